What follows belongs to an exercise in optimizing a design on an open flow for small area; a production flow would make more cautious choices.
In this exercise RTL edits were held to simulation tests only and were not proved equivalent to the original.
Order is by start time. A run may have started before the one above it ended, and the first run may already hold edits.
Some runs may be left out. An edit can pass the tests and still lose a function that they never use.

==> design.v <==
module ascon_permutation (
    input logic clk,
    input logic permutation_start,
    input logic [319:0] state_in,
    output logic [319:0] state_out,
    output logic permutation_done
);
function [63:0] round_constant;
    input integer index;
    begin
        case (index)
            0: round_constant = 64'h000000000000003c;
            1: round_constant = 64'h000000000000002d;
            2: round_constant = 64'h000000000000001e;
            3: round_constant = 64'h000000000000000f;
            4: round_constant = 64'h00000000000000f0;
            5: round_constant = 64'h00000000000000e1;
            6: round_constant = 64'h00000000000000d2;
            7: round_constant = 64'h00000000000000c3;
            8: round_constant = 64'h00000000000000b4;
            9: round_constant = 64'h00000000000000a5;
            10: round_constant = 64'h0000000000000096;
            11: round_constant = 64'h0000000000000087;
            default: round_constant = 64'h0000000000000000;
        endcase
    end
endfunction
function [63:0] rot;
    input [63:0] x;     
    input [5:0] n;      
    begin
        rot = (x >> n) | (x << (64 - n));   
    end
endfunction
logic [3:0] round;
logic [63:0] s0, s1, s2, s3, s4;  
logic [63:0] s0_next, s1_next, s2_next, s3_next, s4_next;
logic [63:0] T[4:0];
always @(posedge clk) begin
    if (permutation_start && !permutation_done) begin
        s2 = s2 ^ round_constant(round);
        s0_next = s0 ^ s4;
        s4_next = s4 ^ s3;
        s2_next = s2 ^ s1;
        T[0] = (s0_next ^ 64'hFFFFFFFFFFFFFFFF) & s1;
        T[1] = (s1 ^ 64'hFFFFFFFFFFFFFFFF) & s2_next;
        T[2] = (s2_next ^ 64'hFFFFFFFFFFFFFFFF) & s3;
        T[3] = (s3 ^ 64'hFFFFFFFFFFFFFFFF) & s4_next;
        T[4] = (s4_next ^ 64'hFFFFFFFFFFFFFFFF) & s0_next;
        s0_next = s0_next ^ T[1];
        s1_next = s1 ^ T[2];
        s2_next = s2_next ^ T[3];
        s3_next = s3 ^ T[4];
        s4_next = s4_next ^ T[0];
        s1_next = s1_next ^ s0_next;
        s0_next = s0_next ^ s4_next;
        s3_next = s3_next ^ s2_next;
        s2_next = s2_next ^ 64'hFFFFFFFFFFFFFFFF;
        s0_next = s0_next ^ rot(s0_next, 19) ^ rot(s0_next, 28);
        s1_next = s1_next ^ rot(s1_next, 61) ^ rot(s1_next, 39);
        s2_next = s2_next ^ rot(s2_next, 1) ^ rot(s2_next, 6);
        s3_next = s3_next ^ rot(s3_next, 10) ^ rot(s3_next, 17);
        s4_next = s4_next ^ rot(s4_next, 7) ^ rot(s4_next, 41);
        s0 = s0_next;
        s1 = s1_next;
        s2 = s2_next;
        s3 = s3_next;
        s4 = s4_next;
        if (round == 11) begin  
            state_out = {s0_next, s1_next, s2_next, s3_next, s4_next};
            permutation_done <= 1;
        end else begin
            round <= round + 1;
        end
    end else if (!permutation_start) begin
        round <= 0;
        permutation_done <= 0;
        state_out <= 0;
        s0 <= state_in[319:256];
        s1 <= state_in[255:192];
        s2 <= state_in[191:128];
        s3 <= state_in[127:64];
        s4 <= state_in[63:0];
    end
end
endmodule
module ascon_state_machine ( 
    input logic clk,
    input logic rst_n,
    input logic msg_start,
    input logic msg_last,
    input logic permutation_done,
    input logic absorb_done,
    output reg [2:0] current_state,
    output reg hash_ready,
    output reg [2:0] squeeze_counter
);
localparam INIT = 3'b000;
localparam IDLE = 3'b001;
localparam ABSORB = 3'b010;
localparam PERMUTE = 3'b011;
localparam SQUEEZE = 3'b100;
always @(posedge clk or negedge rst_n) begin
    if (!rst_n) begin
        current_state <= INIT;
        squeeze_counter <= 2'd0;
        hash_ready <= 1'b0;
    end else begin
        case (current_state)
            INIT: begin  
                current_state <= PERMUTE;
                squeeze_counter <= 2'd0;
                hash_ready <= 1'b0;
            end
            IDLE: begin
                if (msg_start == 1'b1) begin
                    current_state <= ABSORB;
                end else begin
                    current_state <= IDLE;
                end
            end
            ABSORB: begin  
                if(msg_start == 1'b1 && absorb_done == 1'b1)
                    current_state <= PERMUTE;
                else if(msg_start == 1)
                    current_state <= ABSORB;
                else
                    current_state <= IDLE;
            end
            PERMUTE: begin  
                if(msg_last == 1'b0 && permutation_done) begin
                    current_state <= IDLE;
                end else if(msg_last == 1'b1 && permutation_done) begin  
                    current_state <= SQUEEZE;
                end else begin
                end
            end
            SQUEEZE: begin  
                if (squeeze_counter == 3) begin
                    current_state <= IDLE;
                    hash_ready = 1'b1;
                end else begin
                    current_state <= PERMUTE;
                    squeeze_counter <= squeeze_counter + 1;
                end if(hash_ready == 1'b1)
                        squeeze_counter <= 2'd0;
            end
            default: begin
                current_state <= IDLE;
            end
        endcase
    end
end
endmodule
module ascon_statmachine_top (
    input logic clk,
    input logic rst_n,
    input logic [63:0] msg_in,
    input logic msg_start,
    input logic msg_last,
    output logic [0:255] hash_out,
    output wire hash_ready
);
logic [319:0] state_in;
wire [319:0] state_out;
wire [2:0] current_state;  
wire [319:0] permutation_out;
wire [2:0] squeeze_counter;
logic permutation_done;
logic absorb_done;
logic msg_start_prev;
logic msg_start_short;
logic [1:0] pulse_counter;
localparam INIT = 3'b000;
localparam IDLE = 3'b001;
localparam ABSORB = 3'b010;
localparam PERMUTE = 3'b011;
localparam SQUEEZE = 3'b100;
localparam [63:0] IV = 64'h0000080100cc0002;
reg [319:0] state_reg;
ascon_state_machine state_machine (
    .clk(clk),
    .rst_n(rst_n),
    .msg_start(msg_start_short),  
    .msg_last(msg_last),
    .permutation_done(permutation_done),
    .absorb_done(absorb_done),
    .current_state(current_state),
    .hash_ready(hash_ready),
    .squeeze_counter(squeeze_counter)
);
ascon_permutation ascon_permutation (
    .clk(clk),
    .state_in(state_reg),  
    .permutation_start(current_state == PERMUTE),  
    .state_out(permutation_out),
    .permutation_done(permutation_done)
);
always @(posedge clk) begin
    if (!rst_n) begin
        state_reg <= {IV, 256'b0};     
    end else begin
        case (current_state)
            INIT: state_reg <= {IV, 256'b0};  
            IDLE: begin 
                state_in = state_reg;  
                absorb_done <= 0;
            end
            ABSORB: begin
                    if(absorb_done == 0)
                        state_reg <= {state_reg[319:256] ^ msg_in, state_reg[255:0]};  
                        absorb_done <= 1;
                    if(absorb_done == 1) begin
                        absorb_done <= 0;
                        end
                    end 
            PERMUTE: begin   
                    if (permutation_done)
                        state_reg <= permutation_out;  
                    end
            SQUEEZE: begin
                case (squeeze_counter)
                    0: hash_out[192:255] <= state_reg[319:256];  
                    1: hash_out[128:191] <= state_reg[319:256];  
                    2: hash_out[64:127] <= state_reg[319:256];  
                    3: hash_out[0:63] <= state_reg[319:256];  
                    default: hash_out = hash_out;  
                endcase
            end
            default: state_in = state_reg;  
        endcase
    end
end
always @(posedge clk or negedge rst_n) begin
    if (!rst_n) begin
        msg_start_prev <= 0;
        msg_start_short <= 0;
        pulse_counter <= 0;
    end else begin
        msg_start_prev <= msg_start;
        if (msg_start && !msg_start_prev) begin
            msg_start_short <= 1;
            pulse_counter <= 2'd2;
        end else if (pulse_counter > 0) begin
            pulse_counter <= pulse_counter - 1;
        end else begin
            msg_start_short <= 0;
        end
    end
end
endmodule
==> run.sh <==
#!/bin/bash
# synth_recipe.tcl (not shown) runs the flow's synth.tcl, then flattens the netlist and writes it again
# the make line also repeats each setting of config.mk as NAME=value (left out here)
make -C /OpenROAD-flow-scripts/flow DESIGN_CONFIG=/design/flow/config.mk WORK_HOME=/design/flow/orfs CLKGATE_MAP_FILE= SYNTH_SCRIPT=/design/flow/synth_recipe.tcl finish
==> config.mk <==
export PLATFORM = sky130hd
export DESIGN_NAME = ascon_statmachine_top
export DESIGN_NICKNAME = ascon_statmachine_top
export VERILOG_FILES = /design/flow/design.v
export SDC_FILE = /design/flow/constraint.sdc
export NUM_CORES = 4
export LEC_CHECK = 0
export CAP_MARGIN = 20
export CORE_MARGIN = 2
export CORE_UTILIZATION = 40
export SLEW_MARGIN = 20
==> constraint.sdc <==
create_clock -name core_clock -period 6.0 [get_ports {clk}]
set_input_delay 1.2000 -clock core_clock [delete_from_list [all_inputs] [get_ports {clk}]]
set_output_delay 1.2000 -clock core_clock [all_outputs]
set_load 0.01 [all_outputs]
==> flow_summary.toml, run 1 <==
[status]
outcome = "complete, no violations"

[worst_hold_path]
hold_class = "in2async"

[place]
port_buffers = 324
dp.cells = 7356
place_area_um2 = 67570
hpwlAfterDp_mm = 140.4
place.gp.congestion = 0.9506

[worst_setup_path]
critical_path.endpoint_type = "register"
crit_required_ns = 6.72
crit_chain = "nand2_1, nor2_4, buf_12, buf_4, a32o_1, a22oi_1, nor2b_1"
reg2reg_depth = 7
crit_slowest_cell = "buf_4"
r2r_start = "state_machine.current_state[0]"
crit_type = "reg2reg"
critPathMaxStageDelay_ns = 0.92
critPathLaunchType = "register"
path_max_fanout = 129
arrival_ns = 4.06
cp-startpoint = "state_machine.current_state[0]"

[logic_synthesis]
synth-async-reset-ratio_pct = 0.8864
ys.flop_type = "edfxtp_1"
syn_avg_cell_area_um2 = 12.12
yosysTopAreaCellShare_pct = 43.36
ys_top_cells_by_area = "edfxtp_1, dfxtp_1, xnor3_1"
yosysSeqAreaShare_pct = 54.31
yosys-top-cells-count = "edfxtp_1, nand2_1, xnor2_1"
yosysTopAreaCell = "edfxtp_1"
synth-warning-count = 4
synth_edf_count = 902
syn-num-nets = 5357
synthesis.area_um2 = 62460
syn_inst = 5154
yosysUniqueCellTypes = 50
post-synth-top-count-cell = "edfxtp_1"
ys_ff_latch = 1241

[grt]
met3_usage_pct = 4.068
grt_max_degree = 145
busiest_layer = "met2"
grt_use_total_pct = 24.02
grt_pass1_wl_mm = 274.8
met2_usage_pct = 37.40
grt_pass1_vias = 37650
gr-usage-met1_pct = 32.88
overflow = 0
antenna_found_initial = 1

[floorplan]
rows = 145
die_w_um = 399.2
die_y_um = 399.2
coreArea_um2 = 155700
start_util_pct = 40.13
ios = 325
fp.dieArea_um2 = 159300

[cells_and_area]
fin_util_pct = 46.31
area_growth_pct = 15.40
nFillCells = 13960
final_layout_size_suffix_gt1_share_pct = 7.756
design_area_um2 = 72090
antenna-diode-count = 0
fin_cells = 7602
fin_nets = 5636

[sta]
max_freq_mhz = 299.7
final.period_utilization_pct = 55.62
relSlewSlack_pct = 11.49
period_needed_ns = 3.337
rsz0062_at_grt = "false"
timing_hold_violations_final = 0
slew_viol_final = 0
setup_viol = 0
tightest_slew_ns = 1.318
finClkSkew_ns = 0.03917
setup_tns_ns = 0

[detailed_routing]
drc_errors = 0
drt-total-wl_mm = 194.2
avgRoutedWirePerCell_um = 25.55
ant_nets = 0
drtIter0Drc = 4379
via_per_inst = 5.349
firstDrtPassIters = 6
num_vias = 40660

[clocking]
tritoncts = "built"
postCtsResizedCells = 0
clkTransAtPathRegs_ns = 0.06
cts_root_buffer = "clkbuf_16"
clkSinkCount = 1241
clock_path_buffers = 3
post_cts_buffers = 0
clock_latency_ns = 0.79
hold_buffers = 0
h-tree-depth = 4
numCtsBuffers = 133

[flow_run]
cap_violations = 0
-- layout by cell type, fill, tap and decap left out, types with 9 or more instances in the layout --
cell and n:
buf_4 66, dfxtp_1 328, clkbuf_1 43, buf_12 15
dfrtp_1 11, a21o_1 66, clkbuf_16 136, xnor2_2 68
a21oi_1 39, xor3_1 30, nor2_1 326, xnor3_1 226
ha_1 134, nor2_2 64, o21ai_0 114, mux2i_1 18
a32o_1 57, a21boi_0 45, xnor2_1 457, nor2b_1 58
bufinv_16 11, o22ai_1 9, inv_1 225, nand2_1 724
edfxtp_1 902, clkbuf_8 20, o21ai_1 252, a21boi_1 211
a22oi_1 57, maj3_1 31, clkinv_2 14, nand3_1 258
xor2_1 128, clkdlybuf4s50_1 323
-- cell families (layout without fill, tap and decap cells) --
kind of cell / Yosys count / count (layout) / synth area share, %
and+or+nand+nor: 1459 / 1459 / 9.889
DFF: 1241 / 1241 / 54.31
xor gates and xnor gates: 909 / 909 / 19.18
AOI/OAI and AO/OA: 874 / 874 / 9.094
buffers and inverters: 486 / 876 / 4.016
adders and majority gates: 166 / 166 / 3.201
muxes: 19 / 19 / 0.3065
-- metal layers --
metal  share of wire, %  up-vias
li1                   -    18470
met1                 42    20010
met2                 45     1852
met3                8.1      325
met4                4.8        2
met5             0.0046        -
-- cell type report --
| type | instances | area (um^2) | share of cell area [%] |
|---|---|---|---|
| inverters | 225 | 844.6 | 1.172 |
| clock inverters | 47 | 671.9 | 0.9321 |
| multi-input cells | 3427 | 26180 | 36.32 |
| repair buffers | 405 | 4044 | 5.610 |
| clock buffers | 199 | 3840 | 5.327 |
| well taps | 2058 | 2575 | 3.572 |
| flip-flops and latches | 1241 | 33930 | 47.06 |
-- stage by stage --
stage          setup WS [ns]  hold slack [ns]
5_1_grt                2.462           0.4595
6_report               2.663           0.4122
2_1_floorplan         -3.130           0.4310
4_1_cts                2.650           0.4193
3_5_place_dp           1.991           0.4418
3_3_place_gp           1.994           0.4365
-- worst paths after layout --
path | endpoint | slack, ns
setup / recovery | state_reg[295] | 2.66
hold / removal | msg_start_short | 0.41
setup reg to reg | state_reg[295] | 2.66
hold reg to reg | state_reg[92] | 0.45
max in group asynchronous | state_machine.squeeze_counter[0] | 5.05
min in group core_clock | state_reg[92] | 0.45
-- critical path: cells and delay by family (launching register included) --
family,cells,cell delay [ns]
AOI/OAI and AO/OA,2,0.32
buffers and inverters,2,1.40
and+or+nand+nor,3,0.58
DFF,1,0.68
Power of run 1 is left out: the tool's default activity adds up to more than one toggle a clock period on the data nets, which glitch-free logic cannot reach.
==> run 2: changes to the inputs <==
==> design.v (replaced) <==
module ascon_permutation (
    input  logic [319:0] state_in,
    input  logic [3:0]   rc,
    output logic [319:0] state_out
);
function automatic [63:0] rot(input [63:0] x, input integer n);
    rot = (x >> n) | (x << (64 - n));
endfunction
logic [63:0] x0, x1, x2, x3, x4;
logic [63:0] a0, a1, a2, a3, a4;
logic [63:0] b0, b1, b2, b3, b4;
always_comb begin
    x0 = state_in[319:256];
    x1 = state_in[255:192];
    x2 = state_in[191:128] ^ {56'd0, ~rc, rc};
    x3 = state_in[127:64];
    x4 = state_in[63:0];
    a0 = x0 ^ x4;
    a4 = x4 ^ x3;
    a2 = x2 ^ x1;
    b0 = a0 ^ (~x1 & a2);
    b1 = x1 ^ (~a2 & x3);
    b2 = a2 ^ (~x3 & a4);
    b3 = x3 ^ (~a4 & a0);
    b4 = a4 ^ (~a0 & x1);
    b1 = b1 ^ b0;
    b0 = b0 ^ b4;
    b3 = b3 ^ b2;
    b2 = ~b2;
    state_out[319:256] = b0 ^ rot(b0, 19) ^ rot(b0, 28);
    state_out[255:192] = b1 ^ rot(b1, 61) ^ rot(b1, 39);
    state_out[191:128] = b2 ^ rot(b2, 1)  ^ rot(b2, 6);
    state_out[127:64]  = b3 ^ rot(b3, 10) ^ rot(b3, 17);
    state_out[63:0]    = b4 ^ rot(b4, 7)  ^ rot(b4, 41);
end
endmodule
module ascon_state_machine (
    input  logic       clk,
    input  logic       rst_n,
    input  logic       msg_start,
    input  logic       msg_last,
    output logic       run,         
    output logic [3:0] rc,
    output logic       absorb,      
    output logic       capture,     
    output logic       hash_ready
);
logic       start_prev;
logic [1:0] sq;
wire block_edge = msg_start & ~start_prev & ~run & ~hash_ready;
wire last_round = (rc == 4'd7);
always_ff @(posedge clk or negedge rst_n) begin
    if (!rst_n) begin
        start_prev <= 1'b0;
        run        <= 1'b0;
        rc         <= 4'd12;
        sq         <= 2'd0;
        hash_ready <= 1'b0;
    end else begin
        start_prev <= msg_start;
        if (run) begin
            rc <= last_round ? 4'd12 : rc + 4'd1;
            if (last_round) begin
                if (!msg_last) begin
                    run <= 1'b0;
                end else if (sq == 2'd3) begin
                    run        <= 1'b0;
                    hash_ready <= 1'b1;
                end else begin
                    sq <= sq + 2'd1;
                end
            end
        end else if (block_edge) begin
            run <= 1'b1;
        end
    end
end
assign absorb  = run & (rc == 4'd12) & (sq == 2'd0);
assign capture = run & (rc == 4'd12) & (sq != 2'd0);
endmodule
module ascon_statmachine_top (
    input logic clk,
    input logic rst_n,
    input logic [63:0] msg_in,
    input logic msg_start,
    input logic msg_last,
    output logic [0:255] hash_out,
    output wire hash_ready
);
localparam [319:0] INIT_STATE = 320'h6a7a78353667c5aac79a235d95b5ac4847cd172ccff3184fa1893074191cd8dc0033ab61e5b0cdbd;
logic [319:0] state;
logic [319:0] round_out;
logic [63:0]  h2, h1, h0;
logic         run, absorb, capture;
logic [3:0]   rc;
ascon_state_machine state_machine (
    .clk(clk),
    .rst_n(rst_n),
    .msg_start(msg_start),
    .msg_last(msg_last),
    .run(run),
    .rc(rc),
    .absorb(absorb),
    .capture(capture),
    .hash_ready(hash_ready)
);
ascon_permutation ascon_permutation (
    .state_in({state[319:256] ^ (msg_in & {64{absorb}}), state[255:0]}),
    .rc(rc),
    .state_out(round_out)
);
always_ff @(posedge clk) begin
    if (!rst_n)
        state <= INIT_STATE;
    else if (run)
        state <= round_out;
end
always_ff @(posedge clk) begin
    if (capture) begin
        h2 <= state[319:256];
        h1 <= h2;
        h0 <= h1;
    end
end
assign hash_out = {state[319:256], h2, h1, h0};
endmodule
==> flow_summary.toml, run 2 <==
[status]
outcome = "complete, no violations"

[worst_setup_path]
crit_type = "reg2reg"
r2r_setup_slack_ns = 1.60
cp-startpoint = "state_machine.rc[0]"
critPathLaunchType = "register"
critical_path.endpoint_type = "register"
crit_required_ns = 6.46
path_max_fanout = 59
r2r_start = "state_machine.rc[0]"
arrival_ns = 4.86

[logic_synthesis]
synthesis.area_um2 = 34110
yosys-top-cells-count = "xnor2_1, nor2_1, dfxtp_1"
yosysSeqAreaShare_pct = 36.35
ys.flop_type = "dfxtp_1"
syn_avg_cell_area_um2 = 9.735
synth-xor-area-share_pct = 32.15
ys_top_cells_by_area = "xnor2_1, dfxtp_1, edfxtp_1"
synth_compound_area_share_pct = 7.714
ys_ff_latch = 521
syn_inst = 3504
synthSimpleGateAreaFrac_pct = 9.893
syn-num-nets = 3704
synth_edf_count = 192
synth-async-reset-ratio_pct = 1.727
yosysTopAreaCellShare_pct = 22.03
post-synth-top-count-cell = "xnor2_1"
synth_top_family_by_area = "XOR/XNOR gates"
yosysUniqueCellTypes = 67
synthMuxAreaShare_pct = 3.734
synth-warning-count = 3
yosysTopAreaCell = "xnor2_1"
synth_fa_ha_area_share_pct = 6.753

[clocking]
numCtsBuffers = 69
cts_root_buffer = "clkbuf_16"
post_cts_buffers = 0
clock_path_buffers = 3
clock_latency_ns = 0.63
hold_buffers = 0
clkTransAtPathRegs_ns = 0.06
h-tree-depth = 3
postCtsResizedCells = 0
clkSinkCount = 521
tritoncts = "built"

[grt]
grt_pass1_wl_mm = 179.7
antenna_found_initial = 3
grt_max_degree = 102
overflow = 0
grt_use_total_pct = 28.85
grt_pass1_vias = 24550

[sta]
finClkSkew_ns = 0.03235
rsz0062_at_grt = "false"
final.period_utilization_pct = 73.39
setup_tns_ns = 0
period_needed_ns = 4.403
slew_viol_final = 0
setup_viol = 0
tightest_slew_ns = 1.288
timing_hold_violations_final = 0
max_freq_mhz = 227.1
fin_hold_ws_ns = 0.4357
relSlewSlack_pct = 13.49

[cells_and_area]
largest_reg_flops = 320
regMostFlops = "state"
fin_nets = 4015
final_cell_mix = "xnor2_1, nor2_1, clkdlybuf4s50_1"
antenna-diode-count = 0
final_layout_size_suffix_gt1_share_pct = 7.032
fin_util_pct = 48.18
final_common_cell = "xnor2_1"
area_growth_pct = 19.90

[detailed_routing]
via_per_inst = 5.293
avgRoutedWirePerCell_um = 25.63
drt-total-wl_mm = 128.4
num_vias = 26530
drtIter0Drc = 2873
drc_errors = 0
ant_nets = 0
firstDrtPassIters = 6

[place]
port_buffers = 324
hpwlAfterDp_mm = 100.1
place.gp.congestion = 1.076

[floorplan]
die_y_um = 296.0
fp.dieArea_um2 = 87630
coreArea_um2 = 84880
die_w_um = 296.0
start_util_pct = 40.19
rows = 107
ios = 325

[worst_hold_path]
worstHoldStart = "h1[4]"
hold_class = "reg2reg"

[flow_run]
cap_violations = 0
run 2: worst max-delay path: stages (launching register included):
cell and delay (ns):
dfrtp_1 0.47, inv_1 0.11, ha_1 0.21, nand4_4 0.55, buf_12 0.46, buf_4 0.21
or3_1 0.41, a21oi_1 0.19, xnor2_1 0.08, buf_4 0.20, xnor2_1 0.82, xnor2_1 0.20
nor2_1 0.13, o21ai_0 0.08
run 2: layout make-up:
type | instances | area (um^2)
timing repair buffer | 375 | 3690
inverter | 144 | 548.0
fill | 8060 | 43980
sequential | 521 | 12400
clock inverter | 31 | 339.1
multi-input combinational | 2704 | 20620
clock buffer | 93 | 1869
tap | 1144 | 1431
run 2: cells by family (layout without fill, tap and decap cells):
family / after synthesis / after routing
AO/OA/AOI/OAI: 452 / 452
multiplexers: 127 / 127
adder cells (fa/ha/maj): 196 / 196
XOR/XNOR: 1176 / 1176
buffers and inverters: 279 / 643
flip-flops: 521 / 521
AND/OR/NAND/NOR: 753 / 753
run 2: final timing paths:
check / to / cells past startpoint
max in group asynchronous: state_machine.hash_ready / 2
worst min-delay path: h0[4] / 0
min in group asynchronous: state_machine.start_prev / 1
worst min register to register: h0[4] / 0
worst max-delay path: state[8] / 13
worst max register to register: state[8] / 13
run 2: through the flow:
step / cell area, um^2 / std cells / setup WS [ns]
3_3_place_gp: 38640 / 4888 / 1.770
5_1_grt: 40900 / 5012 / 1.473
4_1_cts: 40900 / 5012 / 1.760
3_5_place_dp: 38690 / 4888 / 1.768
6_report: 40900 / 5012 / 1.597
2_1_floorplan: 34120 / 3504 / 1.409
run 2: routing by layer:
| metal | track usage [%] | wire length [um] | up-vias |
|---|---|---|---|
| met5 | 0 | 70 | - |
| met4 | 15.11 | 7345 | 4 |
| met3 | 6.528 | 12430 | 271 |
| met2 | 43.67 | 55340 | 1227 |
| met1 | 38.35 | 53260 | 12740 |
| li1 | - | - | 12290 |
Power of run 2 is left out for the same reason.
==> run 3: changes to the inputs <==
==> flow/run.sh (new file) <==
#!/bin/bash
# Standard ORFS layout with area-oriented tweaks:
#  - port buffers use the smallest buffer (buf_1) instead of clkdlybuf4s50_1
#  - CTS without dummy loads
#  - power (area) recovery after global routing downsizes non-critical cells
set -euo pipefail
export BUFFER_PORTS_ARGS="-buffer_cell sky130_fd_sc_hd__buf_1"
export CTS_ARGS="-sink_clustering_enable -repair_clock_nets -dont_use_dummy_load"
export RECOVER_POWER=100
bash standard.sh > orfs_make.log 2>&1
==> standard.sh (new file) <==
#!/bin/bash
# synth_recipe.tcl (not shown) runs the flow's synth.tcl, then flattens the netlist and writes it again
# the make line also repeats each setting of config.mk as NAME=value (left out here)
make -C /OpenROAD-flow-scripts/flow DESIGN_CONFIG=/design/flow/config.mk WORK_HOME=/design/flow/orfs CLKGATE_MAP_FILE= SYNTH_SCRIPT=/design/flow/synth_recipe.tcl "${@:-finish}"
--- a/config.mk
+++ b/config.mk
@@ -7,5 +7,5 @@
 export LEC_CHECK = 0
 export CAP_MARGIN = 20
 export CORE_MARGIN = 2
-export CORE_UTILIZATION = 40
+export CORE_UTILIZATION = 60
 export SLEW_MARGIN = 20
removed: run.sh
==> flow_summary.toml, run 3 <==
[logic_synthesis]
ys.flop_type = "dfxtp_1"
yosysTopAreaCellShare_pct = 22.03
syn_avg_cell_area_um2 = 9.735
synth_edf_count = 192
yosysUniqueCellTypes = 67
synth-async-reset-ratio_pct = 1.727
ys_ff_latch = 521
syn_inst = 3504
yosys-top-cells-count = "xnor2_1, nor2_1, dfxtp_1"
post-synth-top-count-cell = "xnor2_1"
yosysSeqAreaShare_pct = 36.35
yosysTopAreaCell = "xnor2_1"
synth-warning-count = 3
synthesis.area_um2 = 34110
ys_top_cells_by_area = "xnor2_1, dfxtp_1, edfxtp_1"
syn-num-nets = 3704

[clocking]
clkSinkCount = 521
hold_buffers = 0
clock_path_buffers = 3
postCtsResizedCells = 0
numCtsBuffers = 57
cts_root_buffer = "clkbuf_16"
h-tree-depth = 2
post_cts_buffers = 0
tritoncts = "built"
clkTransAtPathRegs_ns = 0.06
clock_latency_ns = 0.64

[cells_and_area]
largest_reg_flops = 320
regMostFlops = "state"
area_growth_pct = 9.629
fin_nets = 4008
final_layout_size_suffix_gt1_share_pct = 4.992
final_cell_mix = "xnor2_1, nor2_1, buf_1"
final_common_cell = "xnor2_1"

[sta]
slew_viol_final = 329
period_needed_ns = 5.073
setup_viol = 0
timing_hold_violations_final = 0
relSlewSlack_pct = -90.59
setup_tns_ns = 0
tightest_slew_ns = 2.859
max_freq_mhz = 197.1
fin_hold_ws_ns = 0.4351
finClkSkew_ns = 0.05720
final.period_utilization_pct = 84.56
rsz0062_at_grt = "false"

[grt]
grt_max_degree = 207
grt_pass1_vias = 27060
antenna_found_initial = 3
grt_use_total_pct = 44.83
grt_pass1_wl_mm = 189.5
overflow = 0

[detailed_routing]
drt-total-wl_mm = 133.9
avgRoutedWirePerCell_um = 29.33
drc_errors = 0
drtIter0Drc = 3816
ant_nets = 0
num_vias = 28140
via_per_inst = 6.163
firstDrtPassIters = 6

[floorplan]
ios = 325
fp.dieArea_um2 = 58770
die_w_um = 242.4
coreArea_um2 = 56280
die_y_um = 242.4
rows = 87
start_util_pct = 60.61

[worst_setup_path]
path_max_fanout = 48
arrival_ns = 5.60
critical_path.endpoint_type = "register"
crit_required_ns = 6.53
critPathLaunchType = "input pin"
crit_type = "in2reg"

[place]
port_buffers = 324
place.gp.congestion = 1.131
hpwlAfterDp_mm = 104.0

[status]
outcome = "failed layout checks"
so_faults = "max-capacitance violations, max-slew violations"

[flow_run]
cap_violations = 8

[worst_hold_path]
hold_class = "reg2reg"
==> run 3: cell count changes in the layout (fill, tap and decap cells not counted), moves of 6 or more <==
| cell | delta |
|---|---|
| and2_0 | +7 |
| and2_1 | -7 |
| buf_1 | +323 |
| buf_4 | -16 |
| bufinv_16 | -7 |
| clkbuf_16 | -14 |
| clkdlybuf4s50_1 | -323 |
| clkinv_1 | -6 |
| clkinv_2 | -13 |
| o21ai_0 | +13 |
| o21ai_1 | -13 |
| xnor2_1 | +15 |
| xnor2_2 | -14 |
==> run 3: layout make-up <==
type | count | area, um^2
fill | 4603 | 18880
multi-input combinational | 2704 | 20460
inverter | 144 | 544.3
clock buffer | 57 | 1426
sequential | 521 | 12400
tap | 756 | 945.9
antenna | 3 | 7.507
timing repair buffer | 380 | 1612
==> run 3: per-stage QoR <==
stage / setup WS, ns / std cells / instance area [um^2] / util, %
3_5_place_dp: 1.951 / 4504 / 36170 / 64.28
5_1_grt: 0.8504 / 4562 / 37390 / 66.43
4_1_cts: 1.928 / 4561 / 37600 / 66.81
3_3_place_gp: 1.696 / 4504 / 36130 / 64.21
6_report: 0.9266 / 4565 / 37390 / 66.45
2_1_floorplan: 1.409 / 3504 / 34120 / -
==> run 3: cell families (layout without fill, tap and decap cells) <==
logic type / count (synthesis) / count (layout) / synth area share, %
xor gates and xnor gates: 1176 / 1176 / 32.15
and+or+nand+nor: 753 / 753 / 9.893
DFF: 521 / 521 / 36.35
AOI/OAI and AO/OA: 452 / 452 / 7.714
buffers and inverters: 279 / 581 / 3.400
adders and majority gates: 196 / 196 / 6.753
muxes: 127 / 127 / 3.734
other: 0 / 3 / 0
==> run 3: final timing paths <==
path                                      from                  endpoint  slack (ns)  cells after the start
setup / recovery                         rst_n                state[236]        0.93                      5
hold / removal                          h1[35]                    h0[35]        0.44                      0
setup reg to reg           state_machine.rc[0]                state[250]        0.94                     11
hold reg to reg                         h1[35]                    h0[35]        0.44                      0
max in group asynchronous                rst_n       state_machine.rc[1]        2.17                      2
min in group asynchronous                rst_n  state_machine.hash_ready        0.65                      1
==> run 3: worst max-delay path, cell delays in order <==
cell and delay (ns):
clkbuf_4 0.53, clkbuf_1 2.06, clkbuf_2 1.24, o21ai_0 0.24, a21oi_1 0.18
==> run 3: per-layer routing <==
layer / track usage, % / up-vias / wire length, um
met5: 0 / - / 12
met4: 30.28 / 2 / 11030
met3: 10.90 / 496 / 15990
met2: 66.68 / 1881 / 56720
met1: 57.78 / 13540 / 50150
li1: - / 12220 / -
Power of run 3 is left out for the same reason.
==> run 4: changes to the inputs <==
==> flow/run.sh (replaced) <==
#!/bin/bash
# Standard ORFS layout with area-oriented tweaks:
#  - port buffers use the smallest buffer (buf_1) instead of clkdlybuf4s50_1
#  - CTS with small clock buffers and without dummy loads
set -euo pipefail
export BUFFER_PORTS_ARGS="-buffer_cell sky130_fd_sc_hd__buf_1"
export CTS_ARGS="-sink_clustering_enable -repair_clock_nets -dont_use_dummy_load -buf_list sky130_fd_sc_hd__clkbuf_8"
bash standard.sh > orfs_make.log 2>&1
--- a/config.mk
+++ b/config.mk
@@ -7,5 +7,5 @@
 export LEC_CHECK = 0
 export CAP_MARGIN = 20
 export CORE_MARGIN = 2
-export CORE_UTILIZATION = 60
+export CORE_UTILIZATION = 70
 export SLEW_MARGIN = 20
==> flow_summary.toml, run 4 <==
[status]
outcome = "complete, no violations"

[cells_and_area]
nFillCells = 3254
area_growth_pct = 8.906
fin_cells = 4442
design_area_um2 = 37150
final_cell_mix = "xnor2_1, nor2_1, buf_1"
regMostFlops = "state"
fin_nets = 4027
final_layout_size_suffix_gt1_share_pct = 6.824
final_common_cell = "xnor2_1"
largest_reg_flops = 320

[floorplan]
ios = 325
rows = 80
coreArea_um2 = 47950
start_util_pct = 71.14
die_y_um = 224.7
fp.dieArea_um2 = 50510
die_w_um = 224.7

[clocking]
postCtsResizedCells = 0
clock_latency_ns = 0.70
numCtsBuffers = 86
post_cts_buffers = 0
clkSinkCount = 521
clock_path_buffers = 3
clkTransAtPathRegs_ns = 0.06
tritoncts = "built"
cts_root_buffer = "clkbuf_8"
hold_buffers = 0
h-tree-depth = 3

[grt]
grt_max_degree = 100
overflow = 0
grt_use_total_pct = 51.80
antenna_found_initial = 2
grt_pass1_vias = 27570
grt_pass1_wl_mm = 186.6

[logic_synthesis]
post-synth-top-count-cell = "xnor2_1"
syn-num-nets = 3704
synth-async-reset-ratio_pct = 1.727
syn_inst = 3504
ys.flop_type = "dfxtp_1"
yosys-top-cells-count = "xnor2_1, nor2_1, dfxtp_1"
yosysSeqAreaShare_pct = 36.35
synth_edf_count = 192
yosysTopAreaCellShare_pct = 22.03
ys_ff_latch = 521
synthesis.area_um2 = 34110
yosysTopAreaCell = "xnor2_1"
ys_top_cells_by_area = "xnor2_1, dfxtp_1, edfxtp_1"
synth-warning-count = 3
syn_avg_cell_area_um2 = 9.735
yosysUniqueCellTypes = 67

[sta]
fin_hold_ws_ns = 0.4392
slew_viol_final = 0
timing_hold_violations_final = 0
max_freq_mhz = 199.7
final.period_utilization_pct = 83.47
finClkSkew_ns = 0.04040
relSlewSlack_pct = 8.260
tightest_slew_ns = 1.366
setup_viol = 0
setup_tns_ns = 0
rsz0062_at_grt = "false"
period_needed_ns = 5.008

[detailed_routing]
drtIter0Drc = 4058
firstDrtPassIters = 8
via_per_inst = 6.448
avgRoutedWirePerCell_um = 29.57
drt-total-wl_mm = 131.3
num_vias = 28640
drc_errors = 0
ant_nets = 0

[worst_hold_path]
hold_path_depth = 0
hold_class = "reg2reg"
hold_end = "h0[44]"
worstHoldStart = "h1[44]"

[place]
place_area_um2 = 35900
hpwlAfterDp_mm = 100.5
port_buffers = 324
dp.cells = 4354
place.gp.congestion = 1.164

[worst_setup_path]
crit_chain = "nand4_4, buf_4, or3_1, and2_1, xnor2_2, xor2_1, xnor2_1, nor2_1, o21ai_0"
r2r_start = "state_machine.run"
reg2reg_depth = 9
crit_type = "reg2reg"
critPathLaunchType = "register"
crit_slowest_cell = "dfrtp_4"
r2r_setup_slack_ns = 0.99
critical_path.endpoint_type = "register"
crit_required_ns = 6.49
cp_top_family = "simple AND/OR/NAND/NOR gates"
critPathMaxStageDelay_ns = 0.88
reg2reg_to = "state[233]"
arrival_ns = 5.50
path_max_fanout = 63
critPathBufInv = 1

[flow_run]
cap_violations = 0
## run 4: cell counts after synthesis
No cell type changed its count.
## run 4: final cells by class
class                           instances  area (um^2)  share of cell area (%)
Multi-Input combinational cell       2704        20660                   55.61
Sequential cell                       521        12400                   33.39
Timing Repair Buffer                  370         1578                   4.247
Clock buffer                           86         1184                   3.186
Tap cell                              615        769.5                   2.071
Inverter                              144        550.5                   1.482
Antenna cell                            2        5.005                 0.01347
## run 4: metal layers
layer / up-vias / global-route usage, % / wire (um) / part of all wire, %
met5: - / 0.4888 / 10 / 0.0076
met4: 2 / 44.33 / 13820 / 11
met3: 640 / 18.98 / 19560 / 15
met2: 2238 / 73.69 / 53670 / 41
met1: 13520 / 61.95 / 44270 / 34
li1: 12240 / - / - / -
## run 4: worst max-delay path by stage
stage | from | slack, ns | end | cells past startpoint
global route | state_machine.run | 1.02 | state[233] | 9
floorplan | state_machine.rc[0] | 1.41 | h0[0] | 8
global placement | state_machine.run | 1.45 | state[39] | 9
finish | state_machine.run | 0.99 | state[233] | 9
CTS | state_machine.run | 1.35 | state[233] | 9
detailed placement | state_machine.run | 1.43 | state[233] | 9
## run 4: stage by stage
step / setup WS [ns] / util [%]
4_1_cts: 1.350 / 77.34
6_report: 0.9920 / 77.48
3_3_place_gp: 1.452 / 74.80
2_1_floorplan: 1.409 / -
3_5_place_dp: 1.426 / 74.87
5_1_grt: 1.023 / 77.47
## run 4: cells by family (layout without fill, tap and decap cells)
family | after synthesis | after routing | share of synthesized area, %
adder cells (fa/ha/maj) | 196 | 196 | 6.753
AND/OR/NAND/NOR | 753 | 753 | 9.893
buffers and inverters | 279 | 600 | 3.400
flip-flops | 521 | 521 | 36.35
other | 0 | 2 | 0
multiplexers | 127 | 127 | 3.734
AO/OA/AOI/OAI | 452 | 452 | 7.714
XOR/XNOR | 1176 | 1176 | 32.15
Power of run 4 is left out for the same reason.
==> run 5: changes to the inputs <==
==> flow/run.sh (replaced) <==
#!/bin/bash
# Standard ORFS layout with area-oriented tweaks:
#  - port buffers use the smallest buffer (buf_1) instead of clkdlybuf4s50_1
#  - CTS with small clock buffers and without dummy loads
set -euo pipefail
export BUFFER_PORTS_ARGS="-buffer_cell sky130_fd_sc_hd__buf_1"
export CTS_ARGS="-sink_clustering_enable -repair_clock_nets -dont_use_dummy_load -buf_list {sky130_fd_sc_hd__clkbuf_4 sky130_fd_sc_hd__clkbuf_8}"
bash standard.sh > orfs_make.log 2>&1
==> flow_summary.toml, run 5 <==
[status]
outcome = "complete, no violations"

[cells_and_area]
largest_reg_flops = 320
area_growth_pct = 8.906
final_cell_mix = "xnor2_1, nor2_1, buf_1"
fin_util_pct = 77.48
final_layout_size_suffix_gt1_share_pct = 6.824
regMostFlops = "state"
final_common_cell = "xnor2_1"
fin_nets = 4027

[detailed_routing]
via_per_inst = 6.448
drc_errors = 0
wl_met3_mm = 19.56
highest_layer = "met5"
drtIter0Drc = 4058
drt-total-wl_mm = 131.3
wl_met2_mm = 53.67
avgRoutedWirePerCell_um = 29.57
m1WireLength_mm = 44.27
num_vias = 28640
ant_nets = 0
firstDrtPassIters = 8

[clocking]
h-tree-depth = 3
post_cts_buffers = 0
hold_buffers = 0
clock_path_buffers = 3
numCtsBuffers = 86
clkTransAtPathRegs_ns = 0.06
clock_latency_ns = 0.70
clkSinkCount = 521
cts_root_buffer = "clkbuf_8"
tritoncts = "built"
postCtsResizedCells = 0

[logic_synthesis]
syn_inst = 3504
synth_edf_count = 192
synth-warning-count = 3
yosys-top-cells-count = "xnor2_1, nor2_1, dfxtp_1"
syn_avg_cell_area_um2 = 9.735
synthesis.area_um2 = 34110
synth-async-reset-ratio_pct = 1.727
post-synth-top-count-cell = "xnor2_1"
yosysSeqAreaShare_pct = 36.35
ys_top_cells_by_area = "xnor2_1, dfxtp_1, edfxtp_1"
yosysUniqueCellTypes = 67
ys.flop_type = "dfxtp_1"
yosysTopAreaCellShare_pct = 22.03
yosysTopAreaCell = "xnor2_1"
ys_ff_latch = 521
syn-num-nets = 3704

[sta]
relSlewSlack_pct = 8.260
setup_viol = 0
period_needed_ns = 5.008
setup_tns_ns = 0
final.period_utilization_pct = 83.47
tightest_slew_ns = 1.366
timing_hold_violations_final = 0
slew_viol_final = 0
max_freq_mhz = 199.7
finClkSkew_ns = 0.04040
rsz0062_at_grt = "false"

[worst_setup_path]
crit_required_ns = 6.49
critical_path.endpoint_type = "register"
path_max_fanout = 63
arrival_ns = 5.50
critPathLaunchType = "register"
crit_type = "reg2reg"

[floorplan]
start_util_pct = 71.14
coreArea_um2 = 47950
die_w_um = 224.7
die_y_um = 224.7
fp.dieArea_um2 = 50510
ios = 325
rows = 80

[grt]
antenna_found_initial = 2
grt_max_degree = 100
grt_pass1_wl_mm = 186.6
grt_pass1_vias = 27570
grt_use_total_pct = 51.80
overflow = 0

[place]
port_buffers = 324
place.gp.congestion = 1.164
hpwlAfterDp_mm = 100.5

[worst_hold_path]
hold_class = "reg2reg"

[flow_run]
cap_violations = 0
[run 5: worst max-delay path, cell delays in order, from the launching register on]
cell and delay (ns):
dfrtp_4 0.88, nand4_4 0.80, buf_4 0.64, or3_1 0.48
and2_1 0.20, xnor2_2 0.64, xor2_1 0.59, xnor2_1 0.27
nor2_1 0.15, o21ai_0 0.08
[run 5: cell families (layout without fill, tap and decap cells)]
group	after synthesis	in the layout	share of synthesized area [%]
XOR/XNOR	1176	1176	32.15
AND/OR/NAND/NOR	753	753	9.893
flip-flops	521	521	36.35
AO/OA/AOI/OAI	452	452	7.714
buffers and inverters	279	600	3.400
adder cells (fa/ha/maj)	196	196	6.753
multiplexers	127	127	3.734
other	0	2	0
[run 5: routing by layer]
metal	vias up	GRT usage (%)
met1	13520	61.95
met4	2	44.33
met2	2238	73.69
li1	12240	-
met3	640	18.98
met5	-	0.4888
[run 5: final timing paths]
path,from,to,slack (ns),cells past startpoint
max reg2reg,state_machine.run,state[233],0.99,9
max,state_machine.run,state[233],0.99,9
max in group asynchronous,rst_n,state_machine.rc[1],3.83,2
min,h1[44],h0[44],0.44,0
min reg2reg,h1[44],h0[44],0.44,0
min in group asynchronous,rst_n,state_machine.hash_ready,0.74,1
[run 5: area by class of cell]
| type | instances | area (um^2) |
|---|---|---|
| multi-input combinational | 2704 | 20660 |
| sequential | 521 | 12400 |
| fill | 3254 | 10800 |
| timing repair buffer | 370 | 1578 |
| clock buffer | 86 | 1184 |
| tap | 615 | 769.5 |
| inverter | 144 | 550.5 |
| antenna | 2 | 5.005 |
[run 5: stage by stage]
step | hold slack, ns | cells | cell area (um^2) | setup slack [ns]
final | 0.4392 | 4442 | 37150 | 0.9920
after global routing | 0.4463 | 4441 | 37150 | 1.023
after CTS | 0.4443 | 4440 | 37080 | 1.350
after detailed placement | 0.4302 | 4354 | 35900 | 1.426
after global placement | 0.4274 | 4354 | 35860 | 1.452
after floorplan | 0.4554 | 3504 | 34120 | 1.409
Power of run 5 is left out for the same reason.
==> run 6: changes to the inputs <==
==> flow/run.sh (replaced) <==
#!/bin/bash
# ORFS layout with area-oriented changes. Each tool's output goes to the ORFS
# logs under orfs/logs/ and the make output to synth_make.log / layout_make.log.
#  - synthesis: the standard synthesis script, unchanged except that ABC
#    maps for area (flow/area.abc) and full adders are not extracted first;
#    registers, flattening and renaming are as in the standard synthesis
#  - port buffers use the smallest buffer (buf_1) instead of clkdlybuf4s50_1
#  - CTS with clkbuf_8 buffers and without dummy loads
set -euo pipefail
W=$(pwd)
ABC_SCRIPT="$W/flow/area.abc"
{
  head -n 1 "$W/synth_recipe.tcl"
  sed "s#^source \$::env(SCRIPTS_DIR)/synth_preamble.tcl\$#&\nlset abc_args 1 $ABC_SCRIPT#" "$FLOW_HOME/scripts/synth.tcl"
  tail -n +3 "$W/synth_recipe.tcl"
} > "$W/area_synth.tcl"
grep -q "lset abc_args 1" "$W/area_synth.tcl"
bash standard.sh SYNTH_SCRIPT="$W/area_synth.tcl" ADDER_MAP_FILE= synth > synth_make.log 2>&1
export BUFFER_PORTS_ARGS="-buffer_cell sky130_fd_sc_hd__buf_1"
export CTS_ARGS="-sink_clustering_enable -repair_clock_nets -dont_use_dummy_load -buf_list sky130_fd_sc_hd__clkbuf_8"
bash standard.sh > layout_make.log 2>&1
==> flow/area.abc (new file) <==
&get -n
&st
&dch
&nf -R 1000
&put
==> flow_summary.toml, run 6 <==
[status]
outcome = "complete, no violations"

[worst_setup_path]
critPathMaxStageDelay_ns = 0.86
critPathLaunchType = "register"
cp_top_family = "XOR/XNOR gates"
crit_slowest_cell = "xor2_1"
critPathBufInv = 1
crit_chain = "nand4_1, nor3_4, buf_12, nand2_1, xor2_1, mux2i_1, xnor2_2, xor2_1, xor2_1, xnor2_1, mux2i_1, nand2_1"
crit_type = "reg2reg"
critical_path.endpoint_type = "register"
crit_top_cell = "xor2_1"
path_depth = 12
path_max_fanout = 54
crit_required_ns = 6.63
reg2reg_depth = 12
arrival_ns = 5.97

[detailed_routing]
avgRoutedWirePerCell_um = 28.19
num_vias = 24850
drt-total-wl_mm = 110.7
firstDrtPassIters = 7
drtIter0Drc = 3651
via_per_inst = 6.327
drc_errors = 0
ant_nets = 0

[logic_synthesis]
yosysTopAreaCellShare_pct = 23.96
ys.flop_type = "dfxtp_1"
synth_edf_count = 192
ys_ff_latch = 521
yosysSeqAreaShare_pct = 41.36
syn_inst = 2946
yosysTopAreaCell = "xnor2_1"
ys_top_cells_by_area = "xnor2_1, dfxtp_1, edfxtp_1"
yosys-top-cells-count = "xnor2_1, xor2_1, dfxtp_1"
synthesis.area_um2 = 29980
post-synth-top-count-cell = "xnor2_1"
syn-num-nets = 3014
synth-warning-count = 3
synth-async-reset-ratio_pct = 1.727
yosysUniqueCellTypes = 27
syn_avg_cell_area_um2 = 10.18

[clocking]
tritoncts = "built"
hold_buffers = 0
clock_path_buffers = 3
cts_root_buffer = "clkbuf_8"
clkTransAtPathRegs_ns = 0.06
h-tree-depth = 3
numCtsBuffers = 87
clkSinkCount = 521
post_cts_buffers = 0
clock_latency_ns = 0.71
postCtsResizedCells = 0

[floorplan]
fp.dieArea_um2 = 44500
die_y_um = 210.9
ios = 325
rows = 75
coreArea_um2 = 42130
die_w_um = 210.9
start_util_pct = 71.15

[worst_hold_path]
hold_class = "reg2reg"
hold_path_depth = 0

[sta]
setup_tns_ns = 0
tightest_slew_ns = 1.221
timing_hold_violations_final = 0
final.period_utilization_pct = 89.09
fin_hold_ws_ns = 0.4372
max_freq_mhz = 187.1
relSlewSlack_pct = 17.99
slew_viol_final = 0
setup_viol = 0
rsz0062_at_grt = "false"
period_needed_ns = 5.345
finClkSkew_ns = 0.03832

[grt]
grt_use_total_pct = 49.61
grt_pass1_wl_mm = 158.2
antenna_found_initial = 2
overflow = 0
grt_pass1_vias = 24320
grt_max_degree = 137

[place]
port_buffers = 324
dp.cells = 3840
hpwlAfterDp_mm = 82.86
place.gp.congestion = 1.119

[flow_run]
cap_violations = 0

[cells_and_area]
final_common_cell = "xnor2_1"
antenna-diode-count = 0
fin_util_pct = 84.49
final_cell_mix = "xnor2_1, buf_1, dfxtp_1"
regMostFlops = "state"
fin_cells = 3928
fin_nets = 3459
final_layout_size_suffix_gt1_share_pct = 13.25
area_growth_pct = 18.74
largest_reg_flops = 320
run 6: path summary, 6_finish.rpt:
| path | start | endpoint | slack [ns] |
|---|---|---|---|
| worst max-delay path | state_machine.run | state[293] | 0.65 |
| worst min-delay path | h2[42] | h1[42] | 0.44 |
| worst max register to register | state_machine.run | state[293] | 0.65 |
| worst min register to register | h2[42] | h1[42] | 0.44 |
| max in group asynchronous | rst_n | state_machine.run | 4.85 |
| min in group asynchronous | rst_n | state_machine.hash_ready | 0.61 |
run 6: per-stage QoR:
step                setup slack [ns]  area (um^2)
floorplan                     -1.306        32160
global placement               1.167        34340
detailed placement             1.043        34360
CTS                           0.9559        35560
global route                  0.5712        35600
finish                        0.6548        35600
run 6: logic make-up (layout without fill, tap and decap cells):
family                     count (synthesis)  count (layout)  share of synthesized area, %
and+or+nand+nor                          474             474                         6.544
buffers and inverters                     65             508                        0.8138
adders and majority gates                 62              62                         2.070
xor gates and xnor gates                1200            1200                         35.06
muxes                                    201             201                         6.711
AOI/OAI and AO/OA                        423             423                         7.442
DFF                                      521             521                         41.36
run 6: area by class of cell:
class                   count  area, um^2
clock buffers              87        1197
fillers                  2367        6536
inverters                  65       244.0
multi-input cells        2360       19550
flip-flops and latches    521       12400
well taps                 539       674.4
repair buffers            356        1530
run 6: worst register-to-register path, stage by stage, from the launching register on:
cell and delay [ns]:
dfrtp_4 0.84, nand4_1 0.37, nor3_4 0.43, buf_12 0.29, nand2_1 0.17, xor2_1 0.29, mux2i_1 0.20, xnor2_2 0.82
xor2_1 0.86, xor2_1 0.25, xnor2_1 0.54, mux2i_1 0.16, nand2_1 0.09
run 6: layer usage:
metal,routed length (um),track usage [%],vias up
li1,-,-,10610
met1,38100,60.08,11860
met2,47230,72.62,1856
met3,15050,17.26,530
met4,10330,38.51,2
met5,8,0,-
Power of run 6 is left out for the same reason.
==> run 7: changes to the inputs <==
--- a/flow/run.sh
+++ b/flow/run.sh
@@ -17,5 +17,5 @@
 grep -q "lset abc_args 1" "$W/area_synth.tcl"
 bash standard.sh SYNTH_SCRIPT="$W/area_synth.tcl" ADDER_MAP_FILE= synth > synth_make.log 2>&1
 export BUFFER_PORTS_ARGS="-buffer_cell sky130_fd_sc_hd__buf_1"
-export CTS_ARGS="-sink_clustering_enable -repair_clock_nets -dont_use_dummy_load -buf_list sky130_fd_sc_hd__clkbuf_8"
+export CTS_ARGS="-sink_clustering_enable -repair_clock_nets -dont_use_dummy_load -buf_list sky130_fd_sc_hd__clkbuf_8 -sink_clustering_size 24 -sink_clustering_max_diameter 120"
 bash standard.sh > layout_make.log 2>&1
--- a/config.mk
+++ b/config.mk
@@ -7,5 +7,5 @@
 export LEC_CHECK = 0
 export CAP_MARGIN = 20
 export CORE_MARGIN = 2
-export CORE_UTILIZATION = 70
+export CORE_UTILIZATION = 85
 export SLEW_MARGIN = 20
==> flow_summary.toml, run 7 <==
[floorplan]
rows = 68
start_util_pct = 86.57
die_y_um = 191.8
die_w_um = 191.8

[logic_synthesis]
ys_top_cells_by_area = "xnor2_1, dfxtp_1, edfxtp_1"
synthesis.area_um2 = 29980
ys.flop_type = "dfxtp_1"
ys_ff_latch = 521
synth-async-reset-ratio_pct = 1.727
syn-num-nets = 3014
yosys-top-cells-count = "xnor2_1, xor2_1, dfxtp_1"
yosysSeqAreaShare_pct = 41.36
yosysTopAreaCell = "xnor2_1"
yosysTopAreaCellShare_pct = 23.96
synth-warning-count = 3
synth_edf_count = 192
syn_inst = 2946
post-synth-top-count-cell = "xnor2_1"
yosysUniqueCellTypes = 27
syn_avg_cell_area_um2 = 10.18

[status]
haltStage = "global placement without I/O (3_1_place_gp_skip_io)"
error = "[ERROR GPL-0301] Utilization 100.417 % exceeds 100%."
outcome = "stopped before the end"
## run 7: cell counts after synthesis
No cell type changed its count.
## run 7: kinds of logic after synthesis
group | Yosys count | synth area share [%]
XOR/XNOR | 1200 | 35.06
flip-flops | 521 | 41.36
AND/OR/NAND/NOR | 474 | 6.544
AO/OA/AOI/OAI | 423 | 7.442
multiplexers | 201 | 6.711
buffers and inverters | 65 | 0.8138
adder cells (fa/ha/maj) | 62 | 2.070
==> run 8: changes to the inputs <==
--- a/flow/run.sh
+++ b/flow/run.sh
@@ -4,6 +4,7 @@
 #  - synthesis: the standard synthesis script, unchanged except that ABC
 #    maps for area (flow/area.abc) and full adders are not extracted first;
 #    registers, flattening and renaming are as in the standard synthesis
+#  - no timing repair at floorplan (REMOVE_ABC_BUFFERS)
 #  - port buffers use the smallest buffer (buf_1) instead of clkdlybuf4s50_1
 #  - CTS with clkbuf_8 buffers and without dummy loads
 set -euo pipefail
@@ -16,6 +17,9 @@
 } > "$W/area_synth.tcl"
 grep -q "lset abc_args 1" "$W/area_synth.tcl"
 bash standard.sh SYNTH_SCRIPT="$W/area_synth.tcl" ADDER_MAP_FILE= synth > synth_make.log 2>&1
+# no sizing pass on the unbuffered area-mapped netlist at floorplan; the
+# placement-stage repair_design buffers the high-fanout nets instead
+export REMOVE_ABC_BUFFERS=1
 export BUFFER_PORTS_ARGS="-buffer_cell sky130_fd_sc_hd__buf_1"
-export CTS_ARGS="-sink_clustering_enable -repair_clock_nets -dont_use_dummy_load -buf_list sky130_fd_sc_hd__clkbuf_8 -sink_clustering_size 24 -sink_clustering_max_diameter 120"
+export CTS_ARGS="-sink_clustering_enable -repair_clock_nets -dont_use_dummy_load -buf_list sky130_fd_sc_hd__clkbuf_8 -sink_clustering_size 14 -sink_clustering_max_diameter 80"
 bash standard.sh > layout_make.log 2>&1
--- a/config.mk
+++ b/config.mk
@@ -7,5 +7,5 @@
 export LEC_CHECK = 0
 export CAP_MARGIN = 20
 export CORE_MARGIN = 2
-export CORE_UTILIZATION = 85
+export CORE_UTILIZATION = 72
 export SLEW_MARGIN = 20
==> flow_summary.toml, run 8 <==
[worst_setup_path]
crit_type = "reg2reg"
arrival_ns = 5.43
r2r_setup_slack_ns = 1.11
crit_required_ns = 6.54
critical_path.endpoint_type = "register"
path_max_fanout = 50
critPathLaunchType = "register"
crit_top_cell = "xor2_1"
cp_top_family = "XOR/XNOR gates"
reg2reg_to = "state[264]"
crit_chain = "nand4_1, nor3_2, buf_4, buf_4, nand2_1, xor2_1, mux2i_1, xnor2_1, xor2_1, xor2_1, xnor2_1, mux2i_1, nand2_1"
critPathBufInv = 2
critPathMaxStageDelay_ns = 0.85
reg2reg_depth = 13
r2r_start = "state_machine.run"
crit_slowest_cell = "dfrtp_4"

[cells_and_area]
regMostFlops = "state"
final_common_cell = "xnor2_1"
seq_area_um2 = 12400
nFillCells = 2634
design_area_um2 = 33300
area_growth_pct = 11.09
largest_reg_flops = 320
final_cell_mix = "xnor2_1, xor2_1, buf_1"
final_layout_size_suffix_gt1_share_pct = 4.428
fin_nets = 3480
multi_input_area_um2 = 17390

[place]
hpwlAfterDp_mm = 80.47
port_buffers = 324
place_area_um2 = 32680
place.gp.congestion = 1.112

[logic_synthesis]
yosysSeqAreaShare_pct = 41.36
synth-async-reset-ratio_pct = 1.727
syn_avg_cell_area_um2 = 10.18
ys.flop_type = "dfxtp_1"
syn_inst = 2946
synth-warning-count = 3
yosysTopAreaCell = "xnor2_1"
synthesis.area_um2 = 29980
synth_edf_count = 192
ys_top_cells_by_area = "xnor2_1, dfxtp_1, edfxtp_1"
yosys-top-cells-count = "xnor2_1, xor2_1, dfxtp_1"
post-synth-top-count-cell = "xnor2_1"
yosysUniqueCellTypes = 27
yosysTopAreaCellShare_pct = 23.96
ys_ff_latch = 521

[sta]
tightest_slew_ns = 1.344
relSlewSlack_pct = 9.755
finClkSkew_ns = 0.06174
timing_hold_violations_final = 0
period_needed_ns = 4.890
slew_viol_final = 0
final.period_utilization_pct = 81.50
setup_viol = 0
rsz0062_at_grt = "false"
max_freq_mhz = 204.5

[floorplan]
fp.dieArea_um2 = 43280
coreArea_um2 = 40920
die_y_um = 208.1
die_w_um = 208.1
ios = 325
start_util_pct = 73.25
rows = 74

[detailed_routing]
ant_nets = 0
num_vias = 24470
firstDrtPassIters = 6
drc_errors = 0
drt-total-wl_mm = 103.6
drtIter0Drc = 3338
avgRoutedWirePerCell_um = 26.27
via_per_inst = 6.205

[clocking]
tritoncts = "built"
numCtsBuffers = 43
clock_latency_ns = 0.70
post_cts_buffers = 0
clock_path_buffers = 3
postCtsResizedCells = 0
h-tree-depth = 2
clkTransAtPathRegs_ns = 0.10
cts_root_buffer = "clkbuf_8"
clkSinkCount = 521
hold_buffers = 0

[grt]
grt_pass1_vias = 23540
antenna_found_initial = 0
overflow = 0
grt_pass1_wl_mm = 150.2
grt_use_total_pct = 46.76
grt_max_degree = 194

[status]
outcome = "complete, no violations"

[worst_hold_path]
hold_class = "in2async"

[flow_run]
cap_violations = 0
run 8: cell counts after synthesis:
Identical to the previous run, type by type.
run 8: worst max-delay path by stage:
stage	start	to	slack [ns]	cells past startpoint
after detailed placement	state_machine.run	state[293]	1.23	12
after global placement	state_machine.run	state[293]	1.44	12
after floorplan	state_machine.run	h0[0]	-13.02	2
after global routing	state_machine.run	state[264]	1.08	13
after CTS	state_machine.run	state[293]	1.22	12
final	state_machine.run	state[264]	1.11	13
run 8: worst register-to-register path: cells and delay by family (launching register included):
kind / cells / cell delay [ns]
XOR/XNOR: 5 / 1.91
flip-flops: 1 / 0.85
multiplexers: 2 / 0.35
buffers and inverters: 2 / 0.77
AND/OR/NAND/NOR: 4 / 0.88
run 8: stage by stage:
step	TNS [ns]	utilization (%)	cells	setup slack [ns]	hold slack, ns
2_1_floorplan	-5230.74	-	2946	-13.02	0.4111
3_3_place_gp	0	79.82	3898	1.440	0.4112
3_5_place_dp	0	79.85	3898	1.228	0.4309
4_1_cts	0	81.30	3941	1.216	0.4128
5_1_grt	0	81.37	3942	1.081	0.4456
6_report	0	81.38	3943	1.110	0.4224
run 8: cell families after synthesis:
group,share of synthesized area (%)
and+or+nand+nor,6.544
xor gates and xnor gates,35.06
buffers and inverters,0.8138
muxes,6.711
DFF,41.36
AOI/OAI and AO/OA,7.442
adders and majority gates,2.070
run 8: final cells by class:
| type | instances | share of cell area [%] |
|---|---|---|
| sequential | 521 | 37.24 |
| antenna | 1 | 0.007514 |
| inverter | 65 | 0.7326 |
| timing repair buffer | 421 | 6.037 |
| tap | 532 | 1.999 |
| clock buffer | 43 | 1.777 |
| multi-input combinational | 2360 | 52.20 |
run 8: per-layer routing:
| layer | wire, um | vias up | track usage [%] |
|---|---|---|---|
| met1 | 37150 | 11660 | 59.10 |
| met4 | 8756 | 0 | 32.65 |
| li1 | - | 10760 | - |
| met2 | 44760 | 1634 | 70.70 |
| met3 | 12930 | 416 | 11.40 |
| met5 | 0 | - | 0 |
Power of run 8 is left out for the same reason.
==> run 9: changes to the inputs <==
--- a/flow/run.sh
+++ b/flow/run.sh
@@ -6,7 +6,7 @@
 #    registers, flattening and renaming are as in the standard synthesis
 #  - no timing repair at floorplan (REMOVE_ABC_BUFFERS)
 #  - port buffers use the smallest buffer (buf_1) instead of clkdlybuf4s50_1
-#  - CTS with clkbuf_8 buffers and without dummy loads
+#  - CTS with clkbuf_16 buffers, large sink clusters and without dummy loads
 set -euo pipefail
 W=$(pwd)
 ABC_SCRIPT="$W/flow/area.abc"
@@ -21,5 +21,5 @@
 # placement-stage repair_design buffers the high-fanout nets instead
 export REMOVE_ABC_BUFFERS=1
 export BUFFER_PORTS_ARGS="-buffer_cell sky130_fd_sc_hd__buf_1"
-export CTS_ARGS="-sink_clustering_enable -repair_clock_nets -dont_use_dummy_load -buf_list sky130_fd_sc_hd__clkbuf_8 -sink_clustering_size 14 -sink_clustering_max_diameter 80"
+export CTS_ARGS="-sink_clustering_enable -repair_clock_nets -dont_use_dummy_load -buf_list sky130_fd_sc_hd__clkbuf_16 -sink_clustering_size 24 -sink_clustering_max_diameter 120"
 bash standard.sh > layout_make.log 2>&1
==> flow_summary.toml, run 9 <==
[sta]
final.period_utilization_pct = 82.42
max_freq_mhz = 202.2
relSlewSlack_pct = 14.91
tightest_slew_ns = 1.267
timing_hold_violations_final = 0
period_needed_ns = 4.945
rsz0062_at_grt = "false"
slew_viol_final = 0
setup_viol = 0
finClkSkew_ns = 0.04993
fin_hold_ws_ns = 0.4254

[logic_synthesis]
syn_inst = 2946
synth-warning-count = 3
ys_top_cells_by_area = "xnor2_1, dfxtp_1, edfxtp_1"
post-synth-top-count-cell = "xnor2_1"
yosysTopAreaCell = "xnor2_1"
yosysSeqAreaShare_pct = 41.36
yosysUniqueCellTypes = 27
synthesis.area_um2 = 29980
synth-async-reset-ratio_pct = 1.727
yosys-top-cells-count = "xnor2_1, xor2_1, dfxtp_1"
ys.flop_type = "dfxtp_1"
syn_avg_cell_area_um2 = 10.18
yosysTopAreaCellShare_pct = 23.96
synth_edf_count = 192
ys_ff_latch = 521

[detailed_routing]
firstDrtPassIters = 6
drt-total-wl_mm = 104.0
drtIter0Drc = 3461
avgRoutedWirePerCell_um = 26.51
num_vias = 24460
ant_nets = 0
via_per_inst = 6.236
drc_errors = 0

[cells_and_area]
area_growth_pct = 11.19
final_cell_mix = "xnor2_1, xor2_1, buf_1"
final_common_cell = "xnor2_1"
largest_reg_flops = 320
antenna-diode-count = 0
regMostFlops = "state"
fin_nets = 3461
final_layout_size_suffix_gt1_share_pct = 3.922

[floorplan]
coreArea_um2 = 40920
rows = 74
die_y_um = 208.1
start_util_pct = 73.25
die_w_um = 208.1
ios = 325
fp.dieArea_um2 = 43280

[flow_run]
cap_violations = 0

[worst_setup_path]
reg2reg_depth = 11
critical_path.endpoint_type = "register"
crit_slowest_cell = "dfrtp_4"
crit_type = "reg2reg"
cp_top_family = "XOR/XNOR gates"
critPathBufInv = 1
crit_chain = "nand4_1, nor3_2, buf_4, nand2_1, xor2_1, mux2i_1, xnor2_1, xor2_1, xnor2_1, xnor2_1, a21oi_1"
crit_required_ns = 6.44
arrival_ns = 5.38
reg2reg_to = "state[291]"
path_max_fanout = 50
r2r_setup_slack_ns = 1.05
crit_top_cell = "xnor2_1"
r2r_start = "state_machine.run"
critPathMaxStageDelay_ns = 0.85
critPathLaunchType = "register"

[grt]
grt_pass1_vias = 23480
grt_max_degree = 194
grt_use_total_pct = 46.61
overflow = 0
antenna_found_initial = 1
grt_pass1_wl_mm = 150.3

[worst_hold_path]
hold_class = "reg2reg"
hold_path_depth = 0
worstHoldStart = "h1[62]"
hold_end = "h0[62]"

[clocking]
hold_buffers = 0
clkTransAtPathRegs_ns = 0.09
postCtsResizedCells = 0
cts_root_buffer = "clkbuf_16"
clock_path_buffers = 3
clkSinkCount = 521
post_cts_buffers = 0
clock_latency_ns = 0.61
numCtsBuffers = 25
h-tree-depth = 1
tritoncts = "built"

[status]
outcome = "complete, no violations"

[place]
place.gp.congestion = 1.112
port_buffers = 324
hpwlAfterDp_mm = 80.47
-- run 9: cell counts after synthesis --
No cell type changed its count.
-- run 9: per-layer routing --
metal	part of all wire (%)	track usage, %	vias up
li1	-	-	10720
met1	36	59.08	11660
met2	43	70.15	1671
met3	12	11.71	410
met4	8.6	32.21	2
met5	0.011	0	-
-- run 9: logic make-up (layout without fill, tap and decap cells) --
group	after synthesis	count (layout)	share of synthesized area (%)
xor+xnor	1200	1200	35.06
flops	521	521	41.36
simple gates	474	474	6.544
compound gates	423	423	7.442
mux	201	201	6.711
buf+inv	65	510	0.8138
fa+ha+maj	62	62	2.070
-- run 9: how the worst max path moves through the flow --
| stage | slack, ns | from | cells after the start | to |
|---|---|---|---|---|
| 4_1_cts | 1.20 | state_machine.run | 12 | state[293] |
| 6_report | 1.05 | state_machine.run | 11 | state[291] |
| 3_5_place_dp | 1.23 | state_machine.run | 12 | state[293] |
| 2_1_floorplan | -13.02 | state_machine.run | 2 | h0[0] |
| 3_3_place_gp | 1.44 | state_machine.run | 12 | state[293] |
| 5_1_grt | 1.08 | state_machine.run | 13 | state[264] |
-- run 9: layout make-up --
| class | count | area, um^2 |
|---|---|---|
| Clock buffer | 25 | 625.6 |
| Fill cell | 2614 | 7590 |
| Inverter | 65 | 244.0 |
| Multi-Input combinational cell | 2360 | 17390 |
| Sequential cell | 521 | 12400 |
| Tap cell | 532 | 665.6 |
| Timing Repair Buffer | 420 | 2003 |
-- run 9: stage by stage --
step	utilization, %	setup slack [ns]	area, um^2	TNS [ns]	std cells
after floorplan	-	-13.02	29980	-5230.74	2946
after global placement	79.82	1.440	32660	0	3898
after detailed placement	79.85	1.228	32680	0	3898
after CTS	81.38	1.200	33300	0	3923
after global routing	81.45	1.085	33330	0	3923
final	81.45	1.055	33330	0	3923
Power of run 9 is left out for the same reason.
==> run 10: changes to the inputs <==
--- a/config.mk
+++ b/config.mk
@@ -7,5 +7,6 @@
 export LEC_CHECK = 0
 export CAP_MARGIN = 20
 export CORE_MARGIN = 2
-export CORE_UTILIZATION = 72
+export CORE_UTILIZATION = 60
+export GPL_TIMING_DRIVEN = 0
 export SLEW_MARGIN = 20
==> flow_summary.toml, run 10 <==
[status]
outcome = "complete, no violations"

[clocking]
tritoncts = "built"
clkSinkCount = 521
postCtsResizedCells = 0
clkTransAtPathRegs_ns = 0.10
cts_root_buffer = "clkbuf_16"
hold_buffers = 0
clock_path_buffers = 3
post_cts_buffers = 0
clock_latency_ns = 0.63
numCtsBuffers = 25
h-tree-depth = 1

[grt]
antenna_found_initial = 1
grt_pass1_vias = 21330
grt_pass1_wl_mm = 140.6
grt_use_total_pct = 37.65
grt_max_degree = 73
overflow = 0

[worst_setup_path]
path_max_fanout = 38
reg2reg_to = "state[283]"
cp_top_family = "XOR/XNOR gates"
critPathBufInv = 3
crit_slowest_cell = "xor2_1"
reg2reg_depth = 13
critPathLaunchType = "register"
critPathMaxStageDelay_ns = 0.83
critical_path.endpoint_type = "register"
path_depth = 13
arrival_ns = 5.93
crit_type = "reg2reg"
cp-startpoint = "state_machine.run"
cp-endpoint = "state[283]"
crit_chain = "nand4_1, nor3_2, buf_4, buf_4, buf_4, nand2_1, xor2_1, mux2i_1, xnor2_1, xor2_1, xor2_1, xnor2_1, a21oi_1"
crit_required_ns = 6.48
r2r_start = "state_machine.run"
r2r_setup_slack_ns = 0.55

[logic_synthesis]
yosys-top-cells-count = "xnor2_1, xor2_1, dfxtp_1"
ys_top_cells_by_area = "xnor2_1, dfxtp_1, edfxtp_1"
post-synth-top-count-cell = "xnor2_1"
syn_avg_cell_area_um2 = 10.18
yosysTopAreaCell = "xnor2_1"
yosysSeqAreaShare_pct = 41.36
syn_inst = 2946
ys.flop_type = "dfxtp_1"
synthesis.area_um2 = 29980
ys_ff_latch = 521
synth-async-reset-ratio_pct = 1.727
yosysTopAreaCellShare_pct = 23.96
synth-warning-count = 3
synth_edf_count = 192
yosysUniqueCellTypes = 27

[sta]
tightest_slew_ns = 1.228
relSlewSlack_pct = 17.53
period_needed_ns = 5.449
setup_viol = 0
final.period_utilization_pct = 90.82
timing_hold_violations_final = 0
rsz0062_at_grt = "false"
finClkSkew_ns = 0.07125
slew_viol_final = 0
max_freq_mhz = 183.5

[cells_and_area]
fin_cells = 3989
final_common_cell = "xnor2_1"
design_area_um2 = 33340
antenna-diode-count = 0
fin_nets = 3395
regMostFlops = "state"
final_cell_mix = "xnor2_1, xor2_1, buf_1"
area_growth_pct = 11.21
largest_reg_flops = 320
final_layout_size_suffix_gt1_share_pct = 2.226

[floorplan]
die_y_um = 227.5
fp.dieArea_um2 = 51770
die_w_um = 227.5
ios = 325
coreArea_um2 = 49150
rows = 81
start_util_pct = 60.99

[place]
port_buffers = 324
hpwlAfterDp_mm = 80.29
dp.cells = 3964
place.gp.congestion = 1.014
place_area_um2 = 32680

[detailed_routing]
num_vias = 22920
avgRoutedWirePerCell_um = 24.86
drc_errors = 0
via_per_inst = 5.746
drt-total-wl_mm = 99.16
ant_nets = 0
firstDrtPassIters = 5
drtIter0Drc = 2376

[worst_hold_path]
hold_class = "reg2reg"

[flow_run]
cap_violations = 0
[run 10: cell counts after synthesis]
No cell type changed its count.
[run 10: per-stage QoR]
stage	utilization (%)	hold WS [ns]	setup WS [ns]	TNS, ns
final	67.83	0.4208	0.5506	0
after global routing	67.83	0.4422	0.3417	0
after CTS	67.77	0.4291	0.7113	0
after detailed placement	66.49	0.4301	0.7101	0
after global placement	65.15	0.4178	-19.64	-8923.92
after floorplan	-	0.4111	-13.02	-5230.74
[run 10: final cells by class]
class	instances	area, um^2
Clock buffer	25	625.6
Tap cell	664	830.8
Sequential cell	521	12400
Multi-Input combinational cell	2360	17450
Fill cell	4018	15810
Inverter	65	244.0
Timing Repair Buffer	354	1790
[run 10: kinds of logic after synthesis]
family	after synthesis	share of synthesized area (%)
mux	201	6.711
fa+ha+maj	62	2.070
simple gates	474	6.544
compound gates	423	7.442
flops	521	41.36
xor+xnor	1200	35.06
buf+inv	65	0.8138
[run 10: worst min path at each step]
stage | startpoint | to | slack (ns) | cells past startpoint
6_report | h1[58] | h0[58] | 0.42 | 0
2_1_floorplan | state_machine.start_prev | state_machine.run | 0.41 | 1
3_5_place_dp | h2[36] | h1[36] | 0.43 | 0
4_1_cts | h2[3] | h1[3] | 0.43 | 0
5_1_grt | h1[42] | h0[42] | 0.44 | 0
3_3_place_gp | state_machine.start_prev | state_machine.run | 0.42 | 1
[run 10: metal layers]
metal,track usage [%],wire length (um),up-vias,share of wire (%)
met5,0,11,-,0.011
met4,21.08,6443,2,6.5
met3,6.156,8061,199,8.1
met2,57.36,43810,948,44
met1,51.03,40830,11180,41
li1,-,-,10590,-
Power of run 10 is left out for the same reason.
==> run 11: changes to the inputs <==
--- a/config.mk
+++ b/config.mk
@@ -7,6 +7,6 @@
 export LEC_CHECK = 0
 export CAP_MARGIN = 20
 export CORE_MARGIN = 2
-export CORE_UTILIZATION = 60
+export CORE_UTILIZATION = 72
 export GPL_TIMING_DRIVEN = 0
 export SLEW_MARGIN = 20
==> flow_summary.toml, run 11 <==
[logic_synthesis]
synth_top_family_by_area = "XOR/XNOR gates"
yosysTopAreaCell = "xnor2_1"
syn_avg_cell_area_um2 = 10.18
syn_inst = 2946
synthesis.area_um2 = 29980
synth-async-reset-ratio_pct = 1.727
synthSimpleGateAreaFrac_pct = 6.544
ys_ff_latch = 521
yosysTopAreaCellShare_pct = 23.96
ys.flop_type = "dfxtp_1"
synth-warning-count = 3
yosys-top-cells-count = "xnor2_1, xor2_1, dfxtp_1"
post-synth-top-count-cell = "xnor2_1"
ys_top_cells_by_area = "xnor2_1, dfxtp_1, edfxtp_1"
synth_fa_ha_area_share_pct = 2.070
synthMuxAreaShare_pct = 6.711
yosysSeqAreaShare_pct = 41.36
synth-xor-area-share_pct = 35.06
yosysUniqueCellTypes = 27
synth_edf_count = 192
synth_compound_area_share_pct = 7.442

[clocking]
hold_buffers = 0
postCtsResizedCells = 0
clock_latency_ns = 0.61
numCtsBuffers = 25
clock_path_buffers = 3
h-tree-depth = 1
clkTransAtPathRegs_ns = 0.10
tritoncts = "built"
cts_root_buffer = "clkbuf_16"
clkSinkCount = 521
post_cts_buffers = 0

[cells_and_area]
fin_cells = 3855
area_growth_pct = 10.40
fin_nets = 3393
antenna-diode-count = 0
nFillCells = 2672
final_cell_mix = "xnor2_1, xor2_1, buf_1"
largest_reg_flops = 320
final_layout_size_suffix_gt1_share_pct = 1.986
regMostFlops = "state"
final_common_cell = "xnor2_1"

[detailed_routing]
drtIter0Drc = 3298
ant_nets = 0
num_vias = 23920
firstDrtPassIters = 6
drt-total-wl_mm = 98.87
drc_errors = 0
avgRoutedWirePerCell_um = 25.65
via_per_inst = 6.205

[worst_setup_path]
reg2reg_depth = 13
critPathMaxStageDelay_ns = 1.02
r2r_setup_slack_ns = 0.69
cp-endpoint = "state[292]"
crit_chain = "nand4_1, nor3_2, buf_4, buf_4, nand2_1, xor2_1, mux2i_1, xnor2_1, xor2_1, xor2_1, xnor2_1, mux2i_1, nand2_1"
arrival_ns = 5.84
critical_path.endpoint_type = "register"
cp-startpoint = "state_machine.run"
crit_slowest_cell = "xor2_1"
crit_required_ns = 6.53
crit_top_cell = "xor2_1"
critPathLaunchType = "register"
r2r_start = "state_machine.run"
path_depth = 13
path_max_fanout = 37
cp_top_family = "XOR/XNOR gates"
crit_type = "reg2reg"
reg2reg_to = "state[292]"
critPathBufInv = 2

[grt]
grt_pass1_wl_mm = 143.1
antenna_found_initial = 2
grt_use_total_pct = 44.32
overflow = 0
grt_max_degree = 80
grt_pass1_vias = 22680

[floorplan]
start_util_pct = 73.25
fp.dieArea_um2 = 43280
die_y_um = 208.1
rows = 74
coreArea_um2 = 40920
ios = 325
die_w_um = 208.1

[sta]
rsz0062_at_grt = "false"
period_needed_ns = 5.309
max_freq_mhz = 188.4
relSlewSlack_pct = 13.86
timing_hold_violations_final = 0
final.period_utilization_pct = 88.48
fin_hold_ws_ns = 0.4189
setup_viol = 0
tightest_slew_ns = 1.283
slew_viol_final = 0
finClkSkew_ns = 0.04199

[worst_hold_path]
hold_class = "reg2reg"

[status]
outcome = "complete, no violations"

[flow_run]
cap_violations = 0

[place]
place.gp.congestion = 1.068
dp.cells = 3830
hpwlAfterDp_mm = 77.55
port_buffers = 324
==> run 11: cell counts after synthesis <==
No cell type changed its count.
==> run 11: layer usage <==
layer	track usage, %	up-vias	wire length, um
li1	-	10570	-
met5	0	-	20
met4	28.86	4	7843
met3	8.830	320	10580
met1	56.83	11530	36730
met2	68.56	1493	43700
==> run 11: kinds of logic (layout without fill, tap and decap cells) <==
logic type	count (synthesis)	in the layout
and+or+nand+nor	474	474
AOI/OAI and AO/OA	423	423
DFF	521	521
muxes	201	201
adders and majority gates	62	62
buffers and inverters	65	442
xor gates and xnor gates	1200	1200
==> run 11: through the flow <==
| step | instance area (um^2) | utilization (%) | setup slack [ns] | TNS [ns] |
|---|---|---|---|---|
| global placement | 31860 | 77.85 | -18.99 | -8652.65 |
| detailed placement | 32450 | 79.29 | 0.9861 | 0 |
| floorplan | 29980 | - | -13.02 | -5230.74 |
| global route | 33100 | 80.87 | 0.5791 | 0 |
| CTS | 33070 | 80.82 | 0.9122 | 0 |
| finish | 33100 | 80.87 | 0.6914 | 0 |
==> run 11: area by class of cell <==
cell class	instances	area, um^2	share of cell area [%]
sequential	521	12400	37.48
timing repair buffer	352	1758	5.312
clock buffer	25	625.6	1.890
inverter	65	244.0	0.7372
multi-input combinational	2360	17400	52.57
tap	532	665.6	2.011
==> run 11: worst min-delay path by stage <==
stage,start,endpoint,slack [ns],cells past startpoint
after CTS,h1[7],h0[7],0.43,0
final,h1[7],h0[7],0.42,0
after detailed placement,h1[62],h0[62],0.43,0
after global placement,state_machine.start_prev,state_machine.run,0.42,1
after global routing,h1[7],h0[7],0.44,0
after floorplan,state_machine.start_prev,state_machine.run,0.41,1
Power of run 11 is left out for the same reason.
==> run 12: changes to the inputs <==
--- a/flow/run.sh
+++ b/flow/run.sh
@@ -20,6 +20,8 @@
 # no sizing pass on the unbuffered area-mapped netlist at floorplan; the
 # placement-stage repair_design buffers the high-fanout nets instead
 export REMOVE_ABC_BUFFERS=1
+# repair_design buffers high-fanout nets with small buffers only
+export DONT_USE_CELLS="sky130_fd_sc_hd__buf_6 sky130_fd_sc_hd__buf_8 sky130_fd_sc_hd__buf_12 sky130_fd_sc_hd__buf_16 sky130_fd_sc_hd__bufbuf_8 sky130_fd_sc_hd__bufbuf_16"
 export BUFFER_PORTS_ARGS="-buffer_cell sky130_fd_sc_hd__buf_1"
 export CTS_ARGS="-sink_clustering_enable -repair_clock_nets -dont_use_dummy_load -buf_list sky130_fd_sc_hd__clkbuf_16 -sink_clustering_size 24 -sink_clustering_max_diameter 120"
 bash standard.sh > layout_make.log 2>&1
==> flow_summary.toml, run 12 <==
[status]
outcome = "complete, no violations"

[detailed_routing]
num_vias = 23920
drtIter0Drc = 3298
drc_errors = 0
drt-total-wl_mm = 98.87
firstDrtPassIters = 6
ant_nets = 0
avgRoutedWirePerCell_um = 25.65
via_per_inst = 6.205

[worst_setup_path]
reg2reg_to = "state[292]"
reg2reg_depth = 13
path_max_fanout = 37
r2r_start = "state_machine.run"
crit_required_ns = 6.53
cp-startpoint = "state_machine.run"
critPathLaunchType = "register"
r2r_setup_slack_ns = 0.69
arrival_ns = 5.84
critical_path.endpoint_type = "register"
crit_type = "reg2reg"

[worst_hold_path]
hold_path_depth = 0
hold_class = "reg2reg"
worstHoldStart = "h1[7]"
hold_end = "h0[7]"

[sta]
fin_hold_ws_ns = 0.4189
timing_hold_violations_final = 0
slew_viol_final = 0
tightest_slew_ns = 1.283
finClkSkew_ns = 0.04199
max_freq_mhz = 188.4
setup_viol = 0
final.period_utilization_pct = 88.48
relSlewSlack_pct = 13.86
rsz0062_at_grt = "false"
period_needed_ns = 5.309

[logic_synthesis]
synthesis.area_um2 = 29980
ys_top_cells_by_area = "xnor2_1, dfxtp_1, edfxtp_1"
syn_inst = 2946
synth_edf_count = 192
syn_avg_cell_area_um2 = 10.18
synth-warning-count = 3
yosysUniqueCellTypes = 27
post-synth-top-count-cell = "xnor2_1"
ys.flop_type = "dfxtp_1"
yosys-top-cells-count = "xnor2_1, xor2_1, dfxtp_1"
synth-async-reset-ratio_pct = 1.727
yosysTopAreaCellShare_pct = 23.96
yosysTopAreaCell = "xnor2_1"
yosysSeqAreaShare_pct = 41.36
ys_ff_latch = 521

[clocking]
clkSinkCount = 521
post_cts_buffers = 0
clkTransAtPathRegs_ns = 0.10
postCtsResizedCells = 0
tritoncts = "built"
hold_buffers = 0
h-tree-depth = 1
clock_path_buffers = 3
cts_root_buffer = "clkbuf_16"
clock_latency_ns = 0.61
numCtsBuffers = 25

[floorplan]
fp.dieArea_um2 = 43280
ios = 325
coreArea_um2 = 40920
start_util_pct = 73.25
die_w_um = 208.1
rows = 74
die_y_um = 208.1

[cells_and_area]
final_common_cell = "xnor2_1"
multi_input_area_um2 = 17400
final_cell_mix = "xnor2_1, xor2_1, buf_1"
nFillCells = 2672
fin_nets = 3393
seq_area_um2 = 12400
regMostFlops = "state"
final_layout_size_suffix_gt1_share_pct = 1.986
antenna-diode-count = 0
largest_reg_flops = 320
area_growth_pct = 10.40

[grt]
grt_use_total_pct = 44.32
grt_pass1_wl_mm = 143.1
grt_max_degree = 80
overflow = 0
grt_pass1_vias = 22680
antenna_found_initial = 2

[place]
hpwlAfterDp_mm = 77.55
port_buffers = 324
place.gp.congestion = 1.068

[flow_run]
cap_violations = 0
-- run 12: cell counts after synthesis --
No cell type changed its count.
-- run 12: worst max path at each step --
stage | slack (ns) | endpoint | cells past startpoint
6_report | 0.69 | state[292] | 13
5_1_grt | 0.58 | state[317] | 14
4_1_cts | 0.91 | state[292] | 13
3_5_place_dp | 0.99 | state[317] | 14
3_3_place_gp | -18.99 | h0[23] | 2
2_1_floorplan | -13.02 | h0[0] | 2
-- run 12: critical path, cell delays in order (launching register included) --
cell and delay [ns]:
dfrtp_4 0.74, nand4_1 0.28, nor3_2 0.33, buf_4 0.28, buf_4 0.23, nand2_1 0.09, xor2_1 0.33, mux2i_1 0.16
xnor2_1 0.72, xor2_1 1.02, xor2_1 0.17, xnor2_1 0.63, mux2i_1 0.16, nand2_1 0.10
-- run 12: stage by stage --
stage | setup slack (ns) | instance area (um^2) | utilization (%) | TNS (ns) | cells
3_3_place_gp | -18.99 | 31860 | 77.85 | -8652.65 | 3802
5_1_grt | 0.5791 | 33100 | 80.87 | 0 | 3855
3_5_place_dp | 0.9861 | 32450 | 79.29 | 0 | 3830
4_1_cts | 0.9122 | 33070 | 80.82 | 0 | 3855
6_report | 0.6914 | 33100 | 80.87 | 0 | 3855
2_1_floorplan | -13.02 | 29980 | - | -5230.74 | 2946
-- run 12: cell families after synthesis --
logic type | synth area share [%]
AO/OA/AOI/OAI | 7.442
XOR/XNOR | 35.06
adder cells (fa/ha/maj) | 2.070
buffers and inverters | 0.8138
flip-flops | 41.36
multiplexers | 6.711
AND/OR/NAND/NOR | 6.544
-- run 12: metal layers --
metal / vias up / track usage, % / wire length, um
met5: - / 0 / 20
met3: 320 / 8.830 / 10580
met4: 4 / 28.86 / 7843
met1: 11530 / 56.83 / 36730
met2: 1493 / 68.56 / 43700
li1: 10570 / - / -
-- run 12: layout make-up --
class,count,share of cell area [%]
inverter,65,0.7372
multi-input combinational,2360,52.57
timing repair buffer,352,5.312
sequential,521,37.48
clock buffer,25,1.890
tap,532,2.011
Power of run 12 is left out for the same reason.
==> run 13: changes to the inputs <==
--- a/flow/run.sh
+++ b/flow/run.sh
@@ -20,8 +20,6 @@
 # no sizing pass on the unbuffered area-mapped netlist at floorplan; the
 # placement-stage repair_design buffers the high-fanout nets instead
 export REMOVE_ABC_BUFFERS=1
-# repair_design buffers high-fanout nets with small buffers only
-export DONT_USE_CELLS="sky130_fd_sc_hd__buf_6 sky130_fd_sc_hd__buf_8 sky130_fd_sc_hd__buf_12 sky130_fd_sc_hd__buf_16 sky130_fd_sc_hd__bufbuf_8 sky130_fd_sc_hd__bufbuf_16"
 export BUFFER_PORTS_ARGS="-buffer_cell sky130_fd_sc_hd__buf_1"
 export CTS_ARGS="-sink_clustering_enable -repair_clock_nets -dont_use_dummy_load -buf_list sky130_fd_sc_hd__clkbuf_16 -sink_clustering_size 24 -sink_clustering_max_diameter 120"
 bash standard.sh > layout_make.log 2>&1
--- a/config.mk
+++ b/config.mk
@@ -5,8 +5,8 @@
 export SDC_FILE = /design/flow/constraint.sdc
 export NUM_CORES = 4
 export LEC_CHECK = 0
-export CAP_MARGIN = 20
+export CAP_MARGIN = 0
 export CORE_MARGIN = 2
 export CORE_UTILIZATION = 72
 export GPL_TIMING_DRIVEN = 0
-export SLEW_MARGIN = 20
+export SLEW_MARGIN = 0
==> flow_summary.toml, run 13 <==
[sta]
max_freq_mhz = 180.4
timing_hold_violations_final = 0
finClkSkew_ns = 0.03912
final.period_utilization_pct = 92.39
rsz0062_at_grt = "false"
tightest_slew_ns = 1.505
setup_tns_ns = 0
period_needed_ns = 5.543
slew_viol_final = 5
setup_viol = 0
relSlewSlack_pct = -1.064
fin_hold_ws_ns = 0.4329

[status]
outcome = "failed layout checks"
so_faults = "max-capacitance violations, max-slew violations"

[worst_setup_path]
crit_type = "reg2reg"
critPathLaunchType = "register"
arrival_ns = 6.08
critical_path.endpoint_type = "register"
reg2reg_depth = 12
crit_required_ns = 6.53
path_max_fanout = 15

[detailed_routing]
ant_nets = 0
drc_errors = 0
via_per_inst = 6.228
avgRoutedWirePerCell_um = 25.64
num_vias = 23970
drtIter0Drc = 3240
drt-total-wl_mm = 98.67
firstDrtPassIters = 8

[place]
port_buffers = 324
place.gp.congestion = 1.068
dp.cells = 3823
hpwlAfterDp_mm = 77.27
place_area_um2 = 32320

[logic_synthesis]
synthMuxAreaShare_pct = 6.711
synth_edf_count = 192
synth-async-reset-ratio_pct = 1.727
yosysTopAreaCellShare_pct = 23.96
ys.flop_type = "dfxtp_1"
synth-warning-count = 3
ys_ff_latch = 521
yosysSeqAreaShare_pct = 41.36
syn_avg_cell_area_um2 = 10.18
synth_top_family_by_area = "XOR/XNOR gates"
yosysUniqueCellTypes = 27
synth_compound_area_share_pct = 7.442
synth-xor-area-share_pct = 35.06
yosys-top-cells-count = "xnor2_1, xor2_1, dfxtp_1"
synth_fa_ha_area_share_pct = 2.070
syn_inst = 2946
synthesis.area_um2 = 29980
post-synth-top-count-cell = "xnor2_1"
synthSimpleGateAreaFrac_pct = 6.544
ys_top_cells_by_area = "xnor2_1, dfxtp_1, edfxtp_1"
yosysTopAreaCell = "xnor2_1"

[grt]
grt_use_total_pct = 44.33
overflow = 0
grt_pass1_vias = 23040
grt_max_degree = 97
antenna_found_initial = 2
grt_pass1_wl_mm = 143.6

[clocking]
numCtsBuffers = 25
clkSinkCount = 521
hold_buffers = 0
postCtsResizedCells = 0
post_cts_buffers = 0
cts_root_buffer = "clkbuf_16"
h-tree-depth = 1
clkTransAtPathRegs_ns = 0.11
clock_path_buffers = 3
tritoncts = "built"
clock_latency_ns = 0.61

[floorplan]
ios = 325
coreArea_um2 = 40920
fp.dieArea_um2 = 43280
start_util_pct = 73.25
die_y_um = 208.1
die_w_um = 208.1
rows = 74

[cells_and_area]
nFillCells = 2660
largest_reg_flops = 320
final_cell_mix = "xnor2_1, xor2_1, buf_1"
fin_cells = 3848
fin_nets = 3386
final_common_cell = "xnor2_1"
design_area_um2 = 32950
area_growth_pct = 9.908
final_layout_size_suffix_gt1_share_pct = 1.598
antenna-diode-count = 0
regMostFlops = "state"

[flow_run]
cap_violations = 1

[worst_hold_path]
hold_class = "reg2reg"
hold_path_depth = 0
## run 13: cell count changes in the layout (fill, tap and decap cells not counted), sizes merged
cell / change
buf: -7
## run 13: path summary, 6_finish.rpt
path,from,to,slack [ns]
setup reg to reg,state_machine.rc[3],state[292],0.46
hold reg to reg,h1[28],h0[28],0.43
min in group asynchronous,rst_n,state_machine.rc[1],0.53
hold / removal,h1[28],h0[28],0.43
setup / recovery,state_machine.rc[3],state[292],0.46
max in group asynchronous,rst_n,state_machine.sq[1],4.90
## run 13: metrics by stage
step	utilization [%]	worst slack (ns)
4_1_cts	80.49	0.7479
2_1_floorplan	-	-13.02
6_report	80.51	0.4569
3_3_place_gp	77.85	-18.99
3_5_place_dp	78.97	0.7929
5_1_grt	80.51	0.4986
## run 13: cell type report
cell class                 instances  area [um^2]  share of cell area [%]
timing repair buffer             345         1655                   5.024
clock buffer                      25        625.6                   1.899
tap                              532        665.6                   2.020
multi-input combinational       2360        17360                   52.67
inverter                          65        244.0                  0.7405
sequential                       521        12400                   37.64
## run 13: kinds of logic (layout without fill, tap and decap cells)
logic type / Yosys count / after routing
simple gates: 474 / 474
fa+ha+maj: 62 / 62
xor+xnor: 1200 / 1200
flops: 521 / 521
buf+inv: 65 / 435
compound gates: 423 / 423
mux: 201 / 201
## run 13: worst max-delay path, stage by stage, from the launching register on
cell	delay (ns)
dfstp_2	0.67
nand4_1	0.22
nor3_2	0.79
buf_6	0.29
nand2_1	0.10
xor2_1	0.32
mux2i_1	0.16
xnor2_1	0.63
xor2_1	1.06
xor2_1	0.21
xnor2_1	0.69
mux2i_1	0.19
nand2_1	0.12
## run 13: metal layers
metal	share of wire [%]	GRT usage, %
met1	37	57.64
met2	44	67.49
met3	11	8.226
met4	8.5	30.18
met5	0.023	0
Power of run 13 is left out for the same reason.
==> run 14: changes to the inputs <==
--- a/config.mk
+++ b/config.mk
@@ -5,8 +5,8 @@
 export SDC_FILE = /design/flow/constraint.sdc
 export NUM_CORES = 4
 export LEC_CHECK = 0
-export CAP_MARGIN = 0
+export CAP_MARGIN = 10
 export CORE_MARGIN = 2
 export CORE_UTILIZATION = 72
 export GPL_TIMING_DRIVEN = 0
-export SLEW_MARGIN = 0
+export SLEW_MARGIN = 10
==> flow_summary.toml, run 14 <==
[status]
outcome = "complete, no violations"

[place]
hpwlAfterDp_mm = 77.19
place.gp.congestion = 1.068
place_area_um2 = 32340
port_buffers = 324

[grt]
antenna_found_initial = 1
overflow = 0
grt_use_total_pct = 44.05
grt_pass1_wl_mm = 142.2
grt_max_degree = 87
grt_pass1_vias = 22790

[detailed_routing]
highest_layer = "met5"
m1WireLength_mm = 36.24
wl_met2_mm = 44.18
avgRoutedWirePerCell_um = 25.78
drc_errors = 0
drt-total-wl_mm = 99.32
via_per_inst = 6.204
num_vias = 23900
wl_met3_mm = 11.13
ant_nets = 0
firstDrtPassIters = 8
drtIter0Drc = 3273

[logic_synthesis]
yosysUniqueCellTypes = 27
yosysTopAreaCell = "xnor2_1"
synth-warning-count = 3
post-synth-top-count-cell = "xnor2_1"
yosysSeqAreaShare_pct = 41.36
yosys-top-cells-count = "xnor2_1, xor2_1, dfxtp_1"
syn_inst = 2946
syn_avg_cell_area_um2 = 10.18
ys_top_cells_by_area = "xnor2_1, dfxtp_1, edfxtp_1"
yosysTopAreaCellShare_pct = 23.96
synthesis.area_um2 = 29980
synth-async-reset-ratio_pct = 1.727
ys_ff_latch = 521
synth_edf_count = 192
ys.flop_type = "dfxtp_1"

[sta]
finClkSkew_ns = 0.04106
rsz0062_at_grt = "false"
period_needed_ns = 5.749
tightest_slew_ns = 1.365
setup_tns_ns = 0
relSlewSlack_pct = 8.363
max_freq_mhz = 174.0
setup_viol = 0
timing_hold_violations_final = 0
slew_viol_final = 0
final.period_utilization_pct = 95.81

[clocking]
clock_path_buffers = 3
h-tree-depth = 1
hold_buffers = 0
clkTransAtPathRegs_ns = 0.10
clock_latency_ns = 0.62
tritoncts = "built"
numCtsBuffers = 25
clkSinkCount = 521
cts_root_buffer = "clkbuf_16"

[cells_and_area]
final_layout_size_suffix_gt1_share_pct = 1.748
regMostFlops = "state"
largest_reg_flops = 320
final_common_cell = "xnor2_1"
fin_nets = 3389
final_cell_mix = "xnor2_1, xor2_1, buf_1"
area_growth_pct = 10.07
design_area_um2 = 33000

[worst_setup_path]
r2r_start = "state_machine.run"
arrival_ns = 6.29
critPathMaxStageDelay_ns = 0.86
critPathBufInv = 3
crit_required_ns = 6.54
critPathLaunchType = "register"
crit_chain = "nand4_1, nor3_2, buf_6, buf_4, buf_4, nand2_1, xor2_1, mux2i_1, xnor2_1, xor2_1, xnor2_1, xnor2_1, mux2i_1, nand2_1"
cp-startpoint = "state_machine.run"
crit_slowest_cell = "dfrtp_4"
path_max_fanout = 38
cp_top_family = "XOR/XNOR gates"
critical_path.endpoint_type = "register"
crit_type = "reg2reg"
r2r_setup_slack_ns = 0.25
reg2reg_to = "state[302]"
crit_top_cell = "xnor2_1"
reg2reg_depth = 14

[worst_hold_path]
hold_path_depth = 0
hold_end = "h0[7]"
worstHoldStart = "h1[7]"
hold_class = "reg2reg"

[floorplan]
coreArea_um2 = 40920
die_w_um = 208.1
fp.dieArea_um2 = 43280
rows = 74
ios = 325
die_y_um = 208.1
start_util_pct = 73.25

[flow_run]
cap_violations = 0
[run 14: cell type report]
cell class	count	area, um^2
multi-input cells	2360	17370
flip-flops and latches	521	12400
fillers	2661	7925
repair buffers	348	1688
well taps	532	665.6
clock buffers	25	625.6
inverters	65	244.0
diodes	1	2.502
[run 14: how the worst max path moves through the flow]
stage               slack (ns)  cells after the start         end
finish                    0.25                     14  state[302]
global route              0.22                     14  state[317]
CTS                       0.27                     14  state[317]
detailed placement        0.35                     13  state[292]
global placement        -18.99                      2      h0[23]
floorplan               -13.02                      2       h0[0]
[run 14: per-stage QoR]
step	std cells	setup WS (ns)	utilization [%]	hold slack (ns)
final	3852	0.2515	80.63	0.4270
after global routing	3851	0.2208	80.63	0.4308
after CTS	3850	0.2706	80.54	0.4323
after detailed placement	3825	0.3537	79.01	0.4311
after global placement	3802	-18.99	77.85	0.4198
after floorplan	2946	-13.02	-	0.4111
[run 14: timing repair]
item	in CTS	in global routing
setup buffers	0	1
endpoints found under the hold margin	0	0
endpoints found under the setup margin	0	2
resized for setup	0	1
[run 14: worst register-to-register path, stage by stage, from the launching register on]
cell	delay, ns
dfrtp_4	0.86
nand4_1	0.36
nor3_2	0.60
buf_6	0.25
buf_4	0.23
buf_4	0.23
nand2_1	0.10
xor2_1	0.33
mux2i_1	0.17
xnor2_1	0.63
xor2_1	0.74
xnor2_1	0.22
xnor2_1	0.65
mux2i_1	0.20
nand2_1	0.12
[run 14: per-layer routing]
metal	GRT usage, %	vias up
met5	0	-
met4	28.52	2
met3	9.389	353
met2	68.38	1522
met1	55.96	11460
li1	-	10560
[run 14: cells by family (layout without fill, tap and decap cells)]
kind of cell	after synthesis	after routing	share of synthesized area, %
xor gates and xnor gates	1200	1200	35.06
buffers and inverters	65	438	0.8138
other	0	1	0
DFF	521	521	41.36
and+or+nand+nor	474	474	6.544
adders and majority gates	62	62	2.070
AOI/OAI and AO/OA	423	423	7.442
muxes	201	201	6.711
Power of run 14 is left out for the same reason.
==> run 15: changes to the inputs <==
--- a/design.v
+++ b/design.v
@@ -56,8 +56,12 @@
         rc         <= 4'd12;
         sq         <= 2'd0;
         hash_ready <= 1'b0;
+        absorb     <= 1'b0;
+        capture    <= 1'b0;
     end else begin
         start_prev <= msg_start;
+        absorb     <= block_edge;
+        capture    <= run & last_round & msg_last & (sq != 2'd3);
         if (run) begin
             rc <= last_round ? 4'd12 : rc + 4'd1;
             if (last_round) begin
@@ -75,8 +79,6 @@
         end
     end
 end
-assign absorb  = run & (rc == 4'd12) & (sq == 2'd0);
-assign capture = run & (rc == 4'd12) & (sq != 2'd0);
 endmodule
 module ascon_statmachine_top (
     input logic clk,
--- a/config.mk
+++ b/config.mk
@@ -5,8 +5,8 @@
 export SDC_FILE = /design/flow/constraint.sdc
 export NUM_CORES = 4
 export LEC_CHECK = 0
-export CAP_MARGIN = 10
+export CAP_MARGIN = 20
 export CORE_MARGIN = 2
 export CORE_UTILIZATION = 72
 export GPL_TIMING_DRIVEN = 0
-export SLEW_MARGIN = 10
+export SLEW_MARGIN = 20
==> flow_summary.toml, run 15 <==
[status]
outcome = "complete, no violations"

[worst_hold_path]
worstHoldStart = "state_machine.start_prev"
hold_class = "reg2reg"
hold_path_depth = 1

[sta]
relSlewSlack_pct = 15.09
tightest_slew_ns = 1.265
max_freq_mhz = 208.6
finClkSkew_ns = 0.03346
setup_viol = 0
slew_viol_final = 0
final.period_utilization_pct = 79.91
period_needed_ns = 4.794
rsz0062_at_grt = "false"
fin_hold_ws_ns = 0.4303
timing_hold_violations_final = 0

[logic_synthesis]
yosysSeqAreaShare_pct = 41.73
ys.flop_type = "dfxtp_1"
yosysUniqueCellTypes = 26
syn_inst = 2929
yosys-top-cells-count = "xnor2_1, xor2_1, nand2_1"
synth-warning-count = 3
post-synth-top-count-cell = "xnor2_1"
yosysTopAreaCellShare_pct = 25.19
ys_ff_latch = 523
synth-async-reset-ratio_pct = 2.103
ys_top_cells_by_area = "xnor2_1, dfxtp_1, edfxtp_1"
yosysTopAreaCell = "xnor2_1"
syn_avg_cell_area_um2 = 10.18
synthesis.area_um2 = 29830
synth_edf_count = 192

[worst_setup_path]
reg2reg_depth = 12
cp-startpoint = "state_machine.absorb"
path_max_fanout = 33
crit_required_ns = 6.53
r2r_start = "state_machine.absorb"
critical_path.endpoint_type = "register"
crit_slowest_cell = "xnor2_1"
crit_chain = "buf_12, nand2_1, xor2_1, xor2_1, nand2_1, xnor2_1, nand2_1, o21ai_0, xor2_1, xnor2_1, mux2i_1, nand2_1"
crit_type = "reg2reg"
cp_top_family = "XOR/XNOR gates"
critPathMaxStageDelay_ns = 0.83
arrival_ns = 5.32
path_depth = 12
critPathBufInv = 1
critPathLaunchType = "register"
crit_top_cell = "nand2_1"

[floorplan]
die_w_um = 207.5
die_y_um = 207.5
fp.dieArea_um2 = 43070
rows = 74
start_util_pct = 73.06
coreArea_um2 = 40830
ios = 325

[clocking]
post_cts_buffers = 0
clkTransAtPathRegs_ns = 0.10
clock_path_buffers = 3
tritoncts = "built"
postCtsResizedCells = 0
cts_root_buffer = "clkbuf_16"
clkSinkCount = 523
clock_latency_ns = 0.60
numCtsBuffers = 25
h-tree-depth = 1
hold_buffers = 0

[cells_and_area]
final_layout_size_suffix_gt1_share_pct = 1.728
final_common_cell = "xnor2_1"
fin_util_pct = 80.50
design_area_um2 = 32870
final_cell_mix = "xnor2_1, xor2_1, nand2_1"
fin_nets = 3368
largest_reg_flops = 320
nFillCells = 2600
regMostFlops = "state"
area_growth_pct = 10.18

[grt]
antenna_found_initial = 4
grt_max_degree = 74
overflow = 0
grt_use_total_pct = 44.58
grt_pass1_vias = 22500
grt_pass1_wl_mm = 143.0

[flow_run]
cap_violations = 0

[detailed_routing]
via_per_inst = 6.172
ant_nets = 0
drt-total-wl_mm = 98.70
num_vias = 23650
drtIter0Drc = 3330
drc_errors = 0
avgRoutedWirePerCell_um = 25.76
firstDrtPassIters = 8

[place]
place_area_um2 = 32210
place.gp.congestion = 1.085
port_buffers = 324
hpwlAfterDp_mm = 77.16
==> run 15: cell types whose count changed after synthesis, moves of 27 or more <==
cell,change
mux2i_1,-33
nor2b_1,+38
clkinv_1,-43
maj3_1,-43
xnor2_1,+38
nand2_1,+27
==> run 15: metrics by stage <==
stage	setup TNS, ns	cells	setup slack [ns]
after global placement	-2706.61	3785	-9.389
final	0	3832	1.206
after CTS	0	3830	1.643
after floorplan	-1377.06	2929	-5.342
after global routing	0	3830	1.145
after detailed placement	0	3805	1.422
==> run 15: cells by family (layout without fill, tap and decap cells) <==
kind of cell / Yosys count / in the layout / share of synthesized area [%]
xor+xnor: 1257 / 1257 / 36.91
simple gates: 527 / 527 / 7.672
flops: 523 / 523 / 41.73
compound gates: 413 / 413 / 7.135
mux: 168 / 168 / 5.637
buf+inv: 22 / 391 / 0.2768
fa+ha+maj: 19 / 19 / 0.6375
other cells: 0 / 2 / 0
==> run 15: final timing paths <==
check	end	slack [ns]
max in group asynchronous	state_machine.rc[3]	4.60
worst max register to register	state[273]	1.21
worst min register to register	state_machine.absorb	0.43
worst min-delay path	state_machine.absorb	0.43
worst max-delay path	state[273]	1.21
min in group asynchronous	state_machine.absorb	0.70
==> run 15: area by class of cell <==
cell class | instances | area, um^2 | area share [%]
Multi-Input combinational cell | 2384 | 17340 | 52.77
Sequential cell | 523 | 12460 | 37.91
Timing Repair Buffer | 344 | 1685 | 5.128
Tap cell | 532 | 665.6 | 2.025
Clock buffer | 25 | 625.6 | 1.903
Inverter | 22 | 82.58 | 0.2512
Antenna cell | 2 | 5.005 | 0.01523
==> run 15: per-layer routing <==
metal / wire length (um) / GRT usage (%)
met1: 36030 / 56.82
met2: 43240 / 68.08
met3: 11560 / 10.39
met4: 7854 / 29.11
met5: 21 / 1.557
Power of run 15 is left out for the same reason.
==> run 16: changes to the inputs <==
--- a/config.mk
+++ b/config.mk
@@ -5,8 +5,8 @@
 export SDC_FILE = /design/flow/constraint.sdc
 export NUM_CORES = 4
 export LEC_CHECK = 0
-export CAP_MARGIN = 20
+export CAP_MARGIN = 10
 export CORE_MARGIN = 2
 export CORE_UTILIZATION = 72
 export GPL_TIMING_DRIVEN = 0
-export SLEW_MARGIN = 20
+export SLEW_MARGIN = 10
==> flow_summary.toml, run 16 <==
[logic_synthesis]
ys_top_cells_by_area = "xnor2_1, dfxtp_1, edfxtp_1"
yosysUniqueCellTypes = 26
post-synth-top-count-cell = "xnor2_1"
ys_ff_latch = 523
synthesis.area_um2 = 29830
syn_inst = 2929
synth-warning-count = 3
syn_avg_cell_area_um2 = 10.18
yosysSeqAreaShare_pct = 41.73
synth-async-reset-ratio_pct = 2.103
yosys-top-cells-count = "xnor2_1, xor2_1, nand2_1"
synth_edf_count = 192
yosysTopAreaCell = "xnor2_1"
ys.flop_type = "dfxtp_1"
yosysTopAreaCellShare_pct = 25.19

[place]
place.gp.congestion = 1.085
hpwlAfterDp_mm = 76.34
port_buffers = 324
dp.cells = 3801
place_area_um2 = 32100

[clocking]
hold_buffers = 0
h-tree-depth = 1
postCtsResizedCells = 0
tritoncts = "built"
numCtsBuffers = 25
clkSinkCount = 523
clkTransAtPathRegs_ns = 0.09
clock_latency_ns = 0.61
cts_root_buffer = "clkbuf_16"
post_cts_buffers = 0
clock_path_buffers = 3

[sta]
final.period_utilization_pct = 77.67
relSlewSlack_pct = 2.502
setup_tns_ns = 0
finClkSkew_ns = 0.03763
slew_viol_final = 0
setup_viol = 0
timing_hold_violations_final = 0
rsz0062_at_grt = "false"
period_needed_ns = 4.660
tightest_slew_ns = 1.452
max_freq_mhz = 214.6

[floorplan]
ios = 325
fp.dieArea_um2 = 43070
rows = 74
start_util_pct = 73.06
coreArea_um2 = 40830
die_w_um = 207.5
die_y_um = 207.5

[cells_and_area]
design_area_um2 = 32750
fin_util_pct = 80.20
nFillCells = 2641
largest_reg_flops = 320
fin_nets = 3364
seq_area_um2 = 12460
final_layout_size_suffix_gt1_share_pct = 1.488
regMostFlops = "state"
final_common_cell = "xnor2_1"
area_growth_pct = 9.773
final_cell_mix = "xnor2_1, xor2_1, nand2_1"
fin_cells = 3827
multi_input_area_um2 = 17310

[worst_setup_path]
crit_type = "reg2reg"
path_max_fanout = 33
critPathLaunchType = "register"
critical_path.endpoint_type = "register"
arrival_ns = 5.20
reg2reg_depth = 10
crit_required_ns = 6.54

[detailed_routing]
firstDrtPassIters = 6
drc_errors = 0
drtIter0Drc = 3340
drt-total-wl_mm = 96.87
avgRoutedWirePerCell_um = 25.31
via_per_inst = 6.140
num_vias = 23500
ant_nets = 0

[grt]
overflow = 0
met3_usage_pct = 9.894
antenna_found_initial = 1
grt_pass1_wl_mm = 139.9
grt_max_degree = 88
met2_usage_pct = 66.28
busiest_layer = "met2"
gr-usage-met1_pct = 56.67
grt_pass1_vias = 22240
grt_use_total_pct = 43.54

[worst_hold_path]
hold_class = "reg2reg"
hold_path_depth = 1

[flow_run]
cap_violations = 0

[status]
outcome = "complete, no violations"
## run 16: metrics by stage
step / hold slack [ns] / setup slack (ns)
2_1_floorplan: 0.3983 / -5.342
3_3_place_gp: 0.4127 / -9.389
3_5_place_dp: 0.4301 / 1.444
4_1_cts: 0.4456 / 1.567
5_1_grt: 0.4477 / 1.274
6_report: 0.4481 / 1.340
## run 16: metal layers
metal	vias up	part of all wire, %
met1	11350	37
li1	10430	-
met2	1396	44
met5	-	0
met3	319	11
met4	0	7.4
## run 16: path summary, 6_finish.rpt
path,to,start,slack [ns]
min reg2reg,state_machine.absorb,state_machine.start_prev,0.45
min in group asynchronous,state_machine.start_prev,rst_n,0.60
max,state[263],state_machine.absorb,1.34
max in group asynchronous,state_machine.capture,rst_n,4.97
max reg2reg,state[263],state_machine.absorb,1.34
min,state_machine.absorb,state_machine.start_prev,0.45
## run 16: kinds of logic after synthesis
kind of cell / after synthesis / share of synthesized area, %
xor+xnor: 1257 / 36.91
mux: 168 / 5.637
simple gates: 527 / 7.672
compound gates: 413 / 7.135
buf+inv: 22 / 0.2768
flops: 523 / 41.73
fa+ha+maj: 19 / 0.6375
## run 16: worst max-delay path, stage by stage (launching register included)
cell     delay, ns
dfrtp_2       0.81
buf_12        0.27
nand2_1       0.09
xor2_1        0.29
mux2i_1       0.16
xnor2_1       0.95
xor2_1        0.87
xor2_1        0.18
xnor2_1       0.66
mux2i_1       0.18
nand2_1       0.10
## run 16: area by class of cell
cell class	instances	area share [%]
Antenna cell	1	0.007642
Inverter	22	0.2522
Sequential cell	523	38.05
Tap cell	532	2.033
Clock buffer	25	1.911
Multi-Input combinational cell	2384	52.87
Timing Repair Buffer	340	4.879
Power of run 16 is left out for the same reason.
==> run 17: changes to the inputs <==
--- a/config.mk
+++ b/config.mk
@@ -5,8 +5,8 @@
 export SDC_FILE = /design/flow/constraint.sdc
 export NUM_CORES = 4
 export LEC_CHECK = 0
-export CAP_MARGIN = 10
+export CAP_MARGIN = 5
 export CORE_MARGIN = 2
 export CORE_UTILIZATION = 72
 export GPL_TIMING_DRIVEN = 0
-export SLEW_MARGIN = 10
+export SLEW_MARGIN = 5
==> flow_summary.toml, run 17 <==
[sta]
tightest_slew_ns = 1.460
fin_hold_ws_ns = 0.4387
finClkSkew_ns = 0.03927
timing_hold_violations_final = 0
rsz0062_at_grt = "false"
slew_viol_final = 0
period_needed_ns = 4.857
relSlewSlack_pct = 1.988
max_freq_mhz = 205.9
final.period_utilization_pct = 80.95
setup_viol = 0

[clocking]
numCtsBuffers = 25
clock_latency_ns = 0.60
h-tree-depth = 1
post_cts_buffers = 0
tritoncts = "built"
clkSinkCount = 523
clock_path_buffers = 3
hold_buffers = 0
clkTransAtPathRegs_ns = 0.09
cts_root_buffer = "clkbuf_16"
postCtsResizedCells = 0

[worst_setup_path]
crit_top_cell = "nand2_1"
cp-startpoint = "state_machine.absorb"
crit_slowest_cell = "dfrtp_2"
path_max_fanout = 33
cp_top_family = "XOR/XNOR gates"
r2r_start = "state_machine.absorb"
critical_path.endpoint_type = "register"
critPathMaxStageDelay_ns = 0.80
arrival_ns = 5.38
critPathBufInv = 1
crit_type = "reg2reg"
critPathLaunchType = "register"
crit_chain = "buf_12, nand2_1, xor2_1, xor2_1, nand2_1, xnor2_1, nand2_1, o21ai_0, xor2_1, xnor2_1, mux2i_1, nand2_1"
crit_required_ns = 6.53

[detailed_routing]
num_vias = 23680
via_per_inst = 6.188
ant_nets = 0
drtIter0Drc = 3241
avgRoutedWirePerCell_um = 25.80
drc_errors = 0
firstDrtPassIters = 6
drt-total-wl_mm = 98.75

[place]
hpwlAfterDp_mm = 76.49
dp.cells = 3801
place.gp.congestion = 1.085
port_buffers = 324

[logic_synthesis]
ys_ff_latch = 523
synth_edf_count = 192
yosysTopAreaCellShare_pct = 25.19
syn_avg_cell_area_um2 = 10.18
yosysTopAreaCell = "xnor2_1"
synth-warning-count = 3
synthesis.area_um2 = 29830
yosys-top-cells-count = "xnor2_1, xor2_1, nand2_1"
syn_inst = 2929
yosysUniqueCellTypes = 26
ys.flop_type = "dfxtp_1"
synth-async-reset-ratio_pct = 2.103
post-synth-top-count-cell = "xnor2_1"
yosysSeqAreaShare_pct = 41.73
ys_top_cells_by_area = "xnor2_1, dfxtp_1, edfxtp_1"

[grt]
gr-usage-met1_pct = 58.06
met3_usage_pct = 7.943
antenna_found_initial = 3
met2_usage_pct = 68.95
busiest_layer = "met2"
overflow = 0
grt_pass1_vias = 22410
grt_use_total_pct = 44.38
grt_max_degree = 90
grt_pass1_wl_mm = 142.3

[floorplan]
ios = 325
rows = 74
die_w_um = 207.5
start_util_pct = 73.06
die_y_um = 207.5
coreArea_um2 = 40830
fp.dieArea_um2 = 43070

[cells_and_area]
area_growth_pct = 9.723
largest_reg_flops = 320
final_cell_mix = "xnor2_1, xor2_1, nand2_1"
regMostFlops = "state"
final_layout_size_suffix_gt1_share_pct = 1.427
fin_cells = 3827
fin_nets = 3364
final_common_cell = "xnor2_1"

[status]
outcome = "complete, no violations"

[flow_run]
cap_violations = 0

[worst_hold_path]
worstHoldStart = "h1[14]"
hold_class = "reg2reg"
-- run 17: cell count changes in the layout (fill, tap and decap cells not counted) --
| cell | delta |
|---|---|
| xnor2_1 | +2 |
| xnor2_2 | -2 |
-- run 17: metal layers --
layer / share of wire, % / vias to the layer above
met5: 0 / -
met4: 7.4 / 0
met3: 11 / 313
met2: 44 / 1509
met1: 37 / 11440
li1: - / 10420
-- run 17: logic make-up (layout without fill, tap and decap cells) --
kind of cell    Yosys count  in the layout  share of synthesized area, %
other cells               0              1                             0
simple gates            527            527                         7.672
buf+inv                  22            387                        0.2768
flops                   523            523                         41.73
fa+ha+maj                19             19                        0.6375
xor+xnor               1257           1257                         36.91
mux                     168            168                         5.637
compound gates          413            413                         7.135
-- run 17: area by class of cell --
| cell class | count | area [um^2] |
|---|---|---|
| repair buffers | 340 | 1598 |
| inverters | 22 | 82.58 |
| clock buffers | 25 | 625.6 |
| diodes | 1 | 2.502 |
| fillers | 2653 | 8102 |
| well taps | 532 | 665.6 |
| multi-input cells | 2384 | 17300 |
| flip-flops and latches | 523 | 12460 |
-- run 17: worst paths after layout --
| path | slack, ns | cells after the start | endpoint |
|---|---|---|---|
| max reg2reg | 1.14 | 12 | state[273] |
| max in group asynchronous | 4.86 | 2 | state_machine.rc[2] |
| min reg2reg | 0.44 | 0 | h0[14] |
| min | 0.44 | 0 | h0[14] |
| min in group asynchronous | 0.52 | 1 | state_machine.run |
| max | 1.14 | 12 | state[273] |
-- run 17: worst reg2reg max path: stages (launching register included) --
cell and delay [ns]:
dfrtp_2 0.80, buf_12 0.27, nand2_1 0.15, xor2_1 0.56, xor2_1 0.35, nand2_1 0.13, xnor2_1 0.80, nand2_1 0.11
o21ai_0 0.41, xor2_1 0.20, xnor2_1 0.73, mux2i_1 0.18, nand2_1 0.10
-- run 17: per-stage QoR --
stage	instance area (um^2)	setup TNS, ns	setup WS (ns)	utilization [%]
after floorplan	29830	-1377.06	-5.342	-
after global routing	32730	0	1.121	80.15
after global placement	31710	-2706.61	-9.389	77.66
after detailed placement	32100	0	1.458	78.62
final	32730	0	1.143	80.16
after CTS	32730	0	1.558	80.15
Power of run 17 is left out for the same reason.
==> run 18: changes to the inputs <==
--- a/flow/run.sh
+++ b/flow/run.sh
@@ -21,5 +21,5 @@
 # placement-stage repair_design buffers the high-fanout nets instead
 export REMOVE_ABC_BUFFERS=1
 export BUFFER_PORTS_ARGS="-buffer_cell sky130_fd_sc_hd__buf_1"
-export CTS_ARGS="-sink_clustering_enable -repair_clock_nets -dont_use_dummy_load -buf_list sky130_fd_sc_hd__clkbuf_16 -sink_clustering_size 24 -sink_clustering_max_diameter 120"
+export CTS_ARGS="-sink_clustering_enable -repair_clock_nets -dont_use_dummy_load -buf_list sky130_fd_sc_hd__clkbuf_16 -sink_clustering_size 28 -sink_clustering_max_diameter 90"
 bash standard.sh > layout_make.log 2>&1
--- a/config.mk
+++ b/config.mk
@@ -5,8 +5,8 @@
 export SDC_FILE = /design/flow/constraint.sdc
 export NUM_CORES = 4
 export LEC_CHECK = 0
-export CAP_MARGIN = 5
+export CAP_MARGIN = 10
 export CORE_MARGIN = 2
 export CORE_UTILIZATION = 72
 export GPL_TIMING_DRIVEN = 0
-export SLEW_MARGIN = 5
+export SLEW_MARGIN = 10
==> flow_summary.toml, run 18 <==
[status]
outcome = "complete, no violations"

[detailed_routing]
drt-total-wl_mm = 97.56
num_vias = 23500
drc_errors = 0
drtIter0Drc = 3214
firstDrtPassIters = 7
avgRoutedWirePerCell_um = 25.51
ant_nets = 0
via_per_inst = 6.144

[logic_synthesis]
post-synth-top-count-cell = "xnor2_1"
syn_avg_cell_area_um2 = 10.18
yosysTopAreaCell = "xnor2_1"
synthesis.area_um2 = 29830
ys.flop_type = "dfxtp_1"
syn_inst = 2929
yosys-top-cells-count = "xnor2_1, xor2_1, nand2_1"
yosysUniqueCellTypes = 26
ys_ff_latch = 523
synth_edf_count = 192
synth-async-reset-ratio_pct = 2.103
ys_top_cells_by_area = "xnor2_1, dfxtp_1, edfxtp_1"
yosysSeqAreaShare_pct = 41.73
yosysTopAreaCellShare_pct = 25.19
synth-warning-count = 3

[clocking]
hold_buffers = 0
numCtsBuffers = 24
h-tree-depth = 1
postCtsResizedCells = 0
post_cts_buffers = 0
clkTransAtPathRegs_ns = 0.10
clock_latency_ns = 0.61
clkSinkCount = 523
cts_root_buffer = "clkbuf_16"
clock_path_buffers = 3
tritoncts = "built"

[place]
place.gp.congestion = 1.085
port_buffers = 324
place_area_um2 = 32100
pre_cts_ws_ns = 1.444
hpwlAfterDp_mm = 76.34

[cells_and_area]
seq_area_um2 = 12460
regMostFlops = "state"
area_growth_pct = 9.681
final_layout_size_suffix_gt1_share_pct = 1.458
nFillCells = 2666
fin_nets = 3363
final_common_cell = "xnor2_1"
multi_input_area_um2 = 17310
final_cell_mix = "xnor2_1, xor2_1, nand2_1"
design_area_um2 = 32720
antenna-diode-count = 0
largest_reg_flops = 320

[worst_setup_path]
critical_path.endpoint_type = "register"
path_max_fanout = 33
cp-endpoint = "state[273]"
r2r_setup_slack_ns = 1.19
critPathLaunchType = "register"
crit_type = "reg2reg"
cp-startpoint = "state_machine.absorb"
crit_required_ns = 6.53
arrival_ns = 5.34
r2r_start = "state_machine.absorb"
reg2reg_depth = 12
reg2reg_to = "state[273]"

[grt]
overflow = 0
grt_max_degree = 88
grt_use_total_pct = 43.78
antenna_found_initial = 2
grt_pass1_vias = 22390
grt_pass1_wl_mm = 140.6

[floorplan]
die_w_um = 207.5
start_util_pct = 73.06
fp.dieArea_um2 = 43070
ios = 325
rows = 74
die_y_um = 207.5
coreArea_um2 = 40830

[sta]
timing_hold_violations_final = 0
setup_viol = 0
period_needed_ns = 4.812
finClkSkew_ns = 0.04746
final.period_utilization_pct = 80.21
worst_slack_ns = 1.188
fin_hold_ws_ns = 0.4302
relSlewSlack_pct = 10.55
rsz0062_at_grt = "false"
tightest_slew_ns = 1.332
slew_viol_final = 0
max_freq_mhz = 207.8

[flow_run]
cap_violations = 0

[worst_hold_path]
hold_class = "reg2reg"
## run 18: cell counts after synthesis
Identical to the previous run, type by type.
## run 18: cell type report
type	count	share of cell area, %
well taps	532	2.034
clock buffers	24	1.836
flip-flops and latches	523	38.08
repair buffers	340	4.884
multi-input cells	2384	52.92
inverters	22	0.2524
## run 18: cell families (layout without fill, tap and decap cells)
kind of cell             count (synthesis)  in the layout  synth area share (%)
AO/OA/AOI/OAI                          413            413                 7.135
XOR/XNOR                              1257           1257                 36.91
adder cells (fa/ha/maj)                 19             19                0.6375
buffers and inverters                   22            386                0.2768
flip-flops                             523            523                 41.73
multiplexers                           168            168                 5.637
AND/OR/NAND/NOR                        527            527                 7.672
## run 18: layer usage
layer,vias up,wire (um),GRT usage (%)
li1,10410,-,-
met1,11280,35970,56.21
met2,1472,42900,66.97
met3,333,11290,10.05
met4,0,7397,27.96
met5,-,0,0
## run 18: how the worst min path moves through the flow
stage	from	depth (start not counted)	slack, ns	end
final	h1[57]	0	0.43	h0[57]
after global routing	h1[57]	0	0.44	h0[57]
after CTS	h1[57]	0	0.44	h0[57]
after detailed placement	h1[54]	0	0.43	h0[54]
after global placement	state_machine.start_prev	1	0.41	state_machine.absorb
after floorplan	state_machine.start_prev	1	0.40	state_machine.absorb
## run 18: worst max-delay path, stage by stage (launching register included)
cell	delay (ns)
dfrtp_2	0.81
buf_12	0.27
nand2_1	0.09
xor2_1	0.54
xor2_1	0.32
nand2_1	0.13
xnor2_1	0.81
nand2_1	0.10
o21ai_0	0.42
xor2_1	0.21
xnor2_1	0.68
mux2i_1	0.18
nand2_1	0.10
## run 18: stage by stage
stage | cells | TNS, ns | utilization (%)
2_1_floorplan | 2929 | -1377.06 | -
5_1_grt | 3825 | 0 | 80.13
3_5_place_dp | 3801 | 0 | 78.62
3_3_place_gp | 3785 | -2706.61 | 77.66
6_report | 3825 | 0 | 80.13
4_1_cts | 3825 | 0 | 80.09
Power of run 18 is left out for the same reason.

[static timing again, ports no longer ideal]
The results above use ideal ports. As a check the final layouts listed here were re-extracted and re-timed, cells and wires unchanged.
Step 1, drivers: a clkbuf_16 drives clk and a buf_2 each remaining input, both assumed.
Step 2 moves the port delays by t, midway between the first and last clock arrival at a register: inputs arrive t later, outputs are due t later. That takes back most of the time a late clock gives input paths.
a / b / c = no drivers / after step 1 / after step 2; a / b = the first two.
run | shift t [ns] | setup slack, ns | pins driven straight from the clock port
run 1 | 0.859 | 2.663 / 2.663 / 1.998 | 1
run 2 | 0.683 | 1.597 / 1.597 / 1.597 | 1
run 3 | 0.679 | 0.927 / 0.940 / 0.291 | 1
run 4 | 0.736 | 0.992 / 0.992 / 0.992 | 1
run 5 | 0.736 | 0.992 / 0.992 / 0.992 | 1
run 6 | 0.742 | 0.655 / 0.655 / 0.655 | 1
run 8 | 0.722 | 1.110 / 1.110 / 1.110 | 1
run 9 | 0.647 | 1.055 / 1.055 / 1.055 | 1
run 10 | 0.653 | 0.551 / 0.551 / 0.551 | 1
run 11 | 0.654 | 0.691 / 0.691 / 0.691 | 1
run 12 | 0.654 | 0.691 / 0.691 / 0.691 | 1
run 13 | 0.651 | 0.457 / 0.457 / 0.457 | 1
run 14 | 0.661 | 0.251 / 0.251 / 0.251 | 1
run 15 | 0.650 | 1.206 / 1.206 / 0.937 | 1
run 16 | 0.655 | 1.340 / 1.340 / 1.175 | 1
run 17 | 0.645 | 1.143 / 1.143 / 0.994 | 1
run 18 | 0.647 | 1.188 / 1.188 / 1.058 | 1
The setup slack of run 1, which loses most, moves by 0.000 ns with the drivers and by -0.665 ns with both steps.
